This is an optimization exercise on Yosys and OpenROAD, whose aim is small area, not a production implementation.
Where RTL was checked, it was by simulation tests only, not by an equivalence proof against the original.
The runs stand in the order in which they began. Some may have run side by side, so a run need not build on the results above it, and the first need not be the original design.
Not every run is shown, and edits may drop behaviour that the tests do not exercise.
For runs 1, 4 and 5, only the layout was checked, not whether the RTL still works.
In runs 9 to 13 the design's own scripts or RTL, not TritonCTS, make the clock network.
The flow treats the clock pin as an ideal source. Dropping or thinning the clock tree relies on that and would not hold on a real chip.
Power and IR drop assume default switching activity.

--- design/flow/config.mk ---
export PLATFORM = sky130hd
export DESIGN_NAME = system_top
export DESIGN_NICKNAME = system_top
export VERILOG_FILES = /design/flow/design.v
export SDC_FILE = /design/flow/constraint.sdc
export NUM_CORES = 4
export LEC_CHECK = 0
export CAP_MARGIN = 20
export CORE_MARGIN = 2
export CORE_UTILIZATION = 40
export PLACE_DENSITY = 0.6
export SLEW_MARGIN = 20
--- design/flow/constraint.sdc ---
create_clock -name core_clock -period 10.0 [get_ports {i_clk}]
set_input_delay 2.0000 -clock core_clock [delete_from_list [all_inputs] [get_ports {i_clk}]]
set_output_delay 2.0000 -clock core_clock [all_outputs]
set_load 0.01 [all_outputs]
--- design/flow/design.v ---
module system_top (
    input  wire       i_clk,
    input  wire       i_rst_n,
    input  wire       i_uart_rx,
    output wire [3:0] o_vga_r,
    output wire [3:0] o_vga_g,
    output wire [3:0] o_vga_b,
    output wire       o_vga_hsync,
    output wire       o_vga_vsync
);
    reg [6:0] r_ph;
    always @(posedge i_clk or negedge i_rst_n) begin
        if (!i_rst_n)
            r_ph <= 7'd0;
        else if (r_ph == 7'd107)
            r_ph <= 7'd0;
        else
            r_ph <= r_ph + 7'd1;
    end
    wire w_tick = (r_ph == 7'd0) || (r_ph == 7'd54);
    wire w_pix  = (r_ph[1:0] == 2'b00);
    localparam [7:0] U_IDLE = 8'd247;
    reg  [7:0] r_u;
    reg  [2:0] r_bc;      
    reg        r_t1;      
    reg  [2:0] r_k;       
    reg        r_play;    
    localparam [2:0] K_NONE = 3'd0, K_UP = 3'd1, K_DOWN = 3'd2,
                     K_LEFT = 3'd3, K_RIGHT = 3'd4, K_START = 3'd5;
    wire w_clkdrv = (r_u >= 8'd144) && (r_u <= 8'd163);
    wire w_fire   = (r_u == 8'd146);
    wire w_start  = w_fire && !r_play && (r_k == K_START);
    wire w_pre    = (r_u == 8'd147);
    wire w_win    = (r_u >= 8'd148) && (r_u <= 8'd163);
    wire w_samp   = w_tick && !r_u[7] && (r_u[3:0] == 4'd15);
    wire w_stop   = w_tick && (r_u == 8'd143) && i_uart_rx;
    always @(posedge i_clk or negedge i_rst_n) begin
        if (!i_rst_n)
            r_u <= 8'd163;
        else if (w_clkdrv) begin
            if (w_fire)
                r_u <= w_start ? 8'd147 : U_IDLE;
            else if (r_u == 8'd163)
                r_u <= U_IDLE;
            else
                r_u <= r_u + 8'd1;
        end else if (w_tick) begin
            if (r_u == U_IDLE) begin
                if (!i_uart_rx) r_u <= 8'd248;
            end else if (r_u == 8'd255)
                r_u <= i_uart_rx ? U_IDLE : 8'd0;
            else if (r_u == 8'd143)
                r_u <= (i_uart_rx && r_bc == 3'd7) ? 8'd144 : U_IDLE;
            else
                r_u <= r_u + 8'd1;
        end
    end
    always @(posedge i_clk or negedge i_rst_n) begin
        if (!i_rst_n)
            r_bc <= 3'd0;
        else if (w_stop)
            r_bc <= r_bc + 3'd1;
    end
    always @(posedge i_clk) begin
        if (w_stop && r_bc == 3'd0)
            r_t1 <= (r_k != K_NONE);
    end
    wire [2:0] w_bit = r_u[6:4];
    always @(posedge i_clk) begin
        if (w_samp) begin
            if (r_bc == 3'd0) begin
                if (w_bit == 3'd0)
                    r_k <= i_uart_rx ? 3'd1 : 3'd0;
                else if (i_uart_rx)
                    r_k <= K_NONE;
            end else if (r_bc == 3'd1) begin
                case (w_bit)
                    3'd0: r_k <= !r_t1 ? K_NONE : (i_uart_rx ? K_LEFT : K_DOWN);
                    3'd1: begin
                        if (!i_uart_rx) begin
                            if (r_k == K_DOWN) r_k <= K_RIGHT;
                            else if (r_k == K_LEFT) r_k <= K_UP;
                        end
                    end
                    3'd2: begin
                        if (r_k == K_RIGHT) begin
                            if (!i_uart_rx) r_k <= K_NONE;
                        end else if (i_uart_rx)
                            r_k <= K_NONE;
                    end
                    3'd3: begin
                        if (i_uart_rx)
                            r_k <= (r_k == K_UP) ? K_START : K_NONE;
                    end
                    default: begin
                        if (i_uart_rx) r_k <= K_NONE;
                    end
                endcase
            end
        end
    end
    always @(posedge i_clk or negedge i_rst_n) begin
        if (!i_rst_n)
            r_play <= 1'b0;
        else if (w_start)
            r_play <= 1'b1;
    end
    reg [6:0] r_a;
    reg [5:0] r_j;
    always @(posedge i_clk or negedge i_rst_n) begin
        if (!i_rst_n) begin
            r_a <= 7'd36;
            r_j <= 6'd56;
        end else if (w_pre) begin
            r_a <= 7'd36;
            r_j <= 6'd56;
        end else if (w_fire && r_play) begin
            case (r_k)
                K_UP:    if (r_j != 6'd0)  r_j <= r_j - 6'd1;
                K_DOWN:  if (r_j < 6'd54)  r_j <= r_j + 6'd1;
                K_LEFT:  if (r_a > 7'd1)   r_a <= r_a - 7'd1;
                K_RIGHT: if (r_a < 7'd72)  r_a <= r_a + 7'd1;
                default: ;
            endcase
        end
    end
    reg [3:0] r_lx;
    always @(posedge i_clk or negedge i_rst_n) begin
        if (!i_rst_n)
            r_lx <= 4'h1;
        else
            r_lx <= {r_lx[2:0], r_lx[3] ^ r_lx[2]};
    end
    function [9:0] f_fy;
        input [3:0] k;
        case (k)
            4'd1:  f_fy = 10'd28;
            4'd2:  f_fy = 10'd84;
            4'd3:  f_fy = 10'd392;
            4'd4:  f_fy = 10'd196;
            4'd5:  f_fy = 10'd308;
            4'd6:  f_fy = 10'd364;
            4'd7:  f_fy = 10'd336;
            4'd8:  f_fy = 10'd224;
            4'd9:  f_fy = 10'd420;
            4'd10: f_fy = 10'd140;
            4'd11: f_fy = 10'd168;
            4'd12: f_fy = 10'd112;
            4'd13: f_fy = 10'd280;
            4'd14: f_fy = 10'd56;
            4'd15: f_fy = 10'd252;
            default: f_fy = 10'd0;
        endcase
    endfunction
    reg  [3:0] r_k_food;
    wire [9:0] w_fx = r_k_food * 10'd38;
    wire [9:0] w_fy = f_fy(r_k_food);
    wire [9:0] w_sx = {r_a, 3'b000};
    wire [9:0] w_sy = {1'b0, r_j, 3'b010};
    wire w_ate = (w_sx < w_fx + 10'd16) && (w_sx + 10'd64 > w_fx) &&
                 (w_sy < w_fy + 10'd16) && (w_sy + 10'd48 > w_fy);
    always @(posedge i_clk) begin
        if (w_win || w_ate)
            r_k_food <= r_lx;
    end
    reg [9:0] r_h, r_v;
    always @(posedge i_clk or negedge i_rst_n) begin
        if (!i_rst_n) begin
            r_h <= 10'd799;
            r_v <= 10'd524;
        end else if (w_pix) begin
            if (r_h == 10'd799) begin
                r_h <= 10'd0;
                r_v <= (r_v == 10'd524) ? 10'd0 : r_v + 10'd1;
            end else
                r_h <= r_h + 10'd1;
        end
    end
    assign o_vga_hsync = !((r_h >= 10'd656) && (r_h < 10'd752));
    assign o_vga_vsync = !((r_v >= 10'd490) && (r_v < 10'd492));
    wire w_in_snake = (r_h[9:3] >= r_a) && (r_h[9:3] < r_a + 7'd8) &&
                      (r_v >= w_sy) && (r_v < w_sy + 10'd48) && (r_v < 10'd480);
    wire w_in_food  = !w_win &&
                      (r_h >= w_fx) && (r_h < w_fx + 10'd16) &&
                      (r_v >= w_fy) && (r_v < w_fy + 10'd16);
    reg r_g;
    always @(posedge i_clk or negedge i_rst_n) begin
        if (!i_rst_n)
            r_g <= 1'b0;
        else
            r_g <= w_in_snake || w_in_food;
    end
    assign o_vga_r = 4'h0;
    assign o_vga_g = {4{r_g}};
    assign o_vga_b = 4'h0;
endmodule
--- design/flow/run.sh ---
#!/bin/bash
# synth_recipe.tcl (not shown) runs the flow's synth.tcl, then flattens the netlist and writes it again
# the make line also repeats each setting of config.mk as NAME=value (left out here)
make -C /OpenROAD-flow-scripts/flow DESIGN_CONFIG=/design/flow/config.mk WORK_HOME=/design/flow/orfs CLKGATE_MAP_FILE= SYNTH_SCRIPT=/design/flow/synth_recipe.tcl finish
==> results.cfg, run 1 <==
[setup_path]
r2r-end = w_fy[2]$_DFF_P_
worstPathArrival_ns = 5.63
cp_common_cell = ha_1
crit_required_ns = 10.19
r2r-start = r_k_food[2]$_DFFE_PN_
crit_fanout = 6
endpoint_kind = flop
path_cells = inv_1, ha_1, ha_1, or2_2, ha_1, a21oi_1, a21oi_1, nor2_1, nand3_1, xnor2_1, ha_1, a21oi_1, and3_1, o21ai_0, or4b_4, nand4_2, a21oi_2, mux2i_1, inv_1, ha_1, mux2i_1, mux2i_1
critPathLaunchType = flop
slowest_delay_ns = 0.50
critPathKind = reg -> reg
cp_slowest_cell = or4b_4
ff2ff_path_depth = 22
r2r_setup_slack_ns = 4.56

[synthesis]
synth_xor_xnor_area_share_pct = 6.266
synth_cells = 748
ys_seq_area_share_pct = 27.38
synth.mux.area_fraction_pct = 2.656
yosys-top-cells-area = ha_1, dfrtp_1, dfstp_2
yosys.area_share.simple_pct = 17.15
synth_ff_type = dfrtp_1
ys_seq_elements = 72
ys_types = 73
netlist_area_sq_mm = 0.006689
synthArstFlopShare_pct = 79.17
syn_area_per_cell_sq_um = 8.942
synth_top_area_cell = ha_1
synthAdderAreaFrac_pct = 23.08
synth_top_family_by_area = adder cells
synth.top_cell.area_share_pct = 22.63
synth_compound_area_share_pct = 16.89
synth_edf_count = 8
yosys_warnings = 1

[finish]
n_antenna_cell = 0
synthToLayoutAreaGrowth_pct = 7.969
final_common_cell = ha_1
design_area_sq_mm = 0.007222
final_cell_mix = ha_1, inv_1, nor2_1, o21ai_0, nand2_1
nets = 875
fin_cells = 975
drive_gt1_share_pct = 7.152
fin_util_pct = 43.86
fill_cells = 1640

[die]
core_sq_mm = 0.01647
die_x_um = 133.3
initial_utilization_pct = 40.62
io_pins = 17
die-area_sq_mm = 0.01777
rows = 47
chipHeight_um = 133.3

[timing]
fin_crit_sh_pct = 54.39
worst_slack_ns = 4.561
rsz0062_at_grt = false
clock_skew_ns = 0.008174
tightestPinTransition_ns = 0.9577
min_period_ns = 5.439
setup_viol = 0
drv_slew = 0
max_freq_mhz = 183.8
finalSetupTns_ns = 0
relSlewSlack_pct = 34.33
hold_viol = 0
whs_ns = 0.4055

[global_route]
gr-total-overflow = 0
antenna_found_initial = 0
grt_max_degree = 58
grt_use_met1_pct = 23.65
grt_pass1_wl_um = 25850
met2_usage_pct = 29.35
grt_pass1_vias = 5349
grt_usage_pct = 17.83
gr-usage-met3_pct = 3.196
top_usage_layer = met2

[status]
status = finished clean

[clocking]
cts_setup_buffers = 0
cts_hold_buf = 0
cts_resized = 0
clockBufferDepth = 2
cts_tree = done
h-tree-depth = 3
clock_latency_ns = 0.35
clockRootBuffer = clkbuf_16
clk_pin_slew_ns = 0.05
cts_sinks = 72
cts_buffers = 9

[placement]
place_area_sq_mm = 0.006923
hpwl_um = 11400
place_worst_setup_slack_ns = 4.532
post-place-cells = 959
gp_congestion = 0.8499
port_buffers = 8

[drt]
ant_nets = 0
drt-total-wl_um = 15090
drtIter0Drc = 182
firstDrtPassIters = 4
avgViaCountPerCell = 5.394
drcViolationCount = 0
vias = 5259
wl_per_cell_um = 15.48

[hold_path]
min_delay_path_depth = 0
min_to = r_lx[2]$_DFF_PN0_
hold_path.class = reg -> reg
min_from = r_lx[1]$_DFF_PN0_

[power_and_ir_drop]
power.density_mw_per_mm2 = 222.6
finalPower_mw = 1.608
p_leak_nw = 3.325
ir_drop_uv = 87.91

[job]
cap_violations = 0
## worst max-delay path: cells and delay by family (launching register included)
family                   cells  cell delay [ns]
AO/OA/AOI/OAI                5             0.76
XOR/XNOR                     1             0.24
adder cells (fa/ha/maj)      5             1.35
buffers and inverters        2             0.34
flip-flops                   1             0.43
multiplexers                 3             0.72
AND/OR/NAND/NOR              6             1.44
## area by class of cell
class                   instances  area (sq um)  share of cell area [%]
clock buffers                  11         242.7                   3.361
well taps                     220         275.3                   3.812
repair buffers                 11         97.59                   1.351
clock inverters                 5         56.30                  0.7796
inverters                      72         270.3                   3.742
flip-flops and latches         72          1832                   25.36
multi-input cells             584          4448                   61.59
## synthesized netlist by cell type (all sizes together), types with 5 or more instances
| cell | instances |
|---|---|
| ha | 121 |
| dfxtp | 7 |
| a21oi | 38 |
| a31oi | 5 |
| xor2 | 10 |
| nand2b | 14 |
| buf | 15 |
| nor2b | 12 |
| o31ai | 5 |
| inv | 72 |
| dfstp | 20 |
| nand3 | 25 |
| xnor2 | 37 |
| clkbuf | 12 |
| edfxtp | 8 |
| nand4 | 15 |
| a21boi | 6 |
| nand2 | 40 |
| o21a | 14 |
| dfrtp | 37 |
| a211oi | 7 |
| o21ai | 42 |
| and3 | 12 |
| nor3 | 17 |
| a21o | 10 |
| nor3b | 7 |
| nor4 | 6 |
| nor2 | 50 |
| or3 | 7 |
| mux2i | 14 |
| o211ai | 8 |
## layer usage
layer / vias up / share of wire (%)
li1: 2669 / -
met1: 2496 / 48
met2: 74 / 47
met3: 20 / 3.5
met4: 0 / 1.6
met5: - / 0
## flip-flops by register name (all words and copies together), names as in the netlist
register  flops
r_t1          1
r_lx          4
r_ph          7
r_u           8
r_h          10
r_a           7
r_k           3
r_j           6
r_bc          3
w_fy          7
r_g           1
r_v          10
r_k_food      4
r_play        1
## power breakdown
part	internal, mW	switching [mW]
sequential	0.355	0.0779
clock	0.200	0.135
combinational	0.358	0.482
total	0.913	0.695
## kinds of logic after synthesis
group	count (synthesis)
AND/OR/NAND/NOR	218
AO/OA/AOI/OAI	171
adder cells (fa/ha/maj)	123
buffers and inverters	99
flip-flops	72
XOR/XNOR	47
multiplexers	17
other	1
## worst max path at each step
stage | startpoint | endpoint | slack (ns) | cells past startpoint
after floorplan | r_k_food[2]$_DFFE_PN_ | w_fy[8]$_DFF_P_ | 5.26 | 22
after CTS | r_k_food[2]$_DFFE_PN_ | w_fy[2]$_DFF_P_ | 4.51 | 22
after global placement | r_k_food[2]$_DFFE_PN_ | w_fy[3]$_DFF_P_ | 4.84 | 20
final | r_k_food[2]$_DFFE_PN_ | w_fy[2]$_DFF_P_ | 4.56 | 22
after detailed placement | r_k_food[2]$_DFFE_PN_ | w_fy[2]$_DFF_P_ | 4.53 | 22
after global routing | r_k_food[2]$_DFFE_PN_ | w_fy[2]$_DFF_P_ | 4.10 | 22
==> run 2, diff against run 1 <==
--- a/design/flow/design.v
+++ b/design/flow/design.v
@@ -26,6 +26,7 @@
     reg  [2:0] r_k;       
     reg        r_play;    
-    localparam [2:0] K_NONE = 3'd0, K_UP = 3'd1, K_DOWN = 3'd2,
-                     K_LEFT = 3'd3, K_RIGHT = 3'd4, K_START = 3'd5;
+    localparam [2:0] K_NONE = 3'b000, K_START = 3'b001,
+                     K_DOWN = 3'b100, K_UP = 3'b101,
+                     K_RIGHT = 3'b110, K_LEFT = 3'b111;
     wire w_clkdrv = (r_u >= 8'd144) && (r_u <= 8'd163);
     wire w_fire   = (r_u == 8'd146);
@@ -108,4 +109,20 @@
     reg [6:0] r_a;
     reg [5:0] r_j;
+    function [6:0] f_step7;
+        input [6:0] x;
+        input       dec;
+        integer i;
+        reg c;
+        begin
+            c = 1'b1;
+            for (i = 0; i < 7; i = i + 1) begin
+                f_step7[i] = x[i] ^ c;
+                c = c & (x[i] ^ dec);
+            end
+        end
+    endfunction
+    wire w_mv   = w_fire && r_play && r_k[2];
+    wire w_mv_a = w_mv && r_k[1] && (r_k[0] ? (r_a != 7'd1) : (r_a != 7'd72));
+    wire w_mv_j = w_mv && !r_k[1] && (r_k[0] ? (r_j != 6'd0) : (r_j < 6'd54));
     always @(posedge i_clk or negedge i_rst_n) begin
         if (!i_rst_n) begin
@@ -115,12 +132,7 @@
             r_a <= 7'd36;
             r_j <= 6'd56;
-        end else if (w_fire && r_play) begin
-            case (r_k)
-                K_UP:    if (r_j != 6'd0)  r_j <= r_j - 6'd1;
-                K_DOWN:  if (r_j < 6'd54)  r_j <= r_j + 6'd1;
-                K_LEFT:  if (r_a > 7'd1)   r_a <= r_a - 7'd1;
-                K_RIGHT: if (r_a < 7'd72)  r_a <= r_a + 7'd1;
-                default: ;
-            endcase
+        end else begin
+            if (w_mv_a) r_a <= f_step7(r_a, r_k[0]);
+            if (w_mv_j) r_j <= f_step7({1'b0, r_j}, r_k[0]);
         end
     end
@@ -132,32 +144,70 @@
             r_lx <= {r_lx[2:0], r_lx[3] ^ r_lx[2]};
     end
-    function [9:0] f_fy;
+    function [4-1:0] f_m;
         input [3:0] k;
-        case (k)
-            4'd1:  f_fy = 10'd28;
-            4'd2:  f_fy = 10'd84;
-            4'd3:  f_fy = 10'd392;
-            4'd4:  f_fy = 10'd196;
-            4'd5:  f_fy = 10'd308;
-            4'd6:  f_fy = 10'd364;
-            4'd7:  f_fy = 10'd336;
-            4'd8:  f_fy = 10'd224;
-            4'd9:  f_fy = 10'd420;
-            4'd10: f_fy = 10'd140;
-            4'd11: f_fy = 10'd168;
-            4'd12: f_fy = 10'd112;
-            4'd13: f_fy = 10'd280;
-            4'd14: f_fy = 10'd56;
-            4'd15: f_fy = 10'd252;
-            default: f_fy = 10'd0;
-        endcase
-    endfunction
-    reg  [3:0] r_k_food;
-    wire [9:0] w_fx = r_k_food * 10'd38;
-    wire [9:0] w_fy = f_fy(r_k_food);
-    wire [9:0] w_sx = {r_a, 3'b000};
-    wire [9:0] w_sy = {1'b0, r_j, 3'b010};
-    wire w_ate = (w_sx < w_fx + 10'd16) && (w_sx + 10'd64 > w_fx) &&
-                 (w_sy < w_fy + 10'd16) && (w_sy + 10'd48 > w_fy);
+        f_m = (k == 4'd1) ? 4'd1 :
+            (k == 4'd2) ? 4'd3 :
+            (k == 4'd3) ? 4'd14 :
+            (k == 4'd4) ? 4'd7 :
+            (k == 4'd5) ? 4'd11 :
+            (k == 4'd6) ? 4'd13 :
+            (k == 4'd7) ? 4'd12 :
+            (k == 4'd8) ? 4'd8 :
+            (k == 4'd9) ? 4'd15 :
+            (k == 4'd10) ? 4'd5 :
+            (k == 4'd11) ? 4'd6 :
+            (k == 4'd12) ? 4'd4 :
+            (k == 4'd13) ? 4'd10 :
+            (k == 4'd14) ? 4'd2 :
+            (k == 4'd15) ? 4'd9 :
+            4'd0;
+    endfunction
+    function [8-1:0] f_alo;
+        input [3:0] k;
+        f_alo = (k == 4'd1) ? 8'd253 :
+            (k == 4'd2) ? 8'd2 :
+            (k == 4'd3) ? 8'd7 :
+            (k == 4'd4) ? 8'd12 :
+            (k == 4'd5) ? 8'd16 :
+            (k == 4'd6) ? 8'd21 :
+            (k == 4'd7) ? 8'd26 :
+            (k == 4'd8) ? 8'd31 :
+            (k == 4'd9) ? 8'd35 :
+            (k == 4'd10) ? 8'd40 :
+            (k == 4'd11) ? 8'd45 :
+            (k == 4'd12) ? 8'd50 :
+            (k == 4'd13) ? 8'd54 :
+            (k == 4'd14) ? 8'd59 :
+            (k == 4'd15) ? 8'd64 :
+            8'd0;
+    endfunction
+    function [8-1:0] f_jlo;
+        input [3:0] k;
+        f_jlo = (k == 4'd1) ? 8'd254 :
+            (k == 4'd2) ? 8'd5 :
+            (k == 4'd3) ? 8'd43 :
+            (k == 4'd4) ? 8'd19 :
+            (k == 4'd5) ? 8'd33 :
+            (k == 4'd6) ? 8'd40 :
+            (k == 4'd7) ? 8'd36 :
+            (k == 4'd8) ? 8'd22 :
+            (k == 4'd9) ? 8'd47 :
+            (k == 4'd10) ? 8'd12 :
+            (k == 4'd11) ? 8'd15 :
+            (k == 4'd12) ? 8'd8 :
+            (k == 4'd13) ? 8'd29 :
+            (k == 4'd14) ? 8'd1 :
+            (k == 4'd15) ? 8'd26 :
+            8'd0;
+    endfunction
+    reg  [3:0] r_k_food;    
+    wire [3:0] w_m = f_m(r_k_food);
+    wire [7:0] w_da = {1'b0, r_a} - f_alo(r_k_food);
+    wire [7:0] w_dj = {2'b0, r_j} - f_jlo(r_k_food);
+    wire w_ate_x = (w_da[7:4] == 4'd0) &&
+                   (!w_da[3] || (w_da[2:0] == 3'd0) ||
+                    ((w_da[2:0] == 3'd1) && (r_k_food[1:0] != 2'd0)));
+    wire w_ate_y = (w_dj[7:3] == 5'd0);
+    wire w_ate = w_ate_x && w_ate_y;
     always @(posedge i_clk) begin
         if (w_win || w_ate)
@@ -179,9 +229,17 @@
     assign o_vga_hsync = !((r_h >= 10'd656) && (r_h < 10'd752));
     assign o_vga_vsync = !((r_v >= 10'd490) && (r_v < 10'd492));
-    wire w_in_snake = (r_h[9:3] >= r_a) && (r_h[9:3] < r_a + 7'd8) &&
-                      (r_v >= w_sy) && (r_v < w_sy + 10'd48) && (r_v < 10'd480);
+    wire [7:0] w_sdx = {1'b0, r_h[9:3]} - {1'b0, r_a};
+    wire [7:0] w_sdy = {1'b0, r_v[9:3]} - {2'b0, r_j};
+    wire w_rlo = r_v[2] | r_v[1];           
+    wire w_in_snake = (w_sdx[7:3] == 5'd0) && (r_v < 10'd480) &&
+                      (((w_sdy == 8'd0) && w_rlo) ||
+                       ((w_sdy >= 8'd1) && (w_sdy <= 8'd5)) ||
+                       ((w_sdy == 8'd6) && !w_rlo));
+    wire [5:0] w_k3 = {2'b0, r_k_food} + {1'b0, r_k_food, 1'b0};
+    wire [9:0] w_fex = {1'b0, r_h[9:1]} - {4'b0, w_k3};
+    wire [8:0] w_fey = {1'b0, r_v[9:2]} + {5'b0, w_m};
     wire w_in_food  = !w_win &&
-                      (r_h >= w_fx) && (r_h < w_fx + 10'd16) &&
-                      (r_v >= w_fy) && (r_v < w_fy + 10'd16);
+                      !w_fex[9] && (w_fex[8:4] == {1'b0, r_k_food}) && !w_fex[3] &&
+                      (w_fey[8:3] == {2'b0, w_m}) && !w_fey[2];
     reg r_g;
     always @(posedge i_clk or negedge i_rst_n) begin
==> run 2 against run 1 <==
Effect of this change:
- die area is 8.3% lower
- sequential share of layout area is 0.53 points higher
- hold slack worse by 0.021 ns
- non-clock buffer count unchanged
- wire length shrank 2.0%
- critical path depth is 7 lower
- final cell count down 5.5%
- maximum frequency grew 28%
- clock skew increased by 0.0042 ns
==> results.cfg, run 2 <==
[hold_path]
min_delay_path_depth = 0
hold_path.class = reg -> reg

[synthesis]
yosys-top-cells-area = dfrtp_1, ha_1, dfstp_2
synth_ff_type = dfrtp_1
synth_cells = 748
synth.top_cell.area_share_pct = 15.13
ys_seq_elements = 65
syn_area_per_cell_sq_um = 8.180
synth_edf_count = 8
ys_types = 77
synth_commonest_cells = nand2_1, nor2_1, ha_1
synth.most_common_cell = nand2_1
ys_seq_area_share_pct = 27.65
synth_top_area_cell = dfrtp_1
synthArstFlopShare_pct = 87.69
yosys_warnings = 1
netlist_area_sq_mm = 0.006118

[setup_path]
slowest_delay_ns = 0.74
crit_required_ns = 10.26
crit_fanout = 27
critPathLaunchType = flop
critPathKind = reg -> reg
endpoint_kind = flop
ff2ff_path_depth = 15
cp_slowest_cell = ha_1
worstPathArrival_ns = 4.50
path_cells = inv_1, ha_1, nand2_1, nand3_1, o21ai_0, a41oi_2, inv_1, ha_1, nand4_1, a21oi_2, o41ai_4, xor2_1, o21a_1, o32ai_1, a41o_1

[clocking]
clk_pin_slew_ns = 0.06
cts_sinks = 65
cts_setup_buffers = 0
cts_hold_buf = 0
clock_latency_ns = 0.34
h-tree-depth = 3
clockRootBuffer = clkbuf_16
clockBufferDepth = 2
cts_tree = done
cts_resized = 0
cts_buffers = 9

[global_route]
gr-total-overflow = 0
grt_usage_pct = 18.65
grt_max_degree = 58
grt_pass1_wl_um = 24690
grt_pass1_vias = 5016
antenna_found_initial = 0

[timing]
fin_crit_sh_pct = 42.47
hold_viol = 0
finalSetupTns_ns = 0
min_period_ns = 4.247
tightestPinTransition_ns = 0.8390
drv_slew = 0
clock_skew_ns = 0.01233
setup_viol = 0
rsz0062_at_grt = false
max_freq_mhz = 235.5
relSlewSlack_pct = 42.62
whs_ns = 0.3844

[drt]
vias = 5322
firstDrtPassIters = 7
avgViaCountPerCell = 5.779
drtIter0Drc = 423
wl_per_cell_um = 16.05
drt-total-wl_um = 14790
drcViolationCount = 0
ant_nets = 0

[finish]
n_antenna_cell = 0
seq_area_sq_mm = 0.001692
drive_gt1_share_pct = 7.776
nets = 792
multiInputGateArea_sq_mm = 0.004026
top_regs = r_h (10), r_v (10), r_u (8)
fill_cells = 1481
final_common_cell = nand2_1
synthToLayoutAreaGrowth_pct = 6.769
final_cell_mix = nand2_1, nor2_1, ha_1

[die]
io_pins = 17
rows = 45
die-area_sq_mm = 0.01630
die_x_um = 127.7
chipHeight_um = 127.7
initial_utilization_pct = 40.55
core_sq_mm = 0.01509

[placement]
hpwl_um = 10920
gp_congestion = 0.8651
port_buffers = 8

[job]
cap_violations = 0

[status]
status = finished clean
-- run 2: metrics by stage --
step | worst slack [ns] | cells | utilization [%] | instance area (sq um)
2_1_floorplan | 6.465 | 755 | - | 6145
3_3_place_gp | 5.834 | 905 | 41.27 | 6227
3_5_place_dp | 5.776 | 905 | 41.27 | 6227
4_1_cts | 5.769 | 921 | 43.29 | 6533
5_1_grt | 5.468 | 921 | 43.29 | 6533
6_report | 5.753 | 921 | 43.29 | 6533
-- run 2: final cells by class --
cell class	count	area share (%)
Inverter	47	2.701
Multi-Input combinational cell	594	61.64
Clock inverter	6	1.015
Timing Repair Buffer	11	1.494
Clock buffer	10	3.658
Tap cell	188	3.601
Sequential cell	65	25.90
-- run 2: cells by family (layout without fill, tap and decap cells) --
kind of cell               after synthesis  after routing  synth area share [%]
DFF                                     65             65                 27.65
and+or+nand+nor                        274            274                 22.74
muxes                                   10             10                 1.656
AOI/OAI and AO/OA                      189            189                 20.51
adders and majority gates               61             61                 12.97
other                                    1              8               0.06129
buffers and inverters                   96             74                 6.973
xor gates and xnor gates                52             52                 7.444
-- run 2: path summary, 6_finish.rpt --
kind	from	end	slack [ns]
min	r_lx[1]$_DFF_PN0_	r_lx[2]$_DFF_PN0_	0.38
max in group asynchronous	i_rst_n	r_v[1]$_DFFE_PN0P_	7.66
max reg2reg	r_k_food[1]$_DFFE_PP_	r_g$_DFF_PN0_	5.75
max	r_k_food[1]$_DFFE_PP_	r_g$_DFF_PN0_	5.75
min in group asynchronous	i_rst_n	r_u[3]$_DFFE_PN0P_	1.83
min reg2reg	r_lx[1]$_DFF_PN0_	r_lx[2]$_DFF_PN0_	0.38
-- run 2: metal layers --
| layer | vias up | routed length [um] | global-route usage, % |
|---|---|---|---|
| li1 | 2601 | - | - |
| met1 | 2547 | 6944 | 24.91 |
| met2 | 143 | 6968 | 31.36 |
| met3 | 31 | 581 | 2.629 |
| met4 | 0 | 291 | 5.818 |
| met5 | - | 0 | 0 |
-- run 2: worst max-delay path: cells and delay by family (launching register included) --
kind                       cells  cell delay (ns)
DFF                            1             0.47
adders and majority gates      2             1.05
AOI/OAI and AO/OA              7             1.55
buffers and inverters          2             0.25
and+or+nand+nor                3             0.74
xor gates and xnor gates       1             0.12
Power of run 2 is not shown: the default activity estimate is doubtful for this run.
==> run 3, diff against run 2 <==
==> design/flow/flow/run.sh (new file) <==
#!/bin/bash
# Standard ORFS layout, with two synthesis changes that only affect how the
# combinational logic is mapped (registers are mapped exactly as in the
# standard synthesis, before ABC runs):
#   - ABC uses an area-recovery script (flow/abc_area.script)
#   - Yosys's extract_fa is skipped, so adders reach ABC as plain gates
set -euo pipefail
W=$(pwd)
rm -rf "$W/scripts_mod"
cp -r "$FLOW_HOME/scripts" "$W/scripts_mod"
cp "$W/flow/abc_area.script" "$W/scripts_mod/abc_speed.script"
python3 - "$W/scripts_mod/synth.tcl" <<'PY'
import sys
p = sys.argv[1]
s = open(p).read()
old = "  extract_fa {*}[dont_use_extract_fa_args]\n"
assert old in s
s = s.replace(old, "  # extract_fa skipped by this flow\n", 1)
open(p, "w").write(s)
PY
bash standard.sh SCRIPTS_DIR="$W/scripts_mod" finish > "$W/flow_make.log" 2>&1
==> design/flow/flow/abc_area.script (new file) <==
&get -n
&st
&syn2
&dc2
&dch -f
&nf -R 1000
&st
&syn3
&dc2
&dch -f
&nf -R 1000
&st
&syn3
&dc2
&dch -f
&nf -R 1000
&st
&syn3
&dc2
&dch -f
&nf -R 1000
&put
topo
dnsize -c
==> design/flow/standard.sh (new file) <==
#!/bin/bash
# synth_recipe.tcl (not shown) runs the flow's synth.tcl, then flattens the netlist and writes it again
# the make line also repeats each setting of config.mk as NAME=value (left out here)
make -C /OpenROAD-flow-scripts/flow DESIGN_CONFIG=/design/flow/config.mk WORK_HOME=/design/flow/orfs CLKGATE_MAP_FILE= SYNTH_SCRIPT=/design/flow/synth_recipe.tcl "${@:-finish}"
removed: design/flow/run.sh
==> run 3 against run 2 <==
Effect of this change:
- die area down 14%
- sequential cell count unchanged
- register-to-register slack about the same
- final cell count down 4.1%
- critical path depth down 1
- hold slack worse by 0.0093 ns
- clock skew down 0.0050 ns
- core utilization up 2.1 points
- still clean on timing, DRC and antenna
- wire length up 6.2%
- critical endpoint is now r_k_food[2]$_DFFE_PP_
- first-iteration DRC count up 11%
- clock-buffer cell count unchanged
==> results.cfg, run 3 <==
[setup_path]
r2r_setup_slack_ns = 5.76
crit_end = r_k_food[2]$_DFFE_PP_
path_cells = buf_4, clkinv_1, nand2_1, nand2_1, nor2_1, a21oi_1, xnor2_1, a211oi_1, nor2_1, xnor2_1, a22oi_1, nand3_1, a2111oi_0, a31o_1
r2r-end = r_k_food[2]$_DFFE_PP_
ff2ff_path_depth = 14
critPathLaunchType = flop
crit_required_ns = 10.03
worstPathArrival_ns = 4.28
slowest_delay_ns = 0.60
endpoint_kind = flop
crit_fanout = 30
r2r-start = r_k_food[2]$_DFFE_PP_
critPathLaunch = r_k_food[2]$_DFFE_PP_
cp_slowest_cell = a2111oi_0
critPathKind = reg -> reg

[finish]
multiInputGateArea_sq_mm = 0.003372
synthToLayoutAreaGrowth_pct = 10.13
nets = 709
seq_area_sq_mm = 0.001692
fin_cells = 883
top_regs = r_h (10), r_v (10), r_u (8)
fill_cells = 1303
final_cell_mix = nor2_1, nand2_1, a21oi_1, o21ai_0, dfrtp_1
n_antenna_cell = 0
design_area_sq_mm = 0.005754
final_common_cell = nor2_1
drive_gt1_share_pct = 5.626

[synthesis]
ys_types = 57
synthArstFlopShare_pct = 87.69
synth_top_area_cell = dfrtp_1
synth_ff_type = dfrtp_1
yosys_warnings = 1
ys_seq_elements = 65
ys_seq_area_share_pct = 32.38
netlist_area_sq_mm = 0.005225
syn_area_per_cell_sq_um = 7.606
synth_commonest_cells = nor2_1, nand2_1, a21oi_1
yosys-top-cells-area = dfrtp_1, dfstp_2, nor2_1
synth.most_common_cell = nor2_1
synth_cells = 687
synth.top_cell.area_share_pct = 17.72
synth_edf_count = 8

[global_route]
grt_max_degree = 42
gr-total-overflow = 0
grt_pass1_vias = 4919
grt_pass1_wl_um = 25880
grt_usage_pct = 22.88
antenna_found_initial = 0

[drt]
ant_nets = 0
firstDrtPassIters = 5
avgViaCountPerCell = 6.133
vias = 5415
drtIter0Drc = 471
drt-total-wl_um = 15710
wl_per_cell_um = 17.79
drcViolationCount = 0

[timing]
tightestPinTransition_ns = 0.8679
worst_slack_ns = 5.756
finalSetupTns_ns = 0
hold_viol = 0
clock_skew_ns = 0.007282
drv_slew = 0
rsz0062_at_grt = false
fin_crit_sh_pct = 42.44
max_freq_mhz = 235.6
setup_viol = 0
relSlewSlack_pct = 41.87
min_period_ns = 4.244

[clocking]
clockBufferDepth = 2
clockRootBuffer = clkbuf_16
cts_sinks = 65
clk_pin_slew_ns = 0.05
clock_latency_ns = 0.34
cts_resized = 0
h-tree-depth = 3
cts_setup_buffers = 0
cts_tree = done
cts_hold_buf = 0
cts_buffers = 9

[die]
io_pins = 17
rows = 41
core_sq_mm = 0.01267
initial_utilization_pct = 41.24
die_x_um = 118.3
die-area_sq_mm = 0.01399
chipHeight_um = 118.3

[hold_path]
hold_path.class = reg -> reg

[status]
status = finished clean

[placement]
post-place-cells = 867
gp_congestion = 0.9465
place_area_sq_mm = 0.005489
port_buffers = 8
hpwl_um = 11520
place_worst_setup_slack_ns = 5.852

[job]
cap_violations = 0
[run 3: layout make-up]
type / instances / area share, %
Multi-Input combinational cell: 591 / 58.60
Sequential cell: 65 / 29.40
Clock buffer: 10 / 3.979
Tap cell: 172 / 3.740
Timing Repair Buffer: 13 / 1.957
Inverter: 26 / 1.696
Clock inverter: 6 / 0.6306
[run 3: critical path, delay by kind of cell, from the launching register on]
kind	cells	cell delay, ns
and+or+nand+nor	5	1.04
buffers and inverters	2	0.73
AOI/OAI and AO/OA	5	1.53
DFF	1	0.32
xor gates and xnor gates	2	0.31
[run 3: cells by family after synthesis]
logic type               Yosys count  share of synthesized area [%]
AND/OR/NAND/NOR                  298                          27.11
AO/OA/AOI/OAI                    227                          27.04
flip-flops                        65                          32.38
XOR/XNOR                          54                          9.052
buffers and inverters             38                          3.592
adder cells (fa/ha/maj)            3                         0.5747
other                              1                        0.07177
multiplexers                       1                         0.1916
[run 3: through the flow]
step	hold slack [ns]	util, %
after global routing	0.3955	45.41
after CTS	0.3816	45.41
after detailed placement	0.3717	43.32
after floorplan	0.3494	-
final	0.3751	45.41
after global placement	0.3659	43.32
[run 3: how the worst min path moves through the flow]
stage	startpoint	end	slack (ns)	cells after the start
after floorplan	r_lx[1]$_DFF_PN0_	r_lx[2]$_DFF_PN0_	0.35	0
after global placement	r_lx[1]$_DFF_PN0_	r_lx[2]$_DFF_PN0_	0.37	0
after detailed placement	r_lx[1]$_DFF_PN0_	r_lx[2]$_DFF_PN0_	0.37	0
after CTS	r_lx[1]$_DFF_PN0_	r_lx[2]$_DFF_PN0_	0.38	0
after global routing	r_lx[1]$_DFF_PN0_	r_lx[2]$_DFF_PN0_	0.40	0
final	r_lx[1]$_DFF_PN0_	r_lx[2]$_DFF_PN0_	0.38	0
[run 3: routing by layer]
metal / global-route usage (%) / up-vias / wire [um] / share of wire, %
li1: - / 2596 / - / -
met1: 31.43 / 2566 / 7263 / 46
met2: 35.80 / 220 / 7065 / 45
met3: 4.247 / 33 / 990 / 6.3
met4: 8.358 / 0 / 389 / 2.5
met5: 0 / - / 0 / 0
Power of run 3 is not shown: the default activity estimate is doubtful for this run.
==> run 4, diff against run 3 <==
--- a/design/flow/design.v
+++ b/design/flow/design.v
@@ -163,50 +163,14 @@
             4'd0;
     endfunction
-    function [8-1:0] f_alo;
-        input [3:0] k;
-        f_alo = (k == 4'd1) ? 8'd253 :
-            (k == 4'd2) ? 8'd2 :
-            (k == 4'd3) ? 8'd7 :
-            (k == 4'd4) ? 8'd12 :
-            (k == 4'd5) ? 8'd16 :
-            (k == 4'd6) ? 8'd21 :
-            (k == 4'd7) ? 8'd26 :
-            (k == 4'd8) ? 8'd31 :
-            (k == 4'd9) ? 8'd35 :
-            (k == 4'd10) ? 8'd40 :
-            (k == 4'd11) ? 8'd45 :
-            (k == 4'd12) ? 8'd50 :
-            (k == 4'd13) ? 8'd54 :
-            (k == 4'd14) ? 8'd59 :
-            (k == 4'd15) ? 8'd64 :
-            8'd0;
-    endfunction
-    function [8-1:0] f_jlo;
-        input [3:0] k;
-        f_jlo = (k == 4'd1) ? 8'd254 :
-            (k == 4'd2) ? 8'd5 :
-            (k == 4'd3) ? 8'd43 :
-            (k == 4'd4) ? 8'd19 :
-            (k == 4'd5) ? 8'd33 :
-            (k == 4'd6) ? 8'd40 :
-            (k == 4'd7) ? 8'd36 :
-            (k == 4'd8) ? 8'd22 :
-            (k == 4'd9) ? 8'd47 :
-            (k == 4'd10) ? 8'd12 :
-            (k == 4'd11) ? 8'd15 :
-            (k == 4'd12) ? 8'd8 :
-            (k == 4'd13) ? 8'd29 :
-            (k == 4'd14) ? 8'd1 :
-            (k == 4'd15) ? 8'd26 :
-            8'd0;
-    endfunction
     reg  [3:0] r_k_food;    
-    wire [3:0] w_m = f_m(r_k_food);
-    wire [7:0] w_da = {1'b0, r_a} - f_alo(r_k_food);
-    wire [7:0] w_dj = {2'b0, r_j} - f_jlo(r_k_food);
-    wire w_ate_x = (w_da[7:4] == 4'd0) &&
-                   (!w_da[3] || (w_da[2:0] == 3'd0) ||
-                    ((w_da[2:0] == 3'd1) && (r_k_food[1:0] != 2'd0)));
-    wire w_ate_y = (w_dj[7:3] == 5'd0);
+    wire [3:0] w_m  = f_m(r_k_food);
+    wire [5:0] w_k3 = {2'b0, r_k_food} + {1'b0, r_k_food, 1'b0};
+    wire [9:0] w_aex = {1'b0, r_a, 2'b0} + 10'd31 - {4'b0, w_k3};
+    wire [5:0] w_adx = w_aex[9:4] - {2'b0, r_k_food};
+    wire w_ate_x = (w_adx == 6'd0) || (w_adx == 6'd1) ||
+                   ((w_adx == 6'd2) && (w_aex[3:0] <= 4'd6));
+    wire [7:0] w_aey = {1'b0, r_j, 1'b0} + {4'b0, w_m} + 8'd12;
+    wire [4:0] w_ady = w_aey[7:3] - {1'b0, w_m};
+    wire w_ate_y = (w_ady[4:1] == 4'd0);
     wire w_ate = w_ate_x && w_ate_y;
     always @(posedge i_clk) begin
@@ -236,5 +200,4 @@
                        ((w_sdy >= 8'd1) && (w_sdy <= 8'd5)) ||
                        ((w_sdy == 8'd6) && !w_rlo));
-    wire [5:0] w_k3 = {2'b0, r_k_food} + {1'b0, r_k_food, 1'b0};
     wire [9:0] w_fex = {1'b0, r_h[9:1]} - {4'b0, w_k3};
     wire [8:0] w_fey = {1'b0, r_v[9:2]} + {5'b0, w_m};
--- a/design/flow/config.mk
+++ b/design/flow/config.mk
@@ -9,4 +9,7 @@
 export CORE_MARGIN = 2
 export CORE_UTILIZATION = 40
+export CTS_BUF_LIST = sky130_fd_sc_hd__clkbuf_4 sky130_fd_sc_hd__clkbuf_8
+export CTS_CLUSTER_DIAMETER = 60
+export CTS_CLUSTER_SIZE = 20
 export PLACE_DENSITY = 0.6
 export SLEW_MARGIN = 20
==> run 4 against run 3 <==
Effect of this change:
- setup slack worse by 0.61 ns
- via count is 11% lower
- critical path type unchanged
- first-iteration DRC count is 23% lower
- still clean on timing, DRC and antenna
- synthesized cell count is 5.7% lower
- wire length is 16% lower
==> results.cfg, run 4 <==
[status]
status = finished clean

[timing]
clock_skew_ns = 0.01732
relSlewSlack_pct = 33.26
hold_viol = 0
fin_crit_sh_pct = 48.53
max_freq_mhz = 206.1
setup_viol = 0
tightestPinTransition_ns = 0.9882
whs_ns = 0.3895
min_period_ns = 4.853
rsz0062_at_grt = false
drv_slew = 0
finalSetupTns_ns = 0

[job]
cap_violations = 0

[power_and_ir_drop]
pwr-share-clk_pct = 14.3
power.density_mw_per_mm2 = 274.1
p_leak_nw = 2.109
switching_share_pct = 48.74
finalPower_mw = 1.477
ir_drop_uv = 132.7
p_switching_uw = 719.8
sequentialPowerShare_pct = 30.3
p_comb_share_pct = 55.4
internal-power_uw = 757.2

[synthesis]
ys_seq_area_share_pct = 33.95
netlist_area_sq_mm = 0.004982
yosys-top-cells-area = dfrtp_1, dfstp_2, a21oi_1
synthArstFlopShare_pct = 87.69
ys_types = 56
yosys_warnings = 1
synth.most_common_cell = nand2_1
synth_cells = 648
synth_ff_type = dfrtp_1
synth_commonest_cells = nand2_1, nor2_1, a21oi_1
synth_top_area_cell = dfrtp_1
synth.top_cell.area_share_pct = 18.58
ys_seq_elements = 65
syn_area_per_cell_sq_um = 7.689
synth_edf_count = 8

[finish]
fin_util_pct = 44.68
design_area_sq_mm = 0.005389
final_common_cell = nand2_1
drive_gt1_share_pct = 5.689
n_antenna_cell = 0
nets = 666
final_cell_mix = nand2_1, nor2_1, a21oi_1, o21ai_0, dfrtp_1
top_regs = r_h (10), r_v (10), r_u (8)
synthToLayoutAreaGrowth_pct = 8.162

[die]
core_sq_mm = 0.01206
initial_utilization_pct = 41.31
rows = 40
die_x_um = 115.6
chipHeight_um = 115.6
die-area_sq_mm = 0.01336
io_pins = 17

[setup_path]
critPathLaunchType = flop
critPathLaunch = r_k_food[2]$_DFFE_PP_
critPathKind = reg -> reg
worstPathArrival_ns = 4.85
r2r-end = r_k_food[0]$_DFFE_PP_
crit_fanout = 24
endpoint_kind = flop
ff2ff_path_depth = 14
r2r-start = r_k_food[2]$_DFFE_PP_
r2r_setup_slack_ns = 5.15
crit_required_ns = 9.99

[drt]
firstDrtPassIters = 5
drcViolationCount = 0
vias = 4844
wl_per_cell_um = 15.70
drtIter0Drc = 362
ant_nets = 0
drt-total-wl_um = 13130
avgViaCountPerCell = 5.794

[clocking]
clockRootBuffer = clkbuf_8
cts_setup_buffers = 0
cts_hold_buf = 0
cts_resized = 0
h-tree-depth = 3
cts_sinks = 65
cts_tree = done
clockBufferDepth = 2
cts_buffers = 9
clk_pin_slew_ns = 0.07
clock_latency_ns = 0.38

[hold_path]
min_to = r_lx[2]$_DFF_PN0_
min_from = r_lx[1]$_DFF_PN0_
hold_path.class = reg -> reg
min_delay_path_depth = 0

[placement]
port_buffers = 8
hpwl_um = 9533
gp_congestion = 0.9025
place_area_sq_mm = 0.005211

[global_route]
gr-total-overflow = 0
grt_pass1_wl_um = 22020
grt_usage_pct = 20.88
grt_pass1_vias = 4557
antenna_found_initial = 0
grt_max_degree = 58
## run 4: stage by stage
stage | cells | setup slack (ns)
final | 836 | 5.147
after global routing | 836 | 4.729
after CTS | 836 | 5.139
after detailed placement | 820 | 5.146
after global placement | 820 | 5.309
after floorplan | 655 | 5.808
## run 4: cell type report
cell class	instances	area, sq um
fill	1218	6673
multi-input combinational	559	3156
sequential	65	1692
tap	168	210.2
clock buffer	13	160.2
timing repair buffer	9	82.58
inverter	19	71.32
clock inverter	3	17.52
## run 4: kinds of logic after synthesis
| kind of cell | Yosys count | share of synthesized area, % |
|---|---|---|
| and+or+nand+nor | 290 | 27.93 |
| AOI/OAI and AO/OA | 204 | 24.61 |
| DFF | 65 | 33.95 |
| xor gates and xnor gates | 51 | 8.965 |
| buffers and inverters | 31 | 3.240 |
| muxes | 4 | 0.8287 |
| adders and majority gates | 2 | 0.4018 |
| other | 1 | 0.07527 |
## run 4: worst max-delay path, stage by stage, from the launching register on
cell and delay [ns]:
edfxtp_1 0.89, clkinv_1 0.53, nor2_1 0.26, a221o_1 0.30, or4_1 0.18, nor2_1 0.05
a31oi_1 0.19, a21boi_0 0.33, xnor2_1 0.14, nand2_1 0.10, o21ai_0 0.10, nand2b_1 0.18
a2111oi_0 0.40, nand3_1 0.13, o41ai_1 0.69
## run 4: worst max path at each step
stage | cells past startpoint | end | slack [ns]
floorplan | 13 | r_k_food[0]$_DFFE_PP_ | 5.81
global placement | 14 | r_k_food[0]$_DFFE_PP_ | 5.31
detailed placement | 14 | r_k_food[0]$_DFFE_PP_ | 5.15
CTS | 14 | r_k_food[0]$_DFFE_PP_ | 5.14
global route | 15 | r_k_food[0]$_DFFE_PP_ | 4.73
finish | 14 | r_k_food[0]$_DFFE_PP_ | 5.15
## run 4: power by group through the flow
stage	sequential [mW]	clock (mW)	combinational [mW]
floorplan	0.411	0	0.652
global placement	0.445	0	0.787
detailed placement	0.450	0	0.805
CTS	0.445	0.218	0.811
global route	0.462	0.228	0.923
finish	0.448	0.211	0.818
## run 4: per-layer routing
metal,part of all wire [%],global-route usage (%),wire [um]
met3,4.4,4.393,576
met4,2.7,9.558,349
met5,0,0,0
met1,46,26.18,6039
met2,47,34.54,6160
==> run 5, diff against run 4 <==
--- a/design/flow/config.mk
+++ b/design/flow/config.mk
@@ -9,7 +9,7 @@
 export CORE_MARGIN = 2
 export CORE_UTILIZATION = 40
-export CTS_BUF_LIST = sky130_fd_sc_hd__clkbuf_4 sky130_fd_sc_hd__clkbuf_8
-export CTS_CLUSTER_DIAMETER = 60
-export CTS_CLUSTER_SIZE = 20
+export CTS_BUF_LIST = sky130_fd_sc_hd__clkbuf_8
+export CTS_CLUSTER_DIAMETER = 100
+export CTS_CLUSTER_SIZE = 30
 export PLACE_DENSITY = 0.6
 export SLEW_MARGIN = 20
==> run 5 against run 4 <==
Effect of this change:
- cell area shrank 0.21%
- register-to-register slack hardly changed
- sequential cell count did not move
- first-iteration DRC count down 0.55%
- clock-buffer cell count shrank 3
==> results.cfg, run 5 <==
[status]
status = finished clean

[timing]
clock_skew_ns = 0.01741
drv_slew = 0
min_period_ns = 4.858
setup_viol = 0
relSlewSlack_pct = 34.46
tightestPinTransition_ns = 0.9704
finalSetupTns_ns = 0
rsz0062_at_grt = false
fin_crit_sh_pct = 48.58
hold_viol = 0
max_freq_mhz = 205.8

[clocking]
cts_buffers = 9
h-tree-depth = 3
cts_resized = 0
cts_sinks = 65
clock_latency_ns = 0.38
cts_hold_buf = 0
cts_setup_buffers = 0
clockBufferDepth = 2
clockRootBuffer = clkbuf_8
cts_tree = done
clk_pin_slew_ns = 0.07

[drt]
ant_nets = 0
wl_met2_um = 6183
wl_met1_um = 5999
wl_per_cell_um = 15.73
routed.top_layer = met4
drcViolationCount = 0
wl_met3_um = 605
vias = 4853
drtIter0Drc = 360
drt-total-wl_um = 13150
avgViaCountPerCell = 5.805
firstDrtPassIters = 5

[synthesis]
ys_seq_elements = 65
synth.most_common_cell = nand2_1
synth_cells = 648
synth_ff_type = dfrtp_1
synth_top_area_cell = dfrtp_1
yosys_warnings = 1
synth_commonest_cells = nand2_1, nor2_1, a21oi_1
yosys-top-cells-area = dfrtp_1, dfstp_2, a21oi_1
ys_types = 56
ys_seq_area_share_pct = 33.95
netlist_area_sq_mm = 0.004982
synthArstFlopShare_pct = 87.69
syn_area_per_cell_sq_um = 7.689
synth.top_cell.area_share_pct = 18.58
synth_edf_count = 8

[setup_path]
crit_end = r_k_food[0]$_DFFE_PP_
endpoint_kind = flop
worstPathArrival_ns = 4.85
r2r-start = r_k_food[2]$_DFFE_PP_
r2r-end = r_k_food[0]$_DFFE_PP_
ff2ff_path_depth = 14
critPathKind = reg -> reg
crit_fanout = 24
r2r_setup_slack_ns = 5.14
critPathLaunchType = flop
crit_required_ns = 9.99
critPathLaunch = r_k_food[2]$_DFFE_PP_

[die]
rows = 40
die-area_sq_mm = 0.01336
initial_utilization_pct = 41.31
chipHeight_um = 115.6
io_pins = 17
die_x_um = 115.6
core_sq_mm = 0.01206

[finish]
synthToLayoutAreaGrowth_pct = 7.936
nets = 666
fin_cells = 836
final_cell_mix = nand2_1, nor2_1, a21oi_1, o21ai_0, dfrtp_1
drive_gt1_share_pct = 5.240
n_antenna_cell = 0
final_common_cell = nand2_1
top_regs = r_h (10), r_v (10), r_u (8)

[power_and_ir_drop]
p_leak_nw = 2.112
power.density_mw_per_mm2 = 272.7
ir_drop_uv = 119.1

[job]
cap_violations = 0

[global_route]
antenna_found_initial = 0
grt_pass1_wl_um = 22020
gr-total-overflow = 0
grt_usage_pct = 20.88
grt_pass1_vias = 4557
grt_max_degree = 58

[placement]
hpwl_um = 9533
gp_congestion = 0.9025
post-place-cells = 820
port_buffers = 8

[hold_path]
min_delay_path_depth = 0
hold_path.class = reg -> reg
run 5: cell counts after synthesis:
Identical to the previous run, type by type.
run 5: worst min-delay path by stage:
| stage | from | endpoint | slack [ns] |
|---|---|---|---|
| finish | r_lx[1]$_DFF_PN0_ | r_lx[2]$_DFF_PN0_ | 0.39 |
| floorplan | r_lx[1]$_DFF_PN0_ | r_lx[2]$_DFF_PN0_ | 0.35 |
| CTS | r_lx[1]$_DFF_PN0_ | r_lx[2]$_DFF_PN0_ | 0.38 |
| global placement | r_lx[1]$_DFF_PN0_ | r_lx[2]$_DFF_PN0_ | 0.37 |
| detailed placement | r_lx[1]$_DFF_PN0_ | r_lx[2]$_DFF_PN0_ | 0.36 |
| global route | r_lx[1]$_DFF_PN0_ | r_lx[2]$_DFF_PN0_ | 0.39 |
run 5: cell families (layout without fill, tap and decap cells):
group / after synthesis / after routing / synth area share [%]
compound gates: 204 / 204 / 24.61
fa+ha+maj: 2 / 2 / 0.4018
other cells: 1 / 8 / 0.07527
flops: 65 / 65 / 33.95
mux: 4 / 4 / 0.8287
xor+xnor: 51 / 51 / 8.965
buf+inv: 31 / 44 / 3.240
simple gates: 290 / 290 / 27.93
run 5: layout make-up:
cell class,instances,area (sq um)
Clock inverter,6,28.78
Inverter,19,71.32
Sequential cell,65,1692
Tap cell,168,210.2
Timing Repair Buffer,9,82.58
Fill cell,1220,6684
Clock buffer,10,137.6
Multi-Input combinational cell,559,3156
run 5: metrics by stage:
stage	util, %	area [sq um]	power [mW]	setup slack, ns	hold WS [ns]
finish	44.59	5378	1.466	5.142	0.3896
global route	44.59	5378	1.601	4.722	0.3906
CTS	44.59	5378	1.464	5.134	0.3827
detailed placement	43.21	5211	1.255	5.146	0.3580
global placement	43.21	5211	1.232	5.309	0.3744
floorplan	-	5009	1.063	5.808	0.3494
run 5: power by group:
part           leakage, nW  switching [mW]  total [mW]  internal, mW
combinational         1.25           0.490       0.818         0.329
clock               0.0958           0.107       0.200        0.0931
sequential           0.770           0.124       0.448         0.324
run 5: routing by layer:
layer | up-vias | track usage, %
met4 | 0 | 9.558
met1 | 2295 | 26.18
met3 | 31 | 4.393
met2 | 140 | 34.54
met5 | - | 0
li1 | 2387 | -
run 5: worst max-delay path: stages (launching register included):
cell and delay [ns]:
edfxtp_1 0.89, clkinv_1 0.53, nor2_1 0.26, a221o_1 0.30
or4_1 0.18, nor2_1 0.05, a31oi_1 0.19, a21boi_0 0.33
xnor2_1 0.14, nand2_1 0.10, o21ai_0 0.10, nand2b_1 0.18
a2111oi_0 0.40, nand3_1 0.13, o41ai_1 0.69
==> run 6, diff against run 5 <==
--- a/design/flow/design.v
+++ b/design/flow/design.v
@@ -9,16 +9,18 @@
     output wire       o_vga_vsync
 );
-    reg [6:0] r_ph;
-    always @(posedge i_clk or negedge i_rst_n) begin
-        if (!i_rst_n)
-            r_ph <= 7'd0;
-        else if (r_ph == 7'd107)
-            r_ph <= 7'd0;
-        else
-            r_ph <= r_ph + 7'd1;
-    end
-    wire w_tick = (r_ph == 7'd0) || (r_ph == 7'd54);
-    wire w_pix  = (r_ph[1:0] == 2'b00);
-    localparam [7:0] U_IDLE = 8'd247;
+    reg [1:0] r_p;
+    reg [4:0] r_q;
+    always @(posedge i_clk or negedge i_rst_n) begin
+        if (!i_rst_n) begin
+            r_p <= 2'd0;
+            r_q <= 5'd0;
+        end else begin
+            r_p <= r_p + 2'd1;
+            r_q <= (r_q == 5'd26) ? 5'd0 : r_q + 5'd1;
+        end
+    end
+    wire w_tick = !r_p[0] && (r_q == 5'd0);
+    wire w_pix  = (r_p == 2'b00);
+    localparam [7:0] U_IDLE = 8'd247, U_DONE = 8'd144, U_WIN = 8'd145;
     reg  [7:0] r_u;
     reg  [2:0] r_bc;      
@@ -29,21 +31,21 @@
                      K_DOWN = 3'b100, K_UP = 3'b101,
                      K_RIGHT = 3'b110, K_LEFT = 3'b111;
-    wire w_clkdrv = (r_u >= 8'd144) && (r_u <= 8'd163);
-    wire w_fire   = (r_u == 8'd146);
+    wire w_done   = (r_u == U_DONE);
+    wire w_inwin  = (r_u == U_WIN);
+    wire w_fire   = w_done && (r_q == 5'd3);
     wire w_start  = w_fire && !r_play && (r_k == K_START);
-    wire w_pre    = (r_u == 8'd147);
-    wire w_win    = (r_u >= 8'd148) && (r_u <= 8'd163);
+    wire w_pre    = w_inwin && (r_q == 5'd4);
+    wire w_win    = w_inwin && (r_q != 5'd4);
     wire w_samp   = w_tick && !r_u[7] && (r_u[3:0] == 4'd15);
     wire w_stop   = w_tick && (r_u == 8'd143) && i_uart_rx;
     always @(posedge i_clk or negedge i_rst_n) begin
         if (!i_rst_n)
-            r_u <= 8'd163;
-        else if (w_clkdrv) begin
+            r_u <= U_WIN;
+        else if (w_done) begin
             if (w_fire)
-                r_u <= w_start ? 8'd147 : U_IDLE;
-            else if (r_u == 8'd163)
+                r_u <= w_start ? U_WIN : U_IDLE;
+        end else if (w_inwin) begin
+            if ((r_q == 5'd20) || (r_q == 5'd0))
                 r_u <= U_IDLE;
-            else
-                r_u <= r_u + 8'd1;
         end else if (w_tick) begin
             if (r_u == U_IDLE) begin
@@ -52,5 +54,5 @@
                 r_u <= i_uart_rx ? U_IDLE : 8'd0;
             else if (r_u == 8'd143)
-                r_u <= (i_uart_rx && r_bc == 3'd7) ? 8'd144 : U_IDLE;
+                r_u <= (i_uart_rx && r_bc == 3'd7) ? U_DONE : U_IDLE;
             else
                 r_u <= r_u + 8'd1;
--- a/design/flow/flow/run.sh
+++ b/design/flow/flow/run.sh
@@ -19,3 +19,5 @@
 open(p, "w").write(s)
 PY
-bash standard.sh SCRIPTS_DIR="$W/scripts_mod" finish > "$W/flow_make.log" 2>&1
+bash standard.sh SCRIPTS_DIR="$W/scripts_mod" \
+  "CTS_ARGS=-sink_clustering_enable -sink_clustering_size 70 -sink_clustering_max_diameter 1000 -buf_list sky130_fd_sc_hd__clkbuf_16 -root_buf sky130_fd_sc_hd__clkbuf_16 -dont_use_dummy_load -repair_clock_nets" \
+  finish > "$W/flow_make.log" 2>&1
--- a/design/flow/config.mk
+++ b/design/flow/config.mk
@@ -9,7 +9,4 @@
 export CORE_MARGIN = 2
 export CORE_UTILIZATION = 40
-export CTS_BUF_LIST = sky130_fd_sc_hd__clkbuf_8
-export CTS_CLUSTER_DIAMETER = 100
-export CTS_CLUSTER_SIZE = 30
 export PLACE_DENSITY = 0.6
 export SLEW_MARGIN = 20
==> run 6 against run 5 <==
Effect of this change:
- via count decreased by 4.5%
- critical path depth up 3
- highest routed layer unchanged
- largest cell class unchanged
- core utilization decreased by 0.17 points
==> results.cfg, run 6 <==
[drt]
wl_per_cell_um = 15.35
drcViolationCount = 0
vias = 4637
drtIter0Drc = 217
drt-total-wl_um = 11990
ant_nets = 0
avgViaCountPerCell = 5.937
firstDrtPassIters = 5

[synthesis]
syn_area_per_cell_sq_um = 7.831
ys_seq_area_share_pct = 34.87
ys_types = 53
netlist_area_sq_mm = 0.004847
ys_seq_elements = 65
synth_edf_count = 8
yosys-top-cells-area = dfrtp_1, dfstp_2, a21oi_1
synth_cells = 619
yosys_warnings = 1
synth_top_area_cell = dfrtp_1
synthArstFlopShare_pct = 87.69
synth_commonest_cells = nand2_1, a21oi_1, nor2_1
synth.top_cell.area_share_pct = 19.62
synth_ff_type = dfrtp_1
synth.most_common_cell = nand2_1

[setup_path]
crit_family = compound AO/OA/AOI/OAI gates
critPathLaunchType = flop
ff2ff_path_depth = 17
path_cells = clkinv_1, nand2_1, nand2_1, nand2_1, o311ai_0, xnor2_1, nor3_1, a31oi_1, nand2_1, a22o_1, o21ai_0, a21boi_0, xnor2_1, nor2_1, a2111oi_0, a311oi_1, o32ai_1
r2r_setup_slack_ns = 4.71
cp_common_cell = nand2_1
r2r-start = r_k_food[2]$_DFFE_PP_
cp_num_buf_inv = 1
r2r-end = r_k_food[1]$_DFFE_PP_
worstPathArrival_ns = 5.25
crit_fanout = 20
cp_slowest_cell = edfxtp_1
slowest_delay_ns = 0.76
endpoint_kind = flop
crit_required_ns = 9.96
critPathKind = reg -> reg

[timing]
relSlewSlack_pct = 41.43
hold_viol = 0
min_period_ns = 5.287
clock_skew_ns = 0.01214
rsz0062_at_grt = false
worst_slack_ns = 4.713
finalSetupTns_ns = 0
drv_slew = 0
tightestPinTransition_ns = 0.8785
setup_viol = 0
fin_crit_sh_pct = 52.87
max_freq_mhz = 189.1

[clocking]
cts_hold_buf = 0
h-tree-depth = 3
clockBufferDepth = 2
cts_tree = done
cts_resized = 0
clock_latency_ns = 0.34
cts_sinks = 65
clk_pin_slew_ns = 0.04
cts_buffers = 9
clockRootBuffer = clkbuf_16
cts_setup_buffers = 0

[placement]
port_buffers = 8
gp_congestion = 0.9212
place_worst_setup_slack_ns = 4.809
hpwl_um = 8759

[die]
core_sq_mm = 0.01191
chipHeight_um = 114.1
initial_utilization_pct = 40.69
die-area_sq_mm = 0.01301
die_x_um = 114.1
io_pins = 17
rows = 40

[global_route]
grt_pass1_wl_um = 20240
antenna_found_initial = 0
grt_pass1_vias = 4272
grt_max_degree = 58
grt_usage_pct = 19.55
gr-total-overflow = 0

[finish]
seq_area_sq_mm = 0.001690
nets = 639
fill_cells = 1224
n_antenna_cell = 0
synthToLayoutAreaGrowth_pct = 9.138
final_common_cell = nand2_1
top_regs = r_h (10), r_v (10), r_u (8)
multiInputGateArea_sq_mm = 0.002977
final_cell_mix = nand2_1, a21oi_1, nor2_1, o21ai_0, dfrtp_1
drive_gt1_share_pct = 5.047

[hold_path]
min_delay_path_depth = 0
hold_path.class = reg -> reg
min_from = r_lx[1]$_DFF_PN0_
min_to = r_lx[2]$_DFF_PN0_

[status]
status = finished clean

[job]
cap_violations = 0
-- run 6: changes by cell type after synthesis, moves of 5 or more --
| cell | before | now |
|---|---|---|
| nor2_1 | 77 | 57 |
| xnor2_1 | 21 | 36 |
| clkinv_1 | 19 | 31 |
| o21ai_0 | 61 | 48 |
| nand4_1 | 7 | 13 |
| nor2b_1 | 18 | 10 |
| and3_1 | 14 | 9 |
| nand2_1 | 84 | 69 |
| xor2_1 | 30 | 13 |
| nor3_1 | 19 | 26 |
-- run 6: cell type report --
cell class / instances / share of cell area, %
Sequential cell: 65 / 31.95
Timing Repair Buffer: 11 / 1.845
Clock buffer: 9 / 4.257
Tap cell: 147 / 3.477
Inverter: 31 / 2.200
Multi-Input combinational cell: 518 / 56.27
-- run 6: kinds of logic after synthesis --
group           after synthesis  synth area share [%]
buf+inv                      43                 4.259
xor+xnor                     49                 8.854
fa+ha+maj                     3                0.6195
other cells                   1               0.07737
compound gates              192                 24.16
simple gates                266                 27.16
flops                        65                 34.87
-- run 6: how the worst max path moves through the flow --
stage / slack [ns] / to / cells past startpoint / from
2_1_floorplan: 5.64 / r_k_food[0]$_DFFE_PP_ / 17 / r_k_food[2]$_DFFE_PP_
3_3_place_gp: 4.99 / r_k_food[0]$_DFFE_PP_ / 17 / r_k_food[2]$_DFFE_PP_
3_5_place_dp: 4.81 / r_k_food[1]$_DFFE_PP_ / 17 / r_k_food[2]$_DFFE_PP_
4_1_cts: 4.77 / r_k_food[0]$_DFFE_PP_ / 17 / r_k_food[2]$_DFFE_PP_
5_1_grt: 4.10 / r_k_food[2]$_DFFE_PP_ / 19 / r_k_food[2]$_DFFE_PP_
6_report: 4.71 / r_k_food[1]$_DFFE_PP_ / 17 / r_k_food[2]$_DFFE_PP_
-- run 6: routing by layer --
layer  routed length (um)  global-route usage [%]  up-vias  part of all wire (%)
met2                 5685                   32.22      104                    47
met5                    0                       0        -                     0
met1                 5506                   25.12     2208                    46
met4                  277                   8.699        0                   2.3
met3                  519                   3.547       21                   4.3
li1                     -                       -     2304                     -
-- run 6: per-stage QoR --
stage	std cells	hold WS (ns)	cell area (sq um)	utilization, %
global route	781	0.3952	5290	44.41
global placement	772	0.3656	5065	42.52
finish	781	0.3772	5290	44.41
detailed placement	772	0.3637	5065	42.52
floorplan	626	0.3494	4873	-
CTS	781	0.3820	5290	44.41
Power of run 6 is not shown: the default activity estimate is doubtful for this run.
==> run 7, diff against run 6 <==
==> design/flow/flow/run.sh (replaced) <==
#!/bin/bash
# Standard ORFS layout with these changes, none of which touch registers:
#   - ABC maps the combinational logic with an area script
#     (flow/abc_area.script) instead of the speed script
#   - Yosys's extract_fa is skipped, so adders reach ABC as plain gates
#   - the clock tree is one clkbuf_16 driving all clock pins
#     (flow/cts_root.tcl) instead of TritonCTS's H-tree
# All make output goes to flow_make.log; ORFS's per-step logs are in orfs/logs.
set -euo pipefail
W=$(pwd)
rm -rf "$W/scripts_mod"
cp -r "$FLOW_HOME/scripts" "$W/scripts_mod"
cp "$W/flow/abc_area.script" "$W/scripts_mod/abc_speed.script"
cp "$W/flow/cts_root.tcl" "$W/scripts_mod/cts_root.tcl"
python3 - "$W/scripts_mod" <<'PY'
import sys
d = sys.argv[1]
p = d + "/synth.tcl"
s = open(p).read()
old = "  extract_fa {*}[dont_use_extract_fa_args]\n"
assert old in s
s = s.replace(old, "  # extract_fa skipped by this flow\n", 1)
open(p, "w").write(s)
p = d + "/cts.tcl"
s = open(p).read()
old = "log_cmd clock_tree_synthesis {*}$cts_args\n"
assert old in s
s = s.replace(old, "source $::env(SCRIPTS_DIR)/cts_root.tcl\n", 1)
open(p, "w").write(s)
PY
bash standard.sh SCRIPTS_DIR="$W/scripts_mod" finish > "$W/flow_make.log" 2>&1
==> design/flow/flow/abc_area.script (replaced) <==
strash
&get -n
&deepsyn -T 60
&put
dch -f
map -a
mfs2
strash
dch -f
map -a
mfs2
strash
dch -f
map -a
topo
dnsize -c
==> design/flow/flow/cts_root.tcl (new file) <==
# Clock tree for a small design: one clkbuf_16 at the centre of the
# registers drives every clock pin (replaces clock_tree_synthesis).
set block [ord::get_db_block]
set dbu [$block getDbUnitsPerMicron]
set sx 0
set sy 0
set n 0
foreach it [[$block findNet i_clk] getITerms] {
  set loc [[$it getInst] getLocation]
  set sx [expr {$sx + [lindex $loc 0]}]
  set sy [expr {$sy + [lindex $loc 1]}]
  incr n
}
set cx [expr {double($sx) / $n / $dbu}]
set cy [expr {double($sy) / $n / $dbu}]
puts "manual clock root at $cx $cy for $n clock pins"
log_cmd insert_buffer -buffer_cell sky130_fd_sc_hd__clkbuf_16 -net i_clk \
  -location [list $cx $cy] -buffer_name clkbuf_root -net_name clk_root
[$block findNet clk_root] setSigType CLOCK
==> run 7 against run 6 <==
Effect of this change:
- the flow now stops in 4_1_cts
- synthesized cell count rose by 6.3%
- synthesized area fell by 6.1%
==> results.cfg, run 7 <==
[synthesis]
synth_xor_xnor_area_share_pct = 9.618
yosys_warnings = 1
synth.top_cell.area_share_pct = 20.88
synth_commonest_cells = nor2_1, clkinv_1, nand2_1
synth_top_family_by_area = simple AND/OR/NAND/NOR gates
synth_top_area_cell = dfrtp_1
synth_ff_type = dfrtp_1
synthAdderAreaFrac_pct = 0
yosys-top-cells-area = dfrtp_1, nor2_1, dfstp_2
synthArstFlopShare_pct = 87.69
netlist_area_sq_mm = 0.004553
synth.most_common_cell = nor2_1
synth_edf_count = 8
synth.mux.area_fraction_pct = 0
synth_cells = 658
synth_compound_area_share_pct = 13.90
yosys.area_share.simple_pct = 28.47
ys_seq_area_share_pct = 37.13
ys_types = 31
syn_area_per_cell_sq_um = 6.920
ys_seq_elements = 65

[placement]
gp_congestion = 0.8906
hpwl_um = 8638
place_worst_setup_slack_ns = 5.769
port_buffers = 8

[status]
stop_error = Error: cts.tcl, 36 invalid command name "NULL"
stop_stage = 4_1_cts
status = aborted with a tool error

[die]
rows = 38
die_x_um = 110.7
chipHeight_um = 110.7
io_pins = 17
initial_utilization_pct = 41.46
-- run 7: changes by cell type after synthesis, sizes merged, moves of 5 or more --
cell / previous run / this run
a21oi: 64 / 37
a31oi: 11 / 3
and3: 9 / 0
clkinv: 31 / 107
nand2b: 17 / 0
nand4: 13 / 8
nor2: 57 / 175
nor2b: 10 / 0
nor4b: 5 / 0
o211ai: 8 / 2
o21ai: 48 / 38
or3: 8 / 0
xnor2: 36 / 10
xor2: 13 / 40
-- run 7: through the flow --
step	std cells	total power [mW]	instance area, sq um	util (%)
3_3_place_gp	802	0.2827	4747	43.22
3_5_place_dp	802	0.2829	4747	43.22
2_1_floorplan	665	0.2787	4579	-
-- run 7: power by group through the flow --
stage / logic (mW) / clock network (mW) / registers (mW)
floorplan: 0.00571 / 0 / 0.273
global placement: 0.00959 / 0 / 0.273
detailed placement: 0.00989 / 0 / 0.273
-- run 7: how the worst max path moves through the flow --
stage,from,end,slack (ns),cells after the start
after global placement,i_uart_rx,r_u[6]$_DFFE_PN0P_,5.88,10
after floorplan,r_k_food[2]$_DFFE_PP_,r_k_food[0]$_DFFE_PP_,6.50,21
after detailed placement,i_uart_rx,r_u[6]$_DFFE_PN0P_,5.77,10
-- run 7: cell families after synthesis --
family                    count (synthesis)
AOI/OAI and AO/OA                       109
xor gates and xnor gates                 50
buffers and inverters                   119
DFF                                      65
other                                     1
and+or+nand+nor                         314
==> run 8, diff against run 7 <==
==> design/flow/flow/run.sh (replaced) <==
#!/bin/bash
# Standard ORFS layout, with two synthesis changes that only affect how the
# combinational logic is mapped (registers are mapped exactly as in the
# standard synthesis, before ABC runs):
#   - ABC uses an area-recovery script (flow/abc_area.script)
#   - Yosys's extract_fa is skipped, so adders reach ABC as plain gates
set -euo pipefail
W=$(pwd)
rm -rf "$W/scripts_mod"
cp -r "$FLOW_HOME/scripts" "$W/scripts_mod"
cp "$W/flow/abc_area.script" "$W/scripts_mod/abc_speed.script"
python3 - "$W/scripts_mod/synth.tcl" <<'PY'
import sys
p = sys.argv[1]
s = open(p).read()
old = "  extract_fa {*}[dont_use_extract_fa_args]\n"
assert old in s
s = s.replace(old, "  # extract_fa skipped by this flow\n", 1)
open(p, "w").write(s)
PY
bash standard.sh SCRIPTS_DIR="$W/scripts_mod" \
  "CTS_ARGS=-sink_clustering_enable -sink_clustering_size 70 -sink_clustering_max_diameter 1000 -buf_list sky130_fd_sc_hd__clkbuf_8 -root_buf sky130_fd_sc_hd__clkbuf_8 -dont_use_dummy_load -repair_clock_nets" \
  finish > "$W/flow_make.log" 2>&1
==> design/flow/flow/abc_area.script (replaced) <==
&get -n
&st
&syn2
&dc2
&dch -f
&nf -R 1000
&st
&syn3
&dc2
&dch -f
&nf -R 1000
&st
&syn3
&dc2
&dch -f
&nf -R 1000
&st
&syn3
&dc2
&dch -f
&nf -R 1000
&put
topo
dnsize -c
removed: design/flow/flow/cts_root.tcl
==> run 8 against run 7 <==
Effect of this change:
- the run now finishes clean
- synthesized area grew 6.5%
- synthesized cell count down 5.9%
==> results.cfg, run 8 <==
[synthesis]
syn_area_per_cell_sq_um = 7.831
synth.most_common_cell = nand2_1
synthArstFlopShare_pct = 87.69
synth_ff_type = dfrtp_1
netlist_area_sq_mm = 0.004847
synth.top_cell.area_share_pct = 19.62
ys_types = 53
synth_edf_count = 8
ys_seq_elements = 65
synth_top_area_cell = dfrtp_1
ys_seq_area_share_pct = 34.87
yosys_warnings = 1
yosys-top-cells-area = dfrtp_1, dfstp_2, a21oi_1
synth_cells = 619
synth_commonest_cells = nand2_1, a21oi_1, nor2_1

[timing]
min_period_ns = 5.280
drv_slew = 0
clock_skew_ns = 0.01921
hold_viol = 0
rsz0062_at_grt = false
finalSetupTns_ns = 0
setup_viol = 0
relSlewSlack_pct = 41.25
max_freq_mhz = 189.4
tightestPinTransition_ns = 0.8813
fin_crit_sh_pct = 52.80

[setup_path]
cp_slowest_cell = edfxtp_1
r2r_setup_slack_ns = 4.72
crit_required_ns = 9.99
slowest_delay_ns = 0.76
path_cells = clkinv_1, nand2_1, nand2_1, nand2_1, o311ai_0, xnor2_1, nor3_1, a31oi_1, nand2_1, a22o_1, o21ai_0, a21boi_0, xnor2_1, nor2_1, a2111oi_0, a311oi_1, o32ai_1
worstPathArrival_ns = 5.27
endpoint_kind = flop
cp_common_cell = nand2_1
crit_fanout = 20
critPathKind = reg -> reg
critPathLaunchType = flop

[die]
die_x_um = 114.1
rows = 40
die-area_sq_mm = 0.01301
core_sq_mm = 0.01191
initial_utilization_pct = 40.69
chipHeight_um = 114.1
io_pins = 17

[global_route]
grt_pass1_vias = 4245
grt_max_degree = 58
gr-total-overflow = 0
grt_pass1_wl_um = 20200
grt_usage_pct = 19.43
antenna_found_initial = 0

[clocking]
cts_resized = 0
clk_pin_slew_ns = 0.05
clockBufferDepth = 2
cts_hold_buf = 0
clock_latency_ns = 0.37
h-tree-depth = 3
cts_tree = done
cts_sinks = 65
cts_setup_buffers = 0
cts_buffers = 9
clockRootBuffer = clkbuf_8

[finish]
final_cell_mix = nand2_1, a21oi_1, nor2_1, o21ai_0, dfrtp_1
drive_gt1_share_pct = 5.047
seq_area_sq_mm = 0.001690
synthToLayoutAreaGrowth_pct = 7.047
multiInputGateArea_sq_mm = 0.002977
final_common_cell = nand2_1
n_antenna_cell = 0
top_regs = r_h (10), r_v (10), r_u (8)
fill_cells = 1239
nets = 639

[placement]
port_buffers = 8
hpwl_um = 8759
gp_congestion = 0.9212

[drt]
wl_per_cell_um = 15.37
vias = 4645
avgViaCountPerCell = 5.948
drtIter0Drc = 201
ant_nets = 0
drcViolationCount = 0
drt-total-wl_um = 12010
firstDrtPassIters = 4

[status]
status = finished clean

[job]
cap_violations = 0

[hold_path]
hold_path.class = reg -> reg
run 8: changes by cell type after synthesis, moves of 9 or more:
cell / delta
o21ai_0: +10
nand2b_1: +17
clkinv_1: -76
xor2_1: -27
a21oi_1: +27
xnor2_1: +26
and3_1: +9
nor2_1: -118
nor2b_1: +10
run 8: stage by stage:
step / setup slack [ns] / instance area, sq um / hold slack, ns / util [%] / instances
CTS: 4.764 / 5189 / 0.3849 / 43.56 / 781
finish: 4.720 / 5189 / 0.3797 / 43.56 / 781
global placement: 4.988 / 5065 / 0.3656 / 42.52 / 772
floorplan: 5.639 / 4873 / 0.3494 / - / 626
global route: 4.098 / 5189 / 0.3986 / 43.56 / 781
detailed placement: 4.809 / 5065 / 0.3637 / 42.52 / 772
run 8: cell families (layout without fill, tap and decap cells):
family,Yosys count,in the layout,synth area share [%]
xor gates and xnor gates,49,49,8.854
buffers and inverters,43,51,4.259
and+or+nand+nor,266,266,27.16
DFF,65,65,34.87
adders and majority gates,3,3,0.6195
other,1,8,0.07737
AOI/OAI and AO/OA,192,192,24.16
run 8: worst max-delay path, delay by kind of cell, from the launching register on:
kind                   cells  cell delay (ns)
AO/OA/AOI/OAI              8             2.13
buffers and inverters      1             0.44
AND/OR/NAND/NOR            6             0.69
flip-flops                 1             0.76
XOR/XNOR                   2             0.88
run 8: per-layer routing:
layer,vias to the layer above,GRT usage [%],wire length [um]
met4,0,7.561,193
li1,2296,-,-
met5,-,0,0
met2,92,32.02,5706
met3,14,3.706,422
met1,2243,25.28,5684
run 8: path summary, 6_finish.rpt:
check                                 startpoint                    end  depth (start not counted)
max                        r_k_food[2]$_DFFE_PP_  r_k_food[1]$_DFFE_PP_                         17
min                            r_lx[1]$_DFF_PN0_      r_lx[2]$_DFF_PN0_                          0
max reg2reg                r_k_food[2]$_DFFE_PP_  r_k_food[1]$_DFFE_PP_                         17
min reg2reg                    r_lx[1]$_DFF_PN0_      r_lx[2]$_DFF_PN0_                          0
max in group asynchronous                i_rst_n     r_v[7]$_DFFE_PN0P_                          2
min in group asynchronous                i_rst_n     r_h[6]$_DFFE_PN0N_                          2
run 8: cell type report:
type                            count  share of cell area (%)
Clock buffer                        9                   2.387
Inverter                           31                   2.243
Multi-Input combinational cell    518                   57.37
Sequential cell                    65                   32.58
Tap cell                          147                   3.545
Timing Repair Buffer               11                   1.881
Power of run 8 is not shown: the default activity estimate is doubtful for this run.
==> run 9, diff against run 8 <==
==> design/flow/flow/run.sh (replaced) <==
#!/bin/bash
# Standard ORFS layout with these changes, none of which touch registers:
#   - ABC maps the combinational logic with an area script
#     (flow/abc_area.script) instead of the speed script
#   - Yosys's extract_fa is skipped, so adders reach ABC as plain gates
#   - the clock tree is a root buffer and four leaf buffers placed by hand
#     (flow/cts_root.tcl) instead of TritonCTS's H-tree
#   - ports are buffered with buf_1 cells
# All make output goes to flow_make.log; ORFS's per-step logs are in orfs/logs.
set -euo pipefail
W=$(pwd)
rm -rf "$W/scripts_mod"
cp -r "$FLOW_HOME/scripts" "$W/scripts_mod"
cp "$W/flow/abc_area.script" "$W/scripts_mod/abc_speed.script"
cp "$W/flow/cts_root.tcl" "$W/scripts_mod/cts_root.tcl"
python3 - "$W/scripts_mod" <<'PY'
import sys
d = sys.argv[1]
p = d + "/synth.tcl"
s = open(p).read()
old = "  extract_fa {*}[dont_use_extract_fa_args]\n"
assert old in s
s = s.replace(old, "  # extract_fa skipped by this flow\n", 1)
open(p, "w").write(s)
p = d + "/cts.tcl"
s = open(p).read()
old = "log_cmd clock_tree_synthesis {*}$cts_args\n"
assert old in s
s = s.replace(old, "source $::env(SCRIPTS_DIR)/cts_root.tcl\n", 1)
open(p, "w").write(s)
PY
bash standard.sh SCRIPTS_DIR="$W/scripts_mod" "BUFFER_PORTS_ARGS=-buffer_cell sky130_fd_sc_hd__buf_1" finish > "$W/flow_make.log" 2>&1
==> design/flow/flow/abc_area.script (replaced) <==
strash
&get -n
&deepsyn -T 60
&put
dch -f
map -a
mfs2
strash
dch -f
map -a
mfs2
strash
dch -f
map -a
topo
dnsize -c
==> design/flow/flow/cts_root.tcl (new file) <==
set ::clk_root_cell sky130_fd_sc_hd__clkbuf_4
set ::clk_leaf_cell sky130_fd_sc_hd__clkbuf_16
# Two-level clock tree: the registers' clock pins are split into four groups
# around their centre, one leaf buffer drives each group and one root buffer
# drives the leaves (replaces clock_tree_synthesis).
set block [ord::get_db_block]
set dbu [$block getDbUnitsPerMicron]
set sx 0.0
set sy 0.0
set sinks {}
foreach p [get_pins -of_objects [get_nets i_clk]] {
  if { [get_property $p direction] ne "input" } { continue }
  set loc [sta::pin_location $p]
  set x [expr {[lindex $loc 0] * 1e6}]
  set y [expr {[lindex $loc 1] * 1e6}]
  lappend sinks [list $x $y $p]
  set sx [expr {$sx + $x}]
  set sy [expr {$sy + $y}]
}
set n [llength $sinks]
set cx [expr {$sx / $n}]
set cy [expr {$sy / $n}]
foreach q {0 1 2 3} { set pins($q) {}; set qx($q) 0.0; set qy($q) 0.0 }
foreach s $sinks {
  lassign $s x y p
  set q [expr {($x > $cx ? 1 : 0) + ($y > $cy ? 2 : 0)}]
  lappend pins($q) $p
  set qx($q) [expr {$qx($q) + $x}]
  set qy($q) [expr {$qy($q) + $y}]
}
foreach q {0 1 2 3} {
  set m [llength $pins($q)]
  if { $m == 0 } { continue }
  set lx [expr {$qx($q) / $m}]
  set ly [expr {$qy($q) / $m}]
  puts "clock leaf $q: $m pins at $lx $ly"
  insert_buffer -buffer_cell $::clk_leaf_cell -net i_clk \
    -load_pins $pins($q) -location [list $lx $ly] \
    -buffer_name clkbuf_leaf$q -net_name clk_leaf$q
}
insert_buffer -buffer_cell $::clk_root_cell -net i_clk \
  -location [list $cx $cy] -buffer_name clkbuf_root -net_name clk_root
==> run 9 against run 8 <==
Effect of this change:
- cell area fell by 7.3%
- sequential share of layout area rose by 2.6 points
- setup slack improved by 1.0 ns
- maximum frequency rose by 25%
- critical endpoint is now r_k_food[2]$_DFFE_PP_
- final cell count rose by 3.3%
- global-route usage fell by 1.6 points
- synthesized cell count rose by 6.3%
- still clean on timing, DRC and antenna
- register-to-register slack improved by 1.0 ns
- critical path depth rose by 4
==> results.cfg, run 9 <==
[die]
io_pins = 17
die_x_um = 110.7
rows = 38
die-area_sq_mm = 0.01225
core_sq_mm = 0.01098
initial_utilization_pct = 41.46
chipHeight_um = 110.7

[finish]
nets = 672
final_cell_mix = nor2_1, clkinv_1, nand2_1, xor2_1
seq_area_sq_mm = 0.001690
design_area_sq_mm = 0.004811
fill_cells = 1167
synthToLayoutAreaGrowth_pct = 5.661
final_common_cell = nor2_1
top_regs = r_h (10), r_v (10), r_u (8)
multiInputGateArea_sq_mm = 0.002397
drive_gt1_share_pct = 4.198
n_antenna_cell = 0

[hold_path]
hold_path.class = reg -> reg
min_delay_path_depth = 0
min_from = r_lx[1]$_DFF_PN0_
min_to = r_lx[2]$_DFF_PN0_

[global_route]
grt_usage_pct = 17.82
grt_pass1_wl_um = 18840
grt_max_degree = 58
antenna_found_initial = 0
grt_pass1_vias = 4005
gr-total-overflow = 0

[synthesis]
synth.top_cell.area_share_pct = 20.88
synth_ff_type = dfrtp_1
synth_cells = 658
synth_top_area_cell = dfrtp_1
synth_edf_count = 8
syn_area_per_cell_sq_um = 6.920
ys_seq_area_share_pct = 37.13
synth.most_common_cell = nor2_1
yosys_warnings = 1
ys_seq_elements = 65
ys_types = 31
synthArstFlopShare_pct = 87.69
synth_commonest_cells = nor2_1, clkinv_1, nand2_1
netlist_area_sq_mm = 0.004553
yosys-top-cells-area = dfrtp_1, nor2_1, dfstp_2

[placement]
place_area_sq_mm = 0.004703
port_buffers = 8
place_worst_setup_slack_ns = 5.737
gp_congestion = 0.9481
hpwl_um = 8831

[timing]
hold_viol = 0
tightestPinTransition_ns = 0.7265
drv_slew = 0
setup_viol = 0
finalSetupTns_ns = 0
min_period_ns = 4.234
rsz0062_at_grt = false
fin_crit_sh_pct = 42.34
clock_skew_ns = 0.02294
worst_slack_ns = 5.766
relSlewSlack_pct = 51.57
max_freq_mhz = 236.2

[setup_path]
critPathLaunchType = flop
crit_required_ns = 10.06
worstPathArrival_ns = 4.30
r2r-end = r_k_food[2]$_DFFE_PP_
r2r_setup_slack_ns = 5.77
critPathKind = reg -> reg
r2r-start = r_k_food[2]$_DFFE_PP_
crit_fanout = 7
ff2ff_path_depth = 21
endpoint_kind = flop

[clocking]
cts_resized = 0
clk_pin_slew_ns = 0.09
clock_latency_ns = 0.44
cts_setup_buffers = 0
cts_hold_buf = 0

[drt]
drtIter0Drc = 241
ant_nets = 0
drcViolationCount = 0
drt-total-wl_um = 11110
wl_per_cell_um = 13.77
vias = 4182
avgViaCountPerCell = 5.182
firstDrtPassIters = 4

[job]
cap_violations = 0

[status]
status = finished clean
[run 9: changes by cell type after synthesis, moves of 8 or more]
cell and delta:
or3_1 -8, nand2b_1 -17, and3_1 -9, o21ai_0 -10
clkinv_1 +76, xnor2_1 -26, a31oi_1 -8, xor2_1 +27
a21oi_1 -27, nor2b_1 -10, nor2_1 +118
[run 9: kinds of logic (layout without fill, tap and decap cells)]
logic type,Yosys count,count (layout),synth area share [%]
simple gates,314,314,28.47
buf+inv,119,121,10.80
compound gates,109,109,13.90
flops,65,65,37.13
xor+xnor,50,50,9.618
other cells,1,8,0.08236
[run 9: layout make-up, clock buffers not listed]
type / instances / area share [%]
repair buffers: 9 / 0.8062
well taps: 140 / 3.641
flip-flops and latches: 65 / 35.14
inverters: 107 / 8.349
multi-input cells: 481 / 49.83
[run 9: worst max-delay path by stage]
stage	slack [ns]	from	end
floorplan	6.50	r_k_food[2]$_DFFE_PP_	r_k_food[0]$_DFFE_PP_
global placement	5.77	r_k_food[2]$_DFFE_PP_	r_k_food[0]$_DFFE_PP_
detailed placement	5.74	r_k_food[2]$_DFFE_PP_	r_k_food[1]$_DFFE_PP_
CTS	5.73	r_k_food[2]$_DFFE_PP_	r_k_food[1]$_DFFE_PP_
global route	5.24	r_k_food[2]$_DFFE_PP_	r_k_food[2]$_DFFE_PP_
finish	5.77	r_k_food[2]$_DFFE_PP_	r_k_food[2]$_DFFE_PP_
[run 9: metrics by stage]
| step | hold slack [ns] | utilization (%) | std cells |
|---|---|---|---|
| after floorplan | 0.3494 | - | 665 |
| after global placement | 0.3627 | 42.82 | 802 |
| after detailed placement | 0.3656 | 42.82 | 802 |
| after CTS | 0.3656 | 43.80 | 807 |
| after global routing | 0.3946 | 43.80 | 807 |
| final | 0.3858 | 43.80 | 807 |
[run 9: metal layers]
metal	track usage [%]	up-vias	wire [um]
li1	-	2165	-
met1	24.85	1919	5298
met2	30.51	79	5150
met3	1.093	19	402
met4	4.083	0	259
met5	0	-	0
[run 9: critical path, cell delays in order (launching register included)]
cell and delay [ns]:
edfxtp_1 0.50, clkinv_1 0.25, nor2_1 0.36, nor2_1 0.08, clkinv_1 0.05, a21oi_1 0.10
clkinv_1 0.09, nand2_1 0.05, a22oi_1 0.24, clkinv_1 0.22, nor3_1 0.27, nor2_1 0.07
nor2_1 0.15, nand2_1 0.06, o21ai_0 0.13, nand2_1 0.10, xor2_1 0.17, o21ai_0 0.08
nand2_1 0.06, nor4_1 0.26, nand3_1 0.10, o21ai_0 0.46
Power of run 9 is not shown: the default activity estimate is doubtful for this run.
==> run 10, diff against run 9 <==
--- a/design/flow/design.v
+++ b/design/flow/design.v
@@ -23,5 +23,6 @@
     wire w_pix  = (r_p == 2'b00);
     localparam [7:0] U_IDLE = 8'd247, U_DONE = 8'd144, U_WIN = 8'd145;
-    reg  [7:0] r_u;
+    reg  [7:0] r_u_s;     
+    wire [7:0] r_u = r_u_s ^ 8'd145;
     reg  [2:0] r_bc;      
     reg        r_t1;      
@@ -41,20 +42,20 @@
     always @(posedge i_clk or negedge i_rst_n) begin
         if (!i_rst_n)
-            r_u <= U_WIN;
+            r_u_s <= (U_WIN) ^ 8'd145;
         else if (w_done) begin
             if (w_fire)
-                r_u <= w_start ? U_WIN : U_IDLE;
+                r_u_s <= (w_start ? U_WIN : U_IDLE) ^ 8'd145;
         end else if (w_inwin) begin
             if ((r_q == 5'd20) || (r_q == 5'd0))
-                r_u <= U_IDLE;
+                r_u_s <= (U_IDLE) ^ 8'd145;
         end else if (w_tick) begin
             if (r_u == U_IDLE) begin
-                if (!i_uart_rx) r_u <= 8'd248;
+                if (!i_uart_rx) r_u_s <= (8'd248) ^ 8'd145;
             end else if (r_u == 8'd255)
-                r_u <= i_uart_rx ? U_IDLE : 8'd0;
+                r_u_s <= (i_uart_rx ? U_IDLE : 8'd0) ^ 8'd145;
             else if (r_u == 8'd143)
-                r_u <= (i_uart_rx && r_bc == 3'd7) ? U_DONE : U_IDLE;
+                r_u_s <= ((i_uart_rx && r_bc == 3'd7) ? U_DONE : U_IDLE) ^ 8'd145;
             else
-                r_u <= r_u + 8'd1;
+                r_u_s <= (r_u + 8'd1) ^ 8'd145;
         end
     end
@@ -109,6 +110,8 @@
             r_play <= 1'b1;
     end
-    reg [6:0] r_a;
-    reg [5:0] r_j;
+    reg  [6:0] r_a_s;
+    reg  [5:0] r_j_s;
+    wire [6:0] r_a = r_a_s ^ 7'd36;
+    wire [5:0] r_j = r_j_s ^ 6'd56;
     function [6:0] f_step7;
         input [6:0] x;
@@ -129,20 +132,21 @@
     always @(posedge i_clk or negedge i_rst_n) begin
         if (!i_rst_n) begin
-            r_a <= 7'd36;
-            r_j <= 6'd56;
+            r_a_s <= (7'd36) ^ 7'd36;
+            r_j_s <= (6'd56) ^ 6'd56;
         end else if (w_pre) begin
-            r_a <= 7'd36;
-            r_j <= 6'd56;
+            r_a_s <= (7'd36) ^ 7'd36;
+            r_j_s <= (6'd56) ^ 6'd56;
         end else begin
-            if (w_mv_a) r_a <= f_step7(r_a, r_k[0]);
-            if (w_mv_j) r_j <= f_step7({1'b0, r_j}, r_k[0]);
-        end
-    end
-    reg [3:0] r_lx;
-    always @(posedge i_clk or negedge i_rst_n) begin
-        if (!i_rst_n)
-            r_lx <= 4'h1;
+            if (w_mv_a) r_a_s <= (f_step7(r_a, r_k[0])) ^ 7'd36;
+            if (w_mv_j) r_j_s <= (f_step7({1'b0, r_j}, r_k[0])) ^ 6'd56;
+        end
+    end
+    reg  [3:0] r_lx_s;
+    wire [3:0] r_lx = r_lx_s ^ 4'd1;
+    always @(posedge i_clk or negedge i_rst_n) begin
+        if (!i_rst_n)
+            r_lx_s <= (4'h1) ^ 4'd1;
         else
-            r_lx <= {r_lx[2:0], r_lx[3] ^ r_lx[2]};
+            r_lx_s <= ({r_lx[2:0], r_lx[3] ^ r_lx[2]}) ^ 4'd1;
     end
     function [4-1:0] f_m;
@@ -180,15 +184,17 @@
             r_k_food <= r_lx;
     end
-    reg [9:0] r_h, r_v;
+    reg  [9:0] r_h_s, r_v_s;
+    wire [9:0] r_h = r_h_s ^ 10'd799;
+    wire [9:0] r_v = r_v_s ^ 10'd524;
     always @(posedge i_clk or negedge i_rst_n) begin
         if (!i_rst_n) begin
-            r_h <= 10'd799;
-            r_v <= 10'd524;
+            r_h_s <= (10'd799) ^ 10'd799;
+            r_v_s <= (10'd524) ^ 10'd524;
         end else if (w_pix) begin
             if (r_h == 10'd799) begin
-                r_h <= 10'd0;
-                r_v <= (r_v == 10'd524) ? 10'd0 : r_v + 10'd1;
+                r_h_s <= (10'd0) ^ 10'd799;
+                r_v_s <= ((r_v == 10'd524) ? 10'd0 : r_v + 10'd1) ^ 10'd524;
             end else
-                r_h <= r_h + 10'd1;
+                r_h_s <= (r_h + 10'd1) ^ 10'd799;
         end
     end
==> design/flow/flow/abc_area.script (replaced) <==
strash
&get -n
&deepsyn -T 60
&put
dch -f
amap
mfs2
strash
dch -f
amap
topo
dnsize -c
==> run 10 against run 9 <==
Effect of this change:
- still clean on timing, DRC and antenna
- wire length fell by 0.22%
- critical path depth shrank 4
- final cell count is 12% lower
- critical endpoint is now r_k_food[0]$_DFFE_PP_
- highest routed layer unchanged
==> results.cfg, run 10 <==
[clocking]
cts_resized = 0
clk_pin_slew_ns = 0.09
cts_hold_buf = 0
cts_setup_buffers = 0
clock_latency_ns = 0.45

[placement]
port_buffers = 8
place_worst_setup_slack_ns = 5.389
gp_congestion = 0.8715
post-place-cells = 708
hpwl_um = 8435

[synthesis]
synthArstFlopShare_pct = 87.69
yosys_warnings = 1
synth_top_area_cell = dfrtp_1
ys_types = 44
synth_commonest_cells = nor2_1, clkinv_1, dfrtp_1
synth_edf_count = 8
synth_cells = 568
ys_seq_elements = 65
yosys-top-cells-area = dfrtp_1, nor2_1, clkinv_1
syn_area_per_cell_sq_um = 7.441
netlist_area_sq_mm = 0.004227
synth.most_common_cell = nor2_1
synth.top_cell.area_share_pct = 33.75
synth_ff_type = dfrtp_1
ys_seq_area_share_pct = 39.43

[setup_path]
crit_required_ns = 10.07
endpoint_kind = flop
critPathLaunchType = flop
worstPathArrival_ns = 4.70
crit_fanout = 9
path_cells = clkinv_1, nor2_1, nor2_1, a222oi_1, clkinv_1, nor2_1, nor3_1, a31o_1, nor2_1, a211oi_1, nand2_1, o21ai_0, nand2_1, o21ai_0, or4_1, a2111o_1, o22ai_1
cp_slowest_cell = a222oi_1
r2r-start = r_k_food[1]$_DFFE_PP_
critPathKind = reg -> reg
slowest_delay_ns = 0.63
cp_common_cell = nor2_1
crit_family = compound AO/OA/AOI/OAI gates
r2r_setup_slack_ns = 5.38
r2r-end = r_k_food[0]$_DFFE_PP_
ff2ff_path_depth = 17
cp_num_buf_inv = 2

[timing]
max_freq_mhz = 216.3
min_period_ns = 4.624
setup_viol = 0
whs_ns = 0.3817
tightestPinTransition_ns = 0.8459
drv_slew = 0
fin_crit_sh_pct = 46.24
clock_skew_ns = 0.02697
relSlewSlack_pct = 42.15
rsz0062_at_grt = false
finalSetupTns_ns = 0
hold_viol = 0
worst_slack_ns = 5.376

[global_route]
antenna_found_initial = 0
grt_pass1_wl_um = 18680
grt_usage_pct = 19.74
grt_pass1_vias = 3835
grt_max_degree = 58
gr-total-overflow = 0

[drt]
wl_per_cell_um = 15.55
firstDrtPassIters = 5
drt-total-wl_um = 11090
vias = 4054
avgViaCountPerCell = 5.686
ant_nets = 0
drcViolationCount = 0
drtIter0Drc = 228

[die]
core_sq_mm = 0.01028
die-area_sq_mm = 0.01140
io_pins = 17
chipHeight_um = 106.8
die_x_um = 106.8
initial_utilization_pct = 41.12
rows = 37

[job]
cap_violations = 0

[finish]
synthToLayoutAreaGrowth_pct = 5.980
multiInputGateArea_sq_mm = 0.002170
top_regs = r_h_s (10), r_v_s (10), r_u_s (8)
final_common_cell = nor2_1
nets = 582
n_antenna_cell = 0
final_cell_mix = nor2_1, clkinv_1, dfrtp_1, a21oi_1
fin_cells = 713
seq_area_sq_mm = 0.001667
fill_cells = 1064
drive_gt1_share_pct = 1.213

[hold_path]
hold_path.class = reg -> reg
min_from = r_lx_s[1]$_DFF_PN0_
min_to = r_lx_s[2]$_DFF_PN0_
min_delay_path_depth = 0

[status]
status = finished clean
==> run 10: changes by cell type after synthesis, sizes merged, moves of 14 or more <==
cell | before | now
dfstp | 19 | 0
clkinv | 107 | 87
nand3 | 25 | 10
o22ai | 4 | 19
xor2 | 40 | 0
o32ai | 1 | 15
nor2 | 175 | 112
nand2 | 65 | 41
dfrtp | 38 | 57
==> run 10: worst max-delay path by stage <==
stage                                      from                    end  slack (ns)  depth (start not counted)
final                     r_k_food[1]$_DFFE_PP_  r_k_food[0]$_DFFE_PP_        5.38                         17
after global routing      r_k_food[1]$_DFFE_PP_  r_k_food[0]$_DFFE_PP_        4.86                         15
after CTS                 r_k_food[0]$_DFFE_PP_  r_k_food[0]$_DFFE_PP_        5.38                         15
after detailed placement  r_k_food[1]$_DFFE_PP_  r_k_food[0]$_DFFE_PP_        5.39                         17
after global placement    r_k_food[1]$_DFFE_PP_  r_k_food[0]$_DFFE_PP_        5.51                         15
after floorplan           r_k_food[1]$_DFFE_PP_  r_k_food[0]$_DFFE_PP_        6.10                         15
==> run 10: routing by layer <==
layer	vias up	GRT usage (%)	part of all wire, %
met2	96	32.89	46
met4	0	4.917	2.7
met1	1882	28.29	47
met3	19	0.9119	4.5
met5	-	0	0
li1	2057	-	-
==> run 10: layout make-up, clock buffers not listed <==
type                            count  share of cell area (%)
Tap cell                          136                   3.799
Inverter                           87                   7.290
Timing Repair Buffer                9                  0.8659
Sequential cell                    65                   37.21
Multi-Input combinational cell    411                   48.44
==> run 10: cells by family (layout without fill, tap and decap cells) <==
| kind of cell | count (synthesis) | count (layout) | share of synthesized area (%) |
|---|---|---|---|
| xor gates and xnor gates | 1 | 1 | 0.2073 |
| buffers and inverters | 99 | 101 | 9.858 |
| AOI/OAI and AO/OA | 185 | 185 | 28.33 |
| and+or+nand+nor | 217 | 217 | 22.08 |
| other | 1 | 8 | 0.08872 |
| DFF | 65 | 65 | 39.43 |
==> run 10: per-stage QoR <==
step	utilization, %	area [sq um]
5_1_grt	43.58	4479
3_3_place_gp	42.54	4372
3_5_place_dp	42.54	4372
6_report	43.58	4479
4_1_cts	43.58	4479
2_1_floorplan	-	4253
Power of run 10 is not shown: the default activity estimate is doubtful for this run.
==> run 11, diff against run 10 <==
--- a/design/flow/flow/run.sh
+++ b/design/flow/flow/run.sh
@@ -7,4 +7,5 @@
 #     (flow/cts_root.tcl) instead of TritonCTS's H-tree
 #   - ports are buffered with buf_1 cells
+#   - one tie cell drives all constant outputs (no tie fanout repair)
 # All make output goes to flow_make.log; ORFS's per-step logs are in orfs/logs.
 set -euo pipefail
@@ -30,3 +31,4 @@
 open(p, "w").write(s)
 PY
-bash standard.sh SCRIPTS_DIR="$W/scripts_mod" "BUFFER_PORTS_ARGS=-buffer_cell sky130_fd_sc_hd__buf_1" finish > "$W/flow_make.log" 2>&1
+bash standard.sh SCRIPTS_DIR="$W/scripts_mod" "BUFFER_PORTS_ARGS=-buffer_cell sky130_fd_sc_hd__buf_1" \
+  SKIP_REPAIR_TIE_FANOUT=1 finish > "$W/flow_make.log" 2>&1
==> run 11 against run 10 <==
Effect of this change:
- via count down 1.3%
- still clean on timing, DRC and antenna
- setup slack worse by 0.039 ns
- die area unchanged
- sequential cell count unchanged
- synthesized cell count unchanged
- hold slack better by 0.018 ns
==> results.cfg, run 11 <==
[hold_path]
hold_path.class = reg -> reg
min_delay_path_depth = 0
min_from = r_lx_s[1]$_DFF_PN0_
min_to = r_lx_s[2]$_DFF_PN0_

[timing]
drv_slew = 0
whs_ns = 0.3993
fin_crit_sh_pct = 46.63
min_period_ns = 4.663
max_freq_mhz = 214.5
setup_viol = 0
hold_viol = 0
tightestPinTransition_ns = 0.8427
clock_skew_ns = 0.01995
rsz0062_at_grt = false
relSlewSlack_pct = 42.36
finalSetupTns_ns = 0

[drt]
wl_per_cell_um = 15.20
ant_nets = 0
drcViolationCount = 0
vias = 4001
drt-total-wl_um = 10750
firstDrtPassIters = 5
avgViaCountPerCell = 5.659
drtIter0Drc = 193

[placement]
hpwl_um = 8246
gp_congestion = 0.8966
port_buffers = 8

[setup_path]
r2r-end = r_k_food[2]$_DFFE_PP_
ff2ff_path_depth = 15
crit_required_ns = 10.05
crit_fanout = 9
r2r-start = r_k_food[1]$_DFFE_PP_
worstPathArrival_ns = 4.72
r2r_setup_slack_ns = 5.34
endpoint_kind = flop
critPathKind = reg -> reg
critPathLaunchType = flop

[finish]
nets = 576
final_cell_mix = nor2_1, clkinv_1, dfrtp_1, a21oi_1
top_regs = r_h_s (10), r_v_s (10), r_u_s (8)
n_antenna_cell = 0
fill_cells = 1060
final_common_cell = nor2_1
fin_util_pct = 43.40
synthToLayoutAreaGrowth_pct = 5.536
drive_gt1_share_pct = 1.401

[synthesis]
synth_top_area_cell = dfrtp_1
synth_edf_count = 8
ys_seq_area_share_pct = 39.43
ys_seq_elements = 65
syn_area_per_cell_sq_um = 7.441
yosys_warnings = 1
synth_ff_type = dfrtp_1
synth_cells = 568
synth.top_cell.area_share_pct = 33.75
synthArstFlopShare_pct = 87.69
synth_top_family_by_area = compound AO/OA/AOI/OAI gates
synth.most_common_cell = nor2_1
ys_types = 44
yosys-top-cells-area = dfrtp_1, nor2_1, clkinv_1
yosys.area_share.simple_pct = 22.08
synthAdderAreaFrac_pct = 0
synth.mux.area_fraction_pct = 0
netlist_area_sq_mm = 0.004227
synth_xor_xnor_area_share_pct = 0.2072
synth_commonest_cells = nor2_1, clkinv_1, dfrtp_1
synth_compound_area_share_pct = 28.33

[global_route]
antenna_found_initial = 0
grt_pass1_vias = 3773
grt_max_degree = 58
grt_usage_pct = 19.21
grt_pass1_wl_um = 18220
gr-total-overflow = 0

[clocking]
cts_hold_buf = 0
clk_pin_slew_ns = 0.08
cts_resized = 0
cts_setup_buffers = 0
clock_latency_ns = 0.43

[die]
die_x_um = 106.8
io_pins = 17
core_sq_mm = 0.01028
chipHeight_um = 106.8
rows = 37
initial_utilization_pct = 41.12
die-area_sq_mm = 0.01140

[job]
cap_violations = 0

[status]
status = finished clean
[run 11: cell counts after synthesis]
No cell type changed its count.
[run 11: final cells by class, clock buffers not listed]
type / count / area [sq um] / share of cell area (%)
multi-input combinational: 404 / 2143 / 48.05
sequential: 65 / 1667 / 37.36
inverter: 87 / 326.6 / 7.321
tap: 136 / 170.2 / 3.815
timing repair buffer: 10 / 46.29 / 1.038
[run 11: through the flow]
step | cells | setup WS (ns) | cell area [sq um]
2_1_floorplan | 568 | 6.103 | 4227
3_3_place_gp | 702 | 5.457 | 4353
3_5_place_dp | 702 | 5.346 | 4353
4_1_cts | 707 | 5.334 | 4461
5_1_grt | 707 | 4.887 | 4461
6_report | 707 | 5.337 | 4461
[run 11: layer usage]
layer / vias up / GRT usage (%) / share of wire [%]
met5: - / 0 / 0
met4: 0 / 3.061 / 1.8
met3: 16 / 1.581 / 2.8
met2: 64 / 32.53 / 46
met1: 1855 / 27.38 / 49
li1: 2066 / - / -
[run 11: worst max-delay path by stage]
| stage | startpoint | to | slack [ns] | cells after the start |
|---|---|---|---|---|
| after floorplan | r_k_food[1]$_DFFE_PP_ | r_k_food[0]$_DFFE_PP_ | 6.10 | 15 |
| after global placement | r_k_food[1]$_DFFE_PP_ | r_k_food[0]$_DFFE_PP_ | 5.46 | 15 |
| after detailed placement | r_k_food[1]$_DFFE_PP_ | r_k_food[3]$_DFFE_PP_ | 5.35 | 17 |
| after CTS | r_k_food[1]$_DFFE_PP_ | r_k_food[3]$_DFFE_PP_ | 5.33 | 15 |
| after global routing | r_k_food[0]$_DFFE_PP_ | r_k_food[1]$_DFFE_PP_ | 4.89 | 15 |
| final | r_k_food[1]$_DFFE_PP_ | r_k_food[2]$_DFFE_PP_ | 5.34 | 15 |
[run 11: cells by family (layout without fill, tap and decap cells)]
group                     count (synthesis)  in the layout
AOI/OAI and AO/OA                       185            185
xor gates and xnor gates                  1              1
buffers and inverters                    99            102
DFF                                      65             65
other                                     1              1
and+or+nand+nor                         217            217
[run 11: worst max-delay path, stage by stage, from the launching register on]
cell	delay, ns
edfxtp_1	0.51
clkinv_1	0.28
nor2_1	0.26
nor2_1	0.06
a222oi_1	0.67
clkinv_1	0.24
nor2_1	0.17
nor3_1	0.08
a31o_1	0.21
a211oi_1	0.24
nand2_1	0.12
o21ai_0	0.15
o21ai_0	0.10
or4_1	0.53
a2111o_1	0.29
o22ai_1	0.39
Power of run 11 is not shown: the default activity estimate is doubtful for this run.
==> run 12, diff against run 11 <==
--- a/design/flow/flow/run.sh
+++ b/design/flow/flow/run.sh
@@ -4,5 +4,6 @@
 #     (flow/abc_area.script) instead of the speed script
 #   - Yosys's extract_fa is skipped, so adders reach ABC as plain gates
-#   - the clock tree is a root buffer and four leaf buffers placed by hand
+#   - the clock tree is three clkbuf_16 leaf buffers, each driving a
+#     k-means group of registers, fed straight from the clock port
 #     (flow/cts_root.tcl) instead of TritonCTS's H-tree
 #   - ports are buffered with buf_1 cells
==> design/flow/flow/cts_root.tcl (replaced) <==
set ::clk_groups 3
set ::clk_leaf_cell sky130_fd_sc_hd__clkbuf_16
set ::clk_root_cell sky130_fd_sc_hd__clkbuf_4
# Clock tree for a small design (replaces clock_tree_synthesis): the
# registers' clock pins are split into $::clk_groups groups by k-means on
# their positions, and one leaf buffer at each group's centre drives it.
# With four groups or fewer the clock port drives the leaf buffers directly.
set sinks {}
foreach p [get_pins -of_objects [get_nets i_clk]] {
  if { [get_property $p direction] ne "input" } { continue }
  set loc [sta::pin_location $p]
  lappend sinks [list [expr {[lindex $loc 0] * 1e6}] [expr {[lindex $loc 1] * 1e6}] $p]
}
set G $::clk_groups
set n [llength $sinks]
# seed centres with sinks spread along x
set sorted [lsort -real -index 0 $sinks]
for {set g 0} {$g < $G} {incr g} {
  set s [lindex $sorted [expr {int(($g + 0.5) * $n / $G)}]]
  set cx($g) [lindex $s 0]
  set cy($g) [lindex $s 1]
}
for {set iter 0} {$iter < 20} {incr iter} {
  for {set g 0} {$g < $G} {incr g} { set pins($g) {}; set ax($g) 0.0; set ay($g) 0.0 }
  foreach s $sinks {
    lassign $s x y p
    set best 0
    set bd 1e18
    for {set g 0} {$g < $G} {incr g} {
      set d [expr {($x - $cx($g)) ** 2 + ($y - $cy($g)) ** 2}]
      if { $d < $bd } { set bd $d; set best $g }
    }
    lappend pins($best) $p
    set ax($best) [expr {$ax($best) + $x}]
    set ay($best) [expr {$ay($best) + $y}]
  }
  for {set g 0} {$g < $G} {incr g} {
    set m [llength $pins($g)]
    if { $m > 0 } { set cx($g) [expr {$ax($g) / $m}]; set cy($g) [expr {$ay($g) / $m}] }
  }
}
for {set g 0} {$g < $G} {incr g} {
  set m [llength $pins($g)]
  if { $m == 0 } { continue }
  puts "clock leaf $g: $m pins at $cx($g) $cy($g)"
  insert_buffer -buffer_cell $::clk_leaf_cell -net i_clk \
    -load_pins $pins($g) -location [list $cx($g) $cy($g)] \
    -buffer_name clkbuf_leaf$g -net_name clk_leaf$g
}
if { $G > 4 } {
  set sx 0.0
  set sy 0.0
  for {set g 0} {$g < $G} {incr g} { set sx [expr {$sx + $cx($g)}]; set sy [expr {$sy + $cy($g)}] }
  insert_buffer -buffer_cell $::clk_root_cell -net i_clk \
    -location [list [expr {$sx / $G}] [expr {$sy / $G}]] \
    -buffer_name clkbuf_root -net_name clk_root
}
==> run 12 against run 11 <==
Effect of this change:
- sequential share of layout area is 0.27 points higher
- first-iteration DRC count is 16% higher
- setup slack better by 0.018 ns
- global-route usage is 0.21 points lower
- critical endpoint is now r_k_food[0]$_DFFE_PP_
- die area stayed put
- critical path depth stayed put
- largest cell class unchanged
- register-to-register slack better by 0.02 ns
- still clean on timing, DRC and antenna
- via count is 0.25% lower
==> results.cfg, run 12 <==
[status]
status = finished clean

[finish]
fin_cells = 705
drive_gt1_share_pct = 1.054
final_common_cell = nor2_1
design_area_sq_mm = 0.004428
nets = 574
top_regs = r_h_s (10), r_v_s (10), r_u_s (8)
synthToLayoutAreaGrowth_pct = 4.766
final_cell_mix = nor2_1, clkinv_1, dfrtp_1, a21oi_1
n_antenna_cell = 0

[job]
cap_violations = 0

[drt]
drt-total-wl_um = 10550
vias = 3991
drtIter0Drc = 223
drcViolationCount = 0
ant_nets = 0
firstDrtPassIters = 6
avgViaCountPerCell = 5.661
wl_per_cell_um = 14.96

[synthesis]
netlist_area_sq_mm = 0.004227
synth_ff_type = dfrtp_1
ys_seq_area_share_pct = 39.43
synth_cells = 568
synth_top_area_cell = dfrtp_1
yosys-top-cells-area = dfrtp_1, nor2_1, clkinv_1
syn_area_per_cell_sq_um = 7.441
yosys_warnings = 1
synth_commonest_cells = nor2_1, clkinv_1, dfrtp_1
synth_edf_count = 8
ys_seq_elements = 65
ys_types = 44
synth.top_cell.area_share_pct = 33.75
synth.most_common_cell = nor2_1
synthArstFlopShare_pct = 87.69

[setup_path]
critPathKind = reg -> reg
r2r-start = r_k_food[1]$_DFFE_PP_
endpoint_kind = flop
critPathLaunch = r_k_food[1]$_DFFE_PP_
crit_required_ns = 9.80
r2r_setup_slack_ns = 5.36
critPathLaunchType = flop
worstPathArrival_ns = 4.44
crit_fanout = 9

[placement]
place_area_sq_mm = 0.004353
hpwl_um = 8246
post-place-cells = 702
place_worst_setup_slack_ns = 5.346
port_buffers = 8
gp_congestion = 0.8966

[clocking]
cts_hold_buf = 0
clock_latency_ns = 0.16
clk_pin_slew_ns = 0.08
cts_resized = 0
cts_setup_buffers = 0

[die]
core_sq_mm = 0.01028
chipHeight_um = 106.8
rows = 37
io_pins = 17
initial_utilization_pct = 41.12
die-area_sq_mm = 0.01140
die_x_um = 106.8

[timing]
min_period_ns = 4.645
clock_skew_ns = 0.02089
rsz0062_at_grt = false
fin_crit_sh_pct = 46.45
tightestPinTransition_ns = 0.8168
setup_viol = 0
relSlewSlack_pct = 44.14
max_freq_mhz = 215.3
drv_slew = 0
worst_slack_ns = 5.355
hold_viol = 0
finalSetupTns_ns = 0

[global_route]
gr-total-overflow = 0
antenna_found_initial = 0
grt_max_degree = 58
grt_pass1_wl_um = 18060
grt_pass1_vias = 3752
grt_usage_pct = 19.01

[hold_path]
hold_path.class = reg -> reg
min_from = r_lx_s[1]$_DFF_PN0_
-- run 12: area by class of cell, clock buffers not listed --
class | count | area, sq um
fillers | 1065 | 5849
inverters | 87 | 326.6
multi-input cells | 404 | 2143
flip-flops and latches | 65 | 1667
well taps | 136 | 170.2
repair buffers | 10 | 46.29
-- run 12: routing by layer --
layer,GRT usage (%),share of wire [%]
met1,27.50,49
met2,32.39,47
met3,1.033,3.2
met4,2.412,1.2
met5,0,0
-- run 12: final timing paths --
| kind | to | cells past startpoint |
|---|---|---|
| min | r_lx_s[2]$_DFF_PN0_ | 0 |
| max reg2reg | r_k_food[0]$_DFFE_PP_ | 15 |
| max | r_k_food[0]$_DFFE_PP_ | 15 |
| min reg2reg | r_lx_s[2]$_DFF_PN0_ | 0 |
| min in group asynchronous | r_j_s[1]$_DFFE_PN0P_ | 2 |
| max in group asynchronous | r_a_s[4]$_DFFE_PN0P_ | 2 |
-- run 12: logic make-up after synthesis --
family | after synthesis | synth area share (%)
flip-flops | 65 | 39.43
other | 1 | 0.08872
buffers and inverters | 99 | 9.858
AO/OA/AOI/OAI | 185 | 28.33
AND/OR/NAND/NOR | 217 | 22.08
XOR/XNOR | 1 | 0.2073
-- run 12: worst max-delay path: stages, from the launching register on --
cell	delay (ns)
edfxtp_1	0.52
clkinv_1	0.28
nor2_1	0.26
nor2_1	0.06
a222oi_1	0.67
clkinv_1	0.24
nor2_1	0.17
nor3_1	0.08
a31o_1	0.21
a211oi_1	0.24
nand2_1	0.12
o21ai_0	0.16
o21ai_0	0.09
or4_1	0.53
a2111o_1	0.30
o22ai_1	0.37
-- run 12: through the flow --
stage                     hold slack, ns  utilization, %
after floorplan                   0.3494               -
final                             0.3834           43.09
after global placement            0.3677           42.35
after CTS                         0.3686           43.09
after global routing              0.3960           43.09
after detailed placement          0.3724           42.35
Power of run 12 is not shown: the default activity estimate is doubtful for this run.
==> run 13, diff against run 12 <==
--- a/design/flow/design.v
+++ b/design/flow/design.v
@@ -202,10 +202,8 @@
     assign o_vga_vsync = !((r_v >= 10'd490) && (r_v < 10'd492));
     wire [7:0] w_sdx = {1'b0, r_h[9:3]} - {1'b0, r_a};
-    wire [7:0] w_sdy = {1'b0, r_v[9:3]} - {2'b0, r_j};
     wire w_rlo = r_v[2] | r_v[1];           
+    wire [7:0] w_sdy = {1'b0, r_v[9:3]} + {2'b11, ~r_j} + {7'd0, w_rlo};
     wire w_in_snake = (w_sdx[7:3] == 5'd0) && (r_v < 10'd480) &&
-                      (((w_sdy == 8'd0) && w_rlo) ||
-                       ((w_sdy >= 8'd1) && (w_sdy <= 8'd5)) ||
-                       ((w_sdy == 8'd6) && !w_rlo));
+                      (w_sdy <= 8'd5);
     wire [9:0] w_fex = {1'b0, r_h[9:1]} - {4'b0, w_k3};
     wire [8:0] w_fey = {1'b0, r_v[9:2]} + {5'b0, w_m};
==> run 13 against run 12 <==
Effect of this change:
- still clean
- via count decreased by 0.65%
- final cell count increased by 0.43%
- cell area decreased by 0.68%
- largest cell class unchanged
==> results.cfg, run 13 <==
[synthesis]
synth.mux.area_fraction_pct = 0
synth_ff_type = dfrtp_1
yosys_warnings = 1
ys_types = 41
synth.top_cell.area_share_pct = 33.93
synthArstFlopShare_pct = 87.69
synth.most_common_cell = nor2_1
yosys-top-cells-area = dfrtp_1, nor2_1, clkinv_1
netlist_area_sq_mm = 0.004204
synth_top_area_cell = dfrtp_1
synth_top_family_by_area = compound AO/OA/AOI/OAI gates
yosys.area_share.simple_pct = 21.13
synth_xor_xnor_area_share_pct = 0.2083
synthAdderAreaFrac_pct = 0
synth_compound_area_share_pct = 28.39
synth_edf_count = 8
synth_commonest_cells = nor2_1, clkinv_1, dfrtp_1, o21ai_0, nand2_1
ys_seq_elements = 65
ys_seq_area_share_pct = 39.64
synth_cells = 572
syn_area_per_cell_sq_um = 7.350

[finish]
final_cell_mix = nor2_1, clkinv_1, o21ai_0, dfrtp_1, nand2_1
fin_cells = 708
nets = 577
n_antenna_cell = 0
top_regs = r_h_s (10), r_v_s (10), r_u_s (8)
synthToLayoutAreaGrowth_pct = 4.613
final_common_cell = nor2_1
drive_gt1_share_pct = 0.8741

[placement]
hpwl_um = 8013
post-place-cells = 705
port_buffers = 8
gp_congestion = 0.8984

[die]
chipHeight_um = 106.5
die_x_um = 106.5
io_pins = 17
core_sq_mm = 0.01028
rows = 37
die-area_sq_mm = 0.01135
initial_utilization_pct = 40.91

[global_route]
antenna_found_initial = 0
grt_max_degree = 58
grt_pass1_vias = 3726
grt_usage_pct = 18.63
gr-total-overflow = 0
grt_pass1_wl_um = 17710

[hold_path]
hold_path.class = reg -> reg

[timing]
finalSetupTns_ns = 0
rsz0062_at_grt = false
max_freq_mhz = 238.0
hold_viol = 0
clock_skew_ns = 0.02922
fin_crit_sh_pct = 42.01
min_period_ns = 4.201
tightestPinTransition_ns = 0.9122
setup_viol = 0
relSlewSlack_pct = 38.39
whs_ns = 0.4172
drv_slew = 0

[job]
cap_violations = 0

[setup_path]
r2r_setup_slack_ns = 5.80
critPathKind = reg -> reg
r2r-start = r_k_food[2]$_DFFE_PP_
worstPathArrival_ns = 4.07
endpoint_kind = flop
crit_end = r_k_food[0]$_DFFE_PP_
crit_fanout = 9
critPathLaunch = r_k_food[2]$_DFFE_PP_
crit_required_ns = 9.87
critPathLaunchType = flop
ff2ff_path_depth = 17
r2r-end = r_k_food[0]$_DFFE_PP_

[drt]
drtIter0Drc = 178
avgViaCountPerCell = 5.600
vias = 3965
drt-total-wl_um = 10280
wl_per_cell_um = 14.51
drcViolationCount = 0
firstDrtPassIters = 4
ant_nets = 0

[clocking]
cts_hold_buf = 0
clk_pin_slew_ns = 0.10
cts_setup_buffers = 0
cts_resized = 0
clock_latency_ns = 0.17

[status]
status = finished clean
run 13: area by class of cell, clock buffers not listed:
class	count	area [sq um]
fillers	1091	5879
inverters	94	352.8
multi-input cells	401	2095
flip-flops and latches	65	1667
well taps	136	170.2
repair buffers	9	38.79
run 13: cell families after synthesis:
| logic type | count (synthesis) |
|---|---|
| and+or+nand+nor | 209 |
| other | 1 |
| AOI/OAI and AO/OA | 190 |
| DFF | 65 |
| xor gates and xnor gates | 1 |
| buffers and inverters | 106 |
run 13: metal layers:
| metal | global-route usage, % | routed length [um] | share of wire [%] | up-vias |
|---|---|---|---|---|
| li1 | - | - | - | 2044 |
| met1 | 26.22 | 4963 | 48 | 1864 |
| met2 | 32.60 | 4815 | 47 | 48 |
| met3 | 1.165 | 387 | 3.8 | 9 |
| met4 | 2.134 | 108 | 1.1 | 0 |
| met5 | 0 | 0 | 0 | - |
run 13: metrics by stage:
stage | worst slack [ns] | utilization, % | area (sq um)
floorplan | 6.490 | - | 4204
finish | 5.799 | 42.79 | 4398
global route | 5.268 | 42.79 | 4398
global placement | 6.080 | 42.06 | 4323
detailed placement | 5.882 | 42.06 | 4323
CTS | 5.869 | 42.79 | 4398
run 13: how the worst min path moves through the flow:
stage / depth (start not counted) / slack [ns] / from / end
6_report: 0 / 0.42 / r_lx_s[1]$_DFF_PN0_ / r_lx_s[2]$_DFF_PN0_
5_1_grt: 0 / 0.44 / r_lx_s[1]$_DFF_PN0_ / r_lx_s[2]$_DFF_PN0_
4_1_cts: 0 / 0.39 / r_lx_s[1]$_DFF_PN0_ / r_lx_s[2]$_DFF_PN0_
3_5_place_dp: 0 / 0.39 / r_lx_s[1]$_DFF_PN0_ / r_lx_s[2]$_DFF_PN0_
3_3_place_gp: 0 / 0.38 / r_lx_s[1]$_DFF_PN0_ / r_lx_s[2]$_DFF_PN0_
2_1_floorplan: 0 / 0.35 / r_lx_s[1]$_DFF_PN0_ / r_lx_s[2]$_DFF_PN0_
run 13: critical path: stages (launching register included):
cell	delay, ns
edfxtp_1	0.43
clkinv_1	0.22
nor2_1	0.28
nor2_1	0.13
o21ai_0	0.55
clkinv_1	0.26
o21ai_0	0.27
nor2_1	0.09
a21oi_1	0.20
a21boi_0	0.14
o211ai_1	0.15
o21ai_0	0.16
nor2_1	0.12
a21oi_1	0.04
a211oi_1	0.16
o21ai_0	0.10
a2111oi_0	0.28
a31o_1	0.31
Power of run 13 is not shown: the default activity estimate is doubtful for this run.

## what the ideal ports hide
In the flow no input, the clock included, has a driving cell. The finished layouts below were timed again as built, in two steps. Step 1, drivers: a clkbuf_16 drives i_clk and a buf_2 each remaining input, both assumed. Step 2 moves the port delays by t, midway between the first and last clock arrival at a register: inputs arrive t later, outputs are due t later. That takes back most of the time a late clock gives input paths. Slacks: ideal / step 1 / step 2; pairs: ideal / step 1.
| run | t (ns) | slack for setup (ns) | worst setup path after step 2 |
|---|---|---|---|
| run 1 | 0.388 | 4.561 / 4.561 / 4.561 | register to register |
| run 2 | 0.368 | 5.753 / 5.753 / 5.753 | register to register |
| run 3 | 0.373 | 5.756 / 5.756 / 5.756 | register to register |
| run 4 | 0.400 | 5.147 / 5.147 / 5.147 | register to register |
| run 5 | 0.400 | 5.142 / 5.142 / 5.142 | register to register |
| run 6 | 0.373 | 4.713 / 4.713 / 4.713 | register to register |
| run 8 | 0.391 | 4.720 / 4.720 / 4.720 | register to register |
| run 9 | 0.458 | 5.766 / 5.766 / 5.766 | register to register |
| run 10 | 0.460 | 5.376 / 5.376 / 5.376 | register to register |
| run 11 | 0.446 | 5.337 / 5.337 / 5.337 | register to register |
| run 12 | 0.221 | 5.355 / 5.355 / 5.355 | register to register |
| run 13 | 0.216 | 5.799 / 5.799 / 5.799 | register to register |
After both steps setup and hold are still met in every run listed.
